This is an optimization exercise on Yosys and OpenROAD, whose aim is a short achievable clock period and few clock cycles, not a production implementation.
Function was checked by simulation only, so behaviour that the tests miss may differ from the original.
Runs are listed by start time; runs that overlapped did not see each other's results, and the first one shown may already differ from the original design.
Not every run is shown, and edits may drop behaviour that the tests do not exercise.
Power is estimated from default activity; no workload was simulated.

==> flow/design.v <==
module program_counter(
    input clk,
    input rst,
    input [31:0] new_address,
    output reg [31:0] current_address
    );
    always @ (posedge clk) begin
        if (rst) begin
            current_address <= 32'd256;
        end else begin
            current_address <= new_address;
        end
    end
endmodule
`timescale 1ns / 1ps
module control_unit (
            input [5:0] opcode,
            output reg [1:0] RegDst,
            output reg MemRead,
            output reg [1:0] MemtoReg,
            output reg [1:0] ALUOp,
            output reg MemWrite,
            output reg ALUsrc,
            output reg RegWrite,
            output reg Branch,
            output reg Jump,
            output reg jal,
            output reg JumpReg
    );
   always @(*)
   begin
        case(opcode)
        default: begin  
                RegDst    = 2'b00;
                MemRead   = 0;
                MemtoReg  = 2'b00;
                ALUOp     = 2'b00;
                MemWrite  = 0;
                ALUsrc    = 0;
                RegWrite  = 0;
                Branch    = 0;
                Jump      = 0;
                jal       = 0;
                JumpReg   = 0;
                end
        6'b000011: begin  
                RegDst    = 2'b10;
                MemRead   = 0;
                MemtoReg  = 2'b10;
                ALUOp     = 2'b10;
                MemWrite  = 0;
                ALUsrc    = 0;
                RegWrite  = 1;  
                Branch    = 0;
                Jump      = 1;
                jal       = 1;
                JumpReg   = 0;
                end
       6'b000010: begin   
                RegDst    = 2'b00;
                MemRead   = 0;
                MemtoReg  = 2'b00;
                ALUOp     = 2'b10;
                MemWrite  = 0;
                ALUsrc    = 0;
                RegWrite  = 0;
                Branch    = 0;
                Jump      = 1;
                jal       = 0;
                JumpReg   = 0;
                end
        6'b000000: begin  
                RegDst    = 2'b01;
                MemRead   = 0;
                MemtoReg  = 2'b00;
                ALUOp     = 2'b10;
                MemWrite  = 0;
                ALUsrc    = 0;
                RegWrite  = 1;
                Branch    = 0;
                Jump      = 0;
                jal       = 0;
                JumpReg   = 0;
                end
          6'b100000: begin  
                RegDst    = 2'b00;
                MemRead   = 1;
                MemtoReg  = 2'b01;
                ALUOp     = 2'b00;
                MemWrite  = 0;
                ALUsrc    = 1;
                RegWrite  = 1;
                Branch    = 0;
                Jump      = 0;
                jal       = 0;
                JumpReg   = 0;
                end
        6'b100011: begin  
                RegDst    = 2'b00;
                MemRead   = 1;
                MemtoReg  = 2'b01;
                ALUOp     = 2'b00;
                MemWrite  = 0;
                ALUsrc    = 1;
                RegWrite  = 1;
                Branch    = 0;
                Jump      = 0;
                jal       = 0;
                JumpReg   = 0;
                end
        6'b101011: begin  
                RegDst    = 2'b00;
                MemRead   = 0;
                MemtoReg  = 2'b00;
                ALUOp     = 2'b00;
                MemWrite  = 1;
                ALUsrc    = 1;
                RegWrite  = 0;
                Branch    = 0;
                Jump      = 0;
                jal       = 0;
                JumpReg   = 0;
                end
        6'b001000: begin  
                RegDst    = 2'b00;
                MemRead   = 0;
                MemtoReg  = 2'b00;
                ALUOp     = 2'b00;
                MemWrite  = 0;
                ALUsrc    = 1;
                RegWrite  = 1;
                Branch    = 0;
                Jump      = 0;
                jal       = 0;
                JumpReg   = 0;
                end
        6'b000100: begin  
                RegDst    = 2'b00;
                MemRead   = 0;
                MemtoReg  = 2'b00;
                ALUOp     = 2'b01;
                MemWrite  = 0;
                ALUsrc    = 0;
                RegWrite  = 0;
                Branch    = 1;
                Jump      = 0;
                jal       = 0;
                JumpReg   = 0;
                end
        endcase
   end
endmodule
`timescale 1ns / 1ps
module Bit2MUX_5Bit(
    input [1:0] RegDst,
    input [4:0] rt,
    input [4:0] rd,
    output reg [4:0] Write_Register
    );
always @(*) begin
    case( RegDst)
        2'b00:begin
        Write_Register = rt;
        end
        2'b01:begin
        Write_Register = rd;
        end
        2'b10:begin  
        Write_Register = 5'd31;
        end
        default: begin 
        Write_Register = 5'd0;
        end
    endcase
end  
endmodule
`timescale 1ns / 1ps
module register(
    input clk,
    input rst,
    input reg_write,
    input [4:0]read_register_1,
    input [4:0]read_register_2,
    input [4:0]write_register,
    input [31:0]write_data,
    output [31:0]read_data_1,
    output [31:0]read_data_2
    );
    reg [31:0] Regfile [0:31];
    integer i;
    assign read_data_1 = (read_register_1 == 5'd0) ? 32'd0 : Regfile[read_register_1];
    assign read_data_2 = (read_register_2 == 5'd0) ? 32'd0 : Regfile[read_register_2];
    always @(posedge clk)  
    begin
        if (rst)
        begin
            for (i=0; i<32; i=i+1)
            begin
                Regfile[i] <= 32'd0;
            end
        end
        else if (reg_write == 1'b1 && write_register != 5'd0) begin
            Regfile[write_register] <= write_data;
        end
    end
endmodule
`timescale 1ns / 1ps
module alu_control(
           input [1:0] alu_op,   
           input [5:0] func, 
           output reg [3:0] alu_ctrl  
    );
    always @(*)
    begin
                case(alu_op)
                default: alu_ctrl = 4'b0010;
                2'b00:  
                begin
                    alu_ctrl = 4'b0010;
                end
                2'b01:  
                begin
                    alu_ctrl = 4'b0110;
                end
                2'b10:
                begin
                    case(func)
                    default: alu_ctrl = 4'b0101;
                    6'b100000:  
                    begin
                        alu_ctrl = 4'b0010;
                    end
                    6'b100010:  
                    begin
                        alu_ctrl = 4'b0110;
                    end
                    6'b100100:  
                    begin
                        alu_ctrl = 4'b0000;
                    end
                    6'b100101:  
                    begin
                        alu_ctrl = 4'b0001;
                    end
                    6'b101010:  
                    begin
                        alu_ctrl = 4'b0111;
                    end
                    6'b001000:  
                    begin
                        alu_ctrl = 4'b0101;
                    end
                    6'b000000:  
                    begin
                        alu_ctrl = 4'b1111;
                    end
                    endcase
                end
                endcase
            end
        endmodule
`timescale 1ns / 1ps
module sign_extended(
    input [15:0] in,
    output reg [31:0] out
    );
    always @(*)
    begin
        out[31:0] = { {16{in[15]}}, in[15:0] };
    end
endmodule
`timescale 1ns / 1ps
module ALU(
  input [4:0]   shamt,
	input [31:0]	a,
	input [31:0]	b,
	input [3:0] alu_con,
	output reg [31:0]		s,
	output 		zero
	);
	always @(*) begin
    		case(alu_con)
        			4'b0010:
        				    s = a + b;
        			4'b0110:
        				    s = a - b;
        			4'b0000:
        				    s = a & b;
        			4'b0001:
        				    s = a | b;
        			4'b0111:
        				    s = {31'd0, $signed(a) < $signed(b)};
        			4'b1111:
        			      s = b << (shamt);
              default:
                    s = 32'd0;
    	   endcase
	end
    assign zero = (s == 0) ? 1:0;
endmodule
`timescale 1ns / 1ps
module mux(
    input [1:0] MemtoReg,
    input [31:0] data_from_mem,
    input [31:0] alu_result,
    input [31:0] PC_4,
    output reg [31:0] write_data
    );
    always @(*) begin
        case( MemtoReg)
            2'b01:begin
                write_data = data_from_mem;
            end
            2'b00:begin
                write_data = alu_result;
            end
            2'b10:begin
                write_data = PC_4;
            end
            default: begin 
                write_data = 32'd0;
            end
        endcase
    end  
endmodule
module mips_core(
    input clk,
    input rst,                   
    output [31:0] imem_addr,
    input  [31:0] imem_data,
    output [31:0] dmem_addr,
    output [31:0] dmem_wdata,
    output        dmem_we,
    input  [31:0] dmem_rdata
    );
    wire [31:0] new_address, current_address;
    program_counter pc(
        .clk(clk),
        .rst(rst),
        .new_address(new_address),
        .current_address(current_address)
    );
    wire [31:0] instruction;
    assign imem_addr = current_address;
    assign instruction = imem_data;
    wire [1:0]RegDst;
    wire MemRead;
    wire [1:0]MemtoReg;
    wire [1:0] ALUOp;
    wire MemWrite;
    wire ALUsrc;
    wire RegWrite;
    wire Branch;
    wire Jump;
    wire jal;
    wire JumpReg_cu;
    control_unit cu(
        .opcode(instruction[31:26]),
        .RegDst(RegDst),
        .MemRead(MemRead),
        .MemtoReg(MemtoReg),
        .ALUOp(ALUOp),
        .MemWrite(MemWrite),
        .ALUsrc(ALUsrc),
        .RegWrite(RegWrite),
        .Branch(Branch),
        .Jump(Jump),
        .jal(jal),
        .JumpReg(JumpReg_cu)
        );
    wire JumpReg;
    assign JumpReg = JumpReg_cu | ((instruction[31:26] == 6'b000000) && (instruction[5:0] == 6'b001000));
    wire [31:0] write_data, read_data_1, read_data_2;
    wire [4:0] write_register;
    Bit2MUX_5Bit wr_mux(
            .RegDst(RegDst),
            .rt(instruction[20:16]),
            .rd(instruction[15:11]),
            .Write_Register(write_register)
       );
    register rf(
        .clk(clk),
        .rst(rst),
        .reg_write(RegWrite & ~JumpReg),
        .read_register_1(instruction[25:21]),
        .read_register_2(instruction[20:16]),
        .write_register(write_register),
        .write_data(write_data),
        .read_data_1(read_data_1),
        .read_data_2(read_data_2)
        );
    wire [3:0] alu_ctrl;
    alu_control alu_con(
        .alu_op(ALUOp),
        .func(instruction[5:0]),
        .alu_ctrl(alu_ctrl)
        );
    wire [31:0] imm_signed_extended;
    sign_extended se(
        .in(instruction[15:0]),
        .out(imm_signed_extended)
        );
    wire [31:0] alu_result;
    wire zero;
    ALU alu(
        .shamt(instruction[10:6]),
        .a(read_data_1),
        .b(ALUsrc ? imm_signed_extended : read_data_2),
        .alu_con(alu_ctrl),
        .s(alu_result),
        .zero(zero)
        );
    wire [31:0] tmp_new_address;
    assign tmp_new_address = current_address + 4;  
    assign new_address = JumpReg ? read_data_1 : Jump ? {tmp_new_address[31:28], instruction[25:0], 2'b00} :
        ((Branch && zero) ? tmp_new_address + (imm_signed_extended << 2) : tmp_new_address);
    wire [31:0] data_from_mem;
    assign data_from_mem = dmem_rdata;
    mux m(
      .MemtoReg(MemtoReg),
      .data_from_mem(data_from_mem),
      .alu_result(alu_result),
      .PC_4(tmp_new_address),
      .write_data(write_data)
      );
    assign dmem_addr  = alu_result;
    assign dmem_wdata = read_data_2;
    assign dmem_we    = MemWrite;
endmodule
==> flow/run.sh <==
#!/bin/bash
# synth_recipe.tcl (not shown) runs the flow's synth.tcl, then flattens the netlist and writes it again
# the make line also repeats each setting of config.mk as NAME=value (left out here)
make -C /OpenROAD-flow-scripts/flow DESIGN_CONFIG=/design/flow/config.mk WORK_HOME=/design/flow/orfs CLKGATE_MAP_FILE= SYNTH_SCRIPT=/design/flow/synth_recipe.tcl finish
==> flow/config.mk <==
export PLATFORM = sky130hd
export DESIGN_NAME = mips_core
export DESIGN_NICKNAME = mips_core
export VERILOG_FILES = /design/flow/design.v
export SDC_FILE = /design/flow/constraint.sdc
export NUM_CORES = 4
export LEC_CHECK = 0
export CAP_MARGIN = 20
export CORE_MARGIN = 2
export CORE_UTILIZATION = 40
export PLACE_DENSITY = 0.6
export SETUP_SLACK_MARGIN = 0.3
export SLEW_MARGIN = 20
==> flow/constraint.sdc <==
create_clock -name core_clock -period 11.0 [get_ports {clk}]
set_input_delay 2.2000 -clock core_clock [delete_from_list [all_inputs] [get_ports {clk}]]
set_output_delay 2.2000 -clock core_clock [all_outputs]
set_load 0.01 [all_outputs]
==> results of run 1 <==
## timing repair
action,CTS,global route
buffers inserted,1,10
cloned,0,1
pin swaps,2,9
setup endpoints to repair,3,6
gates resized for setup,12,48
## critical path, cell delays in order
cell and delay (ns):
sky130_fd_sc_hd__buf_12 0.23, sky130_fd_sc_hd__buf_12 0.25, sky130_fd_sc_hd__buf_12 0.23, sky130_fd_sc_hd__buf_4 0.21, sky130_fd_sc_hd__buf_4 0.31, sky130_fd_sc_hd__mux4_2 0.55, sky130_fd_sc_hd__a22o_1 0.19, sky130_fd_sc_hd__a211o_1 0.36
sky130_fd_sc_hd__and3_1 0.26, sky130_fd_sc_hd__a21oi_1 0.38, sky130_fd_sc_hd__ha_1 0.35, sky130_fd_sc_hd__buf_4 0.18, sky130_fd_sc_hd__a21o_1 0.17, sky130_fd_sc_hd__nand2_1 0.15, sky130_fd_sc_hd__a311oi_1 0.15, sky130_fd_sc_hd__or2_2 0.32
sky130_fd_sc_hd__or4b_2 0.63, sky130_fd_sc_hd__a31oi_2 0.20, sky130_fd_sc_hd__xor2_1 0.11, sky130_fd_sc_hd__o21ai_1 0.23, sky130_fd_sc_hd__buf_4 0.16, sky130_fd_sc_hd__clkdlybuf4s50_1 0.53
## layout make-up
class | count | area, um^2 | area share
Clock inverter | 64 | 644 | 0.00868
Timing Repair Buffer | 639 | 5650 | 0.0760
Tap cell | 2072 | 2590 | 0.0349
Inverter | 129 | 484 | 0.00652
Antenna cell | 4 | 10.0 | 0.000135
Sequential cell | 1056 | 31400 | 0.423
Clock buffer | 132 | 2880 | 0.0388
Multi-Input combinational cell | 3562 | 30600 | 0.412
## placed cells by master (no fill, tap or decap), types with 22 or more instances in the layout
cell type and count:
sky130_fd_sc_hd__o211ai_1 25, sky130_fd_sc_hd__and3_1 42, sky130_fd_sc_hd__nand4_1 34, sky130_fd_sc_hd__nor2_1 1204
sky130_fd_sc_hd__nand2_1 177, sky130_fd_sc_hd__mux2_2 46, sky130_fd_sc_hd__a211oi_1 37, sky130_fd_sc_hd__nor3_1 64
sky130_fd_sc_hd__or3_1 23, sky130_fd_sc_hd__ha_1 132, sky130_fd_sc_hd__a22oi_1 46, sky130_fd_sc_hd__a21oi_1 115
sky130_fd_sc_hd__buf_4 446, sky130_fd_sc_hd__buf_12 30, sky130_fd_sc_hd__conb_1 32, sky130_fd_sc_hd__inv_1 127
sky130_fd_sc_hd__xnor2_1 47, sky130_fd_sc_hd__mux2i_1 118, sky130_fd_sc_hd__nand3_1 42, sky130_fd_sc_hd__a211o_1 22
sky130_fd_sc_hd__o21ai_0 125, sky130_fd_sc_hd__edfxtp_1 1024, sky130_fd_sc_hd__o221ai_1 27, sky130_fd_sc_hd__clkinv_1 29
sky130_fd_sc_hd__a22o_1 51, sky130_fd_sc_hd__xor2_1 25, sky130_fd_sc_hd__nand2_2 33, sky130_fd_sc_hd__clkbuf_16 113
sky130_fd_sc_hd__a21o_1 24, sky130_fd_sc_hd__a31oi_1 31, sky130_fd_sc_hd__nand2b_2 31, sky130_fd_sc_hd__o22ai_1 36
sky130_fd_sc_hd__clkdlybuf4s50_1 151, sky130_fd_sc_hd__mux4_2 526, sky130_fd_sc_hd__o31ai_1 22, sky130_fd_sc_hd__dfxtp_1 32
## path summary, 6_finish.rpt
check | endpoint
max reg2reg | pc.current_address[11]$_SDFF_PP0_
max | dmem_addr[28]
min reg2reg | pc.current_address[0]$_SDFFE_PP0P_
min | pc.current_address[0]$_SDFFE_PP0P_
## stage by stage
| stage | std cells | util | setup WS, ns |
|---|---|---|---|
| after detailed placement | 7444 | 0.445 | -0.0256 |
| after CTS | 7641 | 0.467 | 0.304 |
| after global routing | 7654 | 0.470 | 0.241 |
| after global placement | 7444 | 0.445 | -0.0908 |
| after floorplan | 5226 | - | 0.830 |
| final | 7658 | 0.470 | 0.370 |
## power breakdown
part           total (mW)  switching (mW)  leakage (nW)  internal [mW]
Combinational        3.57            2.33          14.4           1.23
Sequential           4.62          0.0774          10.8           4.55
Clock                3.76            1.65          1.70           2.12
Total                12.0            4.06          26.9           7.90
## state kept, by name (all words and copies together) (netlist names)
register / flops
pc.current_address: 32
rf.Regfile: 1024
## per-layer routing
metal | GRT usage | part of all wire | up-vias
met5 | 0 | 0.00014 | -
met4 | 0.179 | 0.062 | 6
met3 | 0.0850 | 0.13 | 715
met2 | 0.495 | 0.44 | 3948
met1 | 0.427 | 0.36 | 26000
li1 | - | - | 20500
## cell families (layout without fill, tap and decap cells)
family / after synthesis / in the layout
adders and majority gates: 137 / 137
buffers and inverters: 608 / 964
AOI/OAI and AO/OA: 813 / 813
and+or+nand+nor: 1808 / 1808
xor gates and xnor gates: 72 / 72
DFF: 1056 / 1056
muxes: 700 / 700
other: 1 / 36
==> tab_implementation.tex, run 1 <==
\begin{tabular}{lr}
\hline
Metric & Value \\
\hline
\multicolumn{2}{l}{\textbf{Setup path}} \\
\quad R2R Setup Slk & about 3.3 ns \\
\quad Launch point of the critical path & imem\_data[16] \\
\quad Critical Path AT & between 8 and 9 ns \\
\quad Launch instance of the worst register-to-register path & rf.Regfile[14][10]\$\_SDFFCE\_PN0P\_ \\
\quad Category of the worst setup path launch point & input pin \\
\quad Critical path capture point type & output pin \\
\quad Worst endpoint required time & 8.80 ns \\
\quad Type of the worst setup path & in -> out \\
\quad Depth of the worst register-to-register path & 25 \\
\quad Worst Path Max Fanout & 26 \\
\multicolumn{2}{l}{\textbf{Floorplan}} \\
\quad Total I/O pin count & between 150 and 200 \\
\quad Full die area & 162000 um\^{}2 \\
\quad Core footprint & $\sim$160000 um\^{}2 \\
\quad Std cell rows & roughly 150 \\
\quad Effective utilization at floorplan & 0.402 \\
\quad Die width & 403 um \\
\quad Die height & 403 um \\
\multicolumn{2}{l}{\textbf{Synth}} \\
\quad Seq/Total Area, Yosys & 0.494 \\
\quad Synth area leader & sky130\_fd\_sc\_hd\_\_edfxtp\_1 \\
\quad Cell area after synthesis & around 64000 um\^{}2 \\
\quad Yosys warning count & 8 \\
\quad Most used standard cell by instance count after synthesis & sky130\_fd\_sc\_hd\_\_nor2\_1 \\
\quad Top cell type's share of synthesized area & 0.484 \\
\quad Post-synthesis compound-gate area fraction & 0.0919 \\
\quad Unique masters post-synth & 106 \\
\quad Multiplexer area fraction after synthesis & 0.215 \\
\quad Adder-cell area share of the yosys netlist & 0.0273 \\
\quad Cell types with the largest area share after synthesis & sky130\_fd\_sc\_hd\_\_edfxtp\_1, sky130\_fd\_sc\_hd\_\_mux4\_2, sky130\_fd\_sc\_hd\_\_nor2\_1 \\
\quad Count of flip-flops with a built-in enable after synthesis & between 1000 and 1500 \\
\quad Fraction of registers with async set or reset after synthesis & 0 \\
\quad Synthesized area per cell & about 12 um\^{}2 \\
\quad Gate count of the mapped netlist & around 5200 \\
\quad Dominant combinational cell family by area after synthesis & multiplexers \\
\quad \#FFs+latches synth & 1056 \\
\quad Cell types with the highest counts after synthesis & sky130\_fd\_sc\_hd\_\_nor2\_1, sky130\_fd\_sc\_hd\_\_edfxtp\_1, sky130\_fd\_sc\_hd\_\_mux4\_2 \\
\quad Most used flip-flop cell after synthesis & sky130\_fd\_sc\_hd\_\_edfxtp\_1 \\
\quad Simple-gate area share of the yosys netlist & 0.122 \\
\quad Share of the synthesized netlist area taken by xor and xnor gates & 0.00992 \\
\multicolumn{2}{l}{\textbf{CTS}} \\
\quad Worst skew pair latency & $\sim$0.77 ns \\
\quad Clock-pin slew on the worst setup and hold paths & $\sim$0.08 ns \\
\quad CTS max path bufs & 3 \\
\quad Clock sink count & $\sim$1100 \\
\quad Hold Buf Count CTS & 0 \\
\quad Clock root buffer & sky130\_fd\_sc\_hd\_\_clkbuf\_16 \\
\quad Clock tree from TritonCTS & done \\
\quad CTS H-tree lvls & 3 \\
\quad TritonCTS buffer count & between 100 and 150 \\
\multicolumn{2}{l}{\textbf{Place}} \\
\quad Instance area after placement & between 70000 and 80000 um\^{}2 \\
\quad PortBufs & about 160 \\
\quad GP Congestion & 1.04 \\
\quad Detailed placer's ending HPWL & approximately 180 mm \\
\multicolumn{2}{l}{\textbf{STA}} \\
\quad Max-slew violation total from the final report & 0 \\
\quad Hold\_ws & 0.598 ns \\
\quad Maximum clock rate & between 90 and 100 MHz \\
\quad Post-Route Setup TNS & 0 ns \\
\quad RSZ-0062 raised after global routing & yes \\
\quad Minimum period implied by the final worst setup slack & between 10 and 15 ns \\
\quad Actual slew at the worst max-slew pin & $\sim$1.2 ns \\
\quad Portion of the clock cycle consumed by the worst path in the final layout & 0.966 \\
\quad Hold violation count in the final report & 0 \\
\quad Slew Limit Headroom & 0.179 \\
\quad Setup-violating endpoint count in the final report & 0 \\
\quad Final setup skew & around 0.067 ns \\
\multicolumn{2}{l}{\textbf{Route}} \\
\quad Routed via count & approximately 50000 \\
\quad Antenna Violating Nets Remaining & 0 \\
\quad Routed length per placed instance & 35.1 um \\
\quad Via/cell ratio & $\sim$6.7 \\
\quad Wire length reported by the detailed router & $\sim$270 mm \\
\quad Number of detailed-route iterations in the first pass & 8 \\
\quad Starting DRC count in detailed routing & 8453 \\
\quad DRC viols & 0 \\
\multicolumn{2}{l}{\textbf{Global route}} \\
\quad Largest net degree at the start of global routing & 49 \\
\quad Wire length of the first global-routing pass & roughly 380 mm \\
\quad Via count of the first global-routing pass & between 40000 and 50000 \\
\quad Congestion Overflow GR & 0 \\
\quad Number of antenna violations at the first check in global routing & 11 \\
\quad Tot GR Track Use & 0.326 \\
\multicolumn{2}{l}{\textbf{Finish}} \\
\quad Fraction of layout instances using a drive strength above 1 & 0.252 \\
\quad Final Cell Area & about 74000 um\^{}2 \\
\quad Count of fill cells added during filler insertion & about 14000 \\
\quad Number of nets in the layout & between 5000 and 6000 \\
\quad Area growth from synthesis to layout & 16.9\% \\
\multicolumn{2}{l}{\textbf{Job}} \\
\quad Max-capacitance violation count & 0 \\
\multicolumn{2}{l}{\textbf{Power and ir drop}} \\
\quad Overall Power & about 12 mW \\
\quad Worst vdd ir & 0.137 mV \\
\quad Cell leakage power & between 20 and 30 nW \\
\quad Pwr/cell area & approximately 160 nW/um\^{}2 \\
\multicolumn{2}{l}{\textbf{Min path}} \\
\quad Hold WC Path Type & reg -> reg \\
\quad Worst hold path cell count & 2 \\
\quad Startpoint of the worst hold path & pc.current\_address[0]\$\_SDFFE\_PP0P\_ \\
\multicolumn{2}{l}{\textbf{Status}} \\
\quad Status & finished clean \\
\hline
\end{tabular}
Testbench counts, summed over its fixed seeds: cycles 24,473.
==> run 2, diff against run 1 <==
--- a/flow/design.v
+++ b/flow/design.v
@@ -334,96 +334,156 @@
     input  [31:0] dmem_rdata
     );
-    wire [31:0] new_address, current_address;
-    program_counter pc(
-        .clk(clk),
-        .rst(rst),
-        .new_address(new_address),
-        .current_address(current_address)
-    );
-    wire [31:0] instruction;
-    assign imem_addr = current_address;
-    assign instruction = imem_data;
-    wire [1:0]RegDst;
-    wire MemRead;
-    wire [1:0]MemtoReg;
-    wire [1:0] ALUOp;
-    wire MemWrite;
-    wire ALUsrc;
-    wire RegWrite;
-    wire Branch;
-    wire Jump;
-    wire jal;
-    wire JumpReg_cu;
-    control_unit cu(
-        .opcode(instruction[31:26]),
-        .RegDst(RegDst),
-        .MemRead(MemRead),
-        .MemtoReg(MemtoReg),
-        .ALUOp(ALUOp),
-        .MemWrite(MemWrite),
-        .ALUsrc(ALUsrc),
-        .RegWrite(RegWrite),
-        .Branch(Branch),
-        .Jump(Jump),
-        .jal(jal),
-        .JumpReg(JumpReg_cu)
-        );
-    wire JumpReg;
-    assign JumpReg = JumpReg_cu | ((instruction[31:26] == 6'b000000) && (instruction[5:0] == 6'b001000));
-    wire [31:0] write_data, read_data_1, read_data_2;
-    wire [4:0] write_register;
-    Bit2MUX_5Bit wr_mux(
-            .RegDst(RegDst),
-            .rt(instruction[20:16]),
-            .rd(instruction[15:11]),
-            .Write_Register(write_register)
-       );
-    register rf(
-        .clk(clk),
-        .rst(rst),
-        .reg_write(RegWrite & ~JumpReg),
-        .read_register_1(instruction[25:21]),
-        .read_register_2(instruction[20:16]),
-        .write_register(write_register),
-        .write_data(write_data),
-        .read_data_1(read_data_1),
-        .read_data_2(read_data_2)
-        );
-    wire [3:0] alu_ctrl;
-    alu_control alu_con(
-        .alu_op(ALUOp),
-        .func(instruction[5:0]),
-        .alu_ctrl(alu_ctrl)
-        );
-    wire [31:0] imm_signed_extended;
-    sign_extended se(
-        .in(instruction[15:0]),
-        .out(imm_signed_extended)
-        );
-    wire [31:0] alu_result;
-    wire zero;
-    ALU alu(
-        .shamt(instruction[10:6]),
-        .a(read_data_1),
-        .b(ALUsrc ? imm_signed_extended : read_data_2),
-        .alu_con(alu_ctrl),
-        .s(alu_result),
-        .zero(zero)
-        );
-    wire [31:0] tmp_new_address;
-    assign tmp_new_address = current_address + 4;  
-    assign new_address = JumpReg ? read_data_1 : Jump ? {tmp_new_address[31:28], instruction[25:0], 2'b00} :
-        ((Branch && zero) ? tmp_new_address + (imm_signed_extended << 2) : tmp_new_address);
-    wire [31:0] data_from_mem;
-    assign data_from_mem = dmem_rdata;
-    mux m(
-      .MemtoReg(MemtoReg),
-      .data_from_mem(data_from_mem),
-      .alu_result(alu_result),
-      .PC_4(tmp_new_address),
-      .write_data(write_data)
-      );
-    assign dmem_addr  = alu_result;
-    assign dmem_wdata = read_data_2;
-    assign dmem_we    = MemWrite;
+    reg  [31:0] pc;              
+    reg  [31:0] ras;             
+    reg         d_v;             
+    reg  [31:0] d_ir;
+    reg  [31:0] d_pc4;
+    reg  [31:0] d_pred;          
+    reg         e_v;             
+    reg  [31:0] e_a, e_b, e_sd;
+    reg         e_fa, e_fb, e_fsd;    
+    reg         e_add, e_sub, e_and, e_or, e_slt, e_sll;
+    reg  [4:0]  e_sh;
+    reg  [4:0]  e_dst;
+    reg         e_wr, e_ld, e_st, e_beq, e_jr;
+    reg  [31:0] e_brt;           
+    reg  [31:0] e_pred;          
+    reg  [31:0] m_res;           
+    reg  [31:0] m_wd;
+    reg         m_st, m_ld, m_wr;
+    reg  [4:0]  m_dst;
+    reg  [31:0] w_val;           
+    reg         w_wr;
+    reg  [4:0]  w_dst;
+    reg  [31:0] rf [1:31];
+    assign imem_addr = pc;
+    wire [31:0] pc4  = pc + 32'd4;
+    wire [31:0] fi   = imem_data;
+    wire f_j   = (fi[31:27] == 5'b00001);                         
+    wire f_jr  = (fi[31:26] == 6'd0) && (fi[5:0] == 6'b001000);   
+    wire [31:0] f_jt = {pc4[31:28], fi[25:0], 2'b00};
+    wire [5:0]  op = d_ir[31:26];
+    wire [5:0]  fn = d_ir[5:0];
+    wire [4:0]  rs = d_ir[25:21];
+    wire [4:0]  rt = d_ir[20:16];
+    wire [4:0]  rd = d_ir[15:11];
+    wire [31:0] imm = {{16{d_ir[15]}}, d_ir[15:0]};
+    wire is_r    = (op == 6'b000000);
+    wire is_jr   = is_r && (fn == 6'b001000);
+    wire is_sll  = is_r && (fn == 6'b000000);
+    wire r_add   = is_r && (fn == 6'b100000);
+    wire r_sub   = is_r && (fn == 6'b100010);
+    wire r_and   = is_r && (fn == 6'b100100);
+    wire r_or    = is_r && (fn == 6'b100101);
+    wire r_slt   = is_r && (fn == 6'b101010);
+    wire is_addi = (op == 6'b001000);
+    wire is_ld   = (op == 6'b100011) || (op == 6'b100000);
+    wire is_st   = (op == 6'b101011);
+    wire is_beq  = (op == 6'b000100);
+    wire is_jal  = (op == 6'b000011);
+    wire beq_same = is_beq && (rs == rt);
+    wire beq_diff = is_beq && (rs != rt);
+    wire [4:0] dst = is_jal ? 5'd31 : is_r ? (is_jr ? 5'd0 : rd) :
+                     (is_addi || is_ld) ? rt : 5'd0;
+    wire wr = (dst != 5'd0);
+    wire use_rs = (is_r && !is_sll) || is_addi || is_ld || is_st || beq_diff;
+    wire use_rt = (is_r && !is_jr) || beq_diff;         
+    wire stall = d_v && e_v && e_ld &&
+                 ((use_rs && rs == e_dst) || (use_rt && rt == e_dst));
+    wire [31:0] m_val = m_ld ? dmem_rdata : m_res;
+    wire [31:0] rf_a = (rs == 5'd0) ? 32'd0 : rf[rs];
+    wire [31:0] rf_b = (rt == 5'd0) ? 32'd0 : rf[rt];
+    wire [31:0] va = (m_wr && rs == m_dst) ? m_val :
+                     (w_wr && rs == w_dst) ? w_val : rf_a;
+    wire [31:0] vb = (m_wr && rt == m_dst) ? m_val :
+                     (w_wr && rt == w_dst) ? w_val : rf_b;
+    wire [31:0] brt = d_pc4 + {imm[29:0], 2'b00};
+    wire d_red = d_v && beq_same;
+    wire [31:0] xa = e_fa ? m_res : e_a;
+    wire [31:0] xb = e_fb ? m_res : e_b;
+    wire [31:0] sum  = xa + xb;
+    wire [31:0] diff = xa - xb;
+    wire slt = (xa[31] ^ xb[31]) ? xa[31] : diff[31];
+    wire [31:0] res = ({32{e_add}} & sum) | ({32{e_sub}} & diff) |
+                      ({32{e_and}} & (xa & xb)) | ({32{e_or}} & (xa | xb)) |
+                      {31'd0, e_slt & slt} | ({32{e_sll}} & (xb << e_sh));
+    wire e_mis_b = e_v && e_beq && (xa == xb);
+    wire e_mis_j = e_v && e_jr && (xa != e_pred);
+    wire e_mis = e_mis_b || e_mis_j;
+    wire [31:0] e_tgt = e_jr ? xa : e_brt;
+    assign dmem_addr  = m_res;
+    assign dmem_wdata = m_wd;
+    assign dmem_we    = m_st;
+    integer i;
+    always @(posedge clk) begin
+        if (rst) begin
+            pc   <= 32'd256;
+            ras  <= 32'd0;
+            d_v  <= 1'b0;
+            e_v  <= 1'b0;
+            e_wr <= 1'b0; e_ld <= 1'b0; e_st <= 1'b0; e_beq <= 1'b0; e_jr <= 1'b0;
+            m_st <= 1'b0; m_ld <= 1'b0; m_wr <= 1'b0;
+            w_wr <= 1'b0;
+        end else begin
+            if (e_mis) begin
+                pc  <= e_tgt;
+                d_v <= 1'b0;
+            end else if (stall) begin
+                pc  <= pc;
+            end else if (d_red) begin
+                pc  <= brt;
+                d_v <= 1'b0;
+            end else begin
+                pc    <= f_j ? f_jt : f_jr ? ras : pc4;
+                d_v   <= 1'b1;
+                d_ir  <= fi;
+                d_pc4 <= pc4;
+                d_pred <= ras;
+            end
+            if (d_v && is_jal) ras <= d_pc4;
+            if (e_mis || stall || !d_v) begin
+                e_v  <= 1'b0;
+                e_wr <= 1'b0; e_ld <= 1'b0; e_st <= 1'b0; e_beq <= 1'b0; e_jr <= 1'b0;
+            end else begin
+                e_v   <= 1'b1;
+                e_wr  <= wr;
+                e_ld  <= is_ld;
+                e_st  <= is_st;
+                e_beq <= beq_diff;
+                e_jr  <= is_jr;
+            end
+            e_a   <= is_jal ? d_pc4 : va;
+            e_b   <= (is_addi || is_ld || is_st) ? imm : is_jal ? 32'd0 : vb;
+            e_sd  <= vb;
+            e_fa  <= use_rs && e_wr && rs == e_dst;
+            e_fb  <= use_rt && e_wr && rt == e_dst;
+            e_fsd <= is_st && e_wr && rt == e_dst;
+            e_add <= r_add || is_addi || is_ld || is_st || is_jal;
+            e_sub <= r_sub;
+            e_and <= r_and;
+            e_or  <= r_or;
+            e_slt <= r_slt;
+            e_sll <= is_sll;
+            e_sh  <= d_ir[10:6];
+            e_dst <= dst;
+            e_brt <= brt;
+            e_pred <= d_pred;
+            m_res <= res;
+            m_wd  <= e_fsd ? m_val : e_sd;
+            m_st  <= e_v && e_st;
+            m_ld  <= e_v && e_ld;
+            m_wr  <= e_v && e_wr;
+            m_dst <= e_dst;
+            w_val <= m_val;
+            w_wr  <= m_wr;
+            w_dst <= m_dst;
+        end
+    end
+    always @(posedge clk) begin
+        if (rst) begin
+            for (i = 1; i < 32; i = i + 1) rf[i] <= 32'd0;
+        end else if (w_wr) begin
+            rf[w_dst] <= w_val;
+        end
+    end
 endmodule
==> run 2 against run 1 <==
Compared with the run above:
- final area up 27%
- hold slack worse by 0.19 ns
- die area up 31%
- non-clock buffer count down 275
- register-to-register slack better by 0.43 ns
- largest power group unchanged
==> tab_implementation.tex, run 2 <==
\begin{tabular}{lr}
\hline
Metric & Value \\
\hline
\multicolumn{2}{l}{\textbf{STA}} \\
\quad RSZ-0062 raised after global routing & no \\
\quad Slew Limit Headroom & 0.167 (-0.0117) \\
\quad Post-Route Setup TNS & 0 ns (unchanged) \\
\quad Hold violation count in the final report & 0 (unchanged) \\
\quad Portion of the clock cycle consumed by the worst path in the final layout & 0.658 (-0.308) \\
\quad Max-slew violation total from the final report & 0 (unchanged) \\
\quad Maximum clock rate & 138 MHz (+47\%) \\
\quad Actual slew at the worst max-slew pin & 1.25 ns (+0.0250 ns) \\
\quad Minimum period implied by the final worst setup slack & 7.24 ns (-3.39 ns) \\
\quad Final setup skew & 0.0749 ns (+0.00802 ns) \\
\quad Setup-violating endpoint count in the final report & 0 (unchanged) \\
\quad Hold\_ws & 0.412 ns (-0.186 ns) \\
\multicolumn{2}{l}{\textbf{Route}} \\
\quad Routed via count & 56600 (+11\%) \\
\quad Routed length per placed instance & 33.7 um (-4.2\%) \\
\quad DRC viols & 0 (unchanged) \\
\quad Antenna Violating Nets Remaining & 0 (unchanged) \\
\quad Via/cell ratio & 6.28 (-6.0\%) \\
\quad Number of detailed-route iterations in the first pass & 10 (+2) \\
\quad Starting DRC count in detailed routing & 8003 (-5.3\%) \\
\quad Wire length reported by the detailed router & 304 mm (+13\%) \\
\multicolumn{2}{l}{\textbf{Status}} \\
\quad Status & finished clean \\
\multicolumn{2}{l}{\textbf{Power and ir drop}} \\
\quad Share of power burned in registers & 0.446 (+0.059) \\
\quad Pwr/cell area & 166 nW/um\^{}2 (+2.9\%) \\
\quad Worst vdd ir & 0.131 mV (-4.6\%) \\
\quad Combinational power share & 0.202 (-0.097) \\
\quad Internal power of the cells & 10.9 mW (+37\%) \\
\quad Cell leakage power & 33.2 nW (+23\%) \\
\quad Switching part of the total & 0.304 (-0.0353) \\
\quad Switching power & 4.74 mW (+17\%) \\
\quad Part of the total power dissipated in the clock network & 0.352 (+0.037) \\
\quad Overall Power & 15.6 mW (+30\%) \\
\multicolumn{2}{l}{\textbf{Finish}} \\
\quad Highest-count cells in the layout ignoring fill and taps & sky130\_fd\_sc\_hd\_\_edfxtp\_1, sky130\_fd\_sc\_hd\_\_and2\_1, sky130\_fd\_sc\_hd\_\_mux4\_2 \\
\quad Number of flip-flops under the largest register name & 1024 (unchanged) \\
\quad Number of non-filler instances in the completed layout & 9025 (+18\%) \\
\quad Number of nets in the layout & 6307 (+11\%) \\
\quad Count of fill cells added during filler insertion & 18200 (+30\%) \\
\quad Most common cell after layout, fill and taps aside & sky130\_fd\_sc\_hd\_\_edfxtp\_1 \\
\quad Area growth from synthesis to layout & 12.9\% \\
\quad Fraction of layout instances using a drive strength above 1 & 0.207 (-0.0445) \\
\quad Biggest register & rf \\
\multicolumn{2}{l}{\textbf{Global route}} \\
\quad Number of antenna violations at the first check in global routing & 21 (+10) \\
\quad Global routing usage on met1 & 0.380 (-0.0465) \\
\quad Congestion Overflow GR & 0 (unchanged) \\
\quad Global routing usage on met3 & 0.0571 (-0.0279) \\
\quad Via count of the first global-routing pass & 55500 (+12\%) \\
\quad Tot GR Track Use & 0.284 (-0.0423) \\
\quad GR Layer Usage met2 & 0.447 (-0.0476) \\
\quad Wire length of the first global-routing pass & 425 mm (+13\%) \\
\quad GRT Max-Usage Layer & met2 \\
\quad Largest net degree at the start of global routing & 122 (+150\%) \\
\multicolumn{2}{l}{\textbf{Job}} \\
\quad Max-capacitance violation count & 0 (unchanged) \\
\multicolumn{2}{l}{\textbf{CTS}} \\
\quad Post-CTS Resized & 0 (-12) \\
\quad Buffers inserted during post-CTS setup optimization & 0 (-1) \\
\quad Clock root buffer & sky130\_fd\_sc\_hd\_\_clkbuf\_16 \\
\quad CTS H-tree lvls & 4 (+1) \\
\quad TritonCTS buffer count & 164 (+48\%) \\
\quad CTS max path bufs & 3 (unchanged) \\
\quad Worst skew pair latency & 0.86 ns (+0.09 ns) \\
\quad Clock tree from TritonCTS & done \\
\quad Clock sink count & 1490 (+41\%) \\
\quad Clock-pin slew on the worst setup and hold paths & 0.06 ns (-0.02 ns) \\
\quad Hold Buf Count CTS & 0 (unchanged) \\
\multicolumn{2}{l}{\textbf{Setup path}} \\
\quad Cell seen most often among critical-path stages & sky130\_fd\_sc\_hd\_\_buf\_4 \\
\quad Launch point of the critical path & e\_fa\$\_DFFE\_PN\_ \\
\quad Critical path capture point type & flip-flop \\
\quad Launch instance of the worst register-to-register path & e\_fa\$\_DFFE\_PN\_ \\
\quad Critical Path AT & 7.68 ns (-0.75 ns) \\
\quad Depth of the worst register-to-register path & 14 (-44\%) \\
\quad Worst endpoint required time & 11.44 ns (+2.64 ns) \\
\quad Critical Path Max Stage Delay & 0.80 ns (+0.17 ns) \\
\quad Type of the worst setup path & reg -> reg \\
\quad Category of the worst setup path launch point & flip-flop \\
\quad CP max-delay cell & sky130\_fd\_sc\_hd\_\_nand2\_4 \\
\quad Worst Path Max Fanout & 65 (+150\%) \\
\quad Cells along the critical path & buf\_4 > buf\_4 > mux2i\_2 > ha\_1 > or2\_2 > nor2\_1 > nand2\_1 > or4\_1 > nand4b\_1 > nand2\_4 > nor3\_2 > nand2\_1 > inv\_4 > buf\_4 \\
\quad R2R Setup Slk & 3.76 ns (+0.43 ns) \\
\quad Terminus of the critical flop-to-flop path & d\_ir[3]\$\_DFFE\_PP\_ \\
\multicolumn{2}{l}{\textbf{Place}} \\
\quad Cell count after placement & 8706 (+17\%) \\
\quad GP Congestion & 0.989 (-5.2\%) \\
\quad Detailed placer's ending HPWL & 198 mm (+8.1\%) \\
\quad PortBufs & 162 (unchanged) \\
\multicolumn{2}{l}{\textbf{Floorplan}} \\
\quad Total I/O pin count & 163 (unchanged) \\
\quad Std cell rows & 167 (+14\%) \\
\quad Full die area & 212000 um\^{}2 (+31\%) \\
\quad Core footprint & 207000 um\^{}2 (+31\%) \\
\quad Effective utilization at floorplan & 0.402 (about the same) \\
\quad Die height & 460 um (+14\%) \\
\quad Die width & 460 um (+14\%) \\
\multicolumn{2}{l}{\textbf{Synth}} \\
\quad Share of the synthesized netlist area taken by xor and xnor gates & 0.0143 (+0.00437) \\
\quad Yosys warning count & 1 (-7) \\
\quad Gate count of the mapped netlist & 6123 (+18\%) \\
\quad Dominant combinational cell family by area after synthesis & multiplexers \\
\quad Unique masters post-synth & 92 (-13\%) \\
\quad Synth area leader & sky130\_fd\_sc\_hd\_\_edfxtp\_1 \\
\quad Top cell type's share of synthesized area & 0.506 (+0.0223) \\
\quad Cell types with the largest area share after synthesis & sky130\_fd\_sc\_hd\_\_edfxtp\_1, sky130\_fd\_sc\_hd\_\_mux4\_2, sky130\_fd\_sc\_hd\_\_and2\_1 \\
\quad Cell area after synthesis & 83300 um\^{}2 (+31\%) \\
\quad Adder-cell area share of the yosys netlist & 0.0211 (-0.00625) \\
\quad Fraction of registers with async set or reset after synthesis & 0 (unchanged) \\
\quad Post-synthesis compound-gate area fraction & 0.0702 (-0.0217) \\
\quad \#FFs+latches synth & 1490 (+41\%) \\
\quad Most used standard cell by instance count after synthesis & sky130\_fd\_sc\_hd\_\_edfxtp\_1 \\
\quad Cell types with the highest counts after synthesis & sky130\_fd\_sc\_hd\_\_edfxtp\_1, sky130\_fd\_sc\_hd\_\_and2\_1, sky130\_fd\_sc\_hd\_\_mux4\_2 \\
\quad Simple-gate area share of the yosys netlist & 0.121 (-0.000756) \\
\quad Multiplexer area fraction after synthesis & 0.213 (-0.00167) \\
\quad Synthesized area per cell & 13.6 um\^{}2 (+11\%) \\
\quad Seq/Total Area, Yosys & 0.527 (+0.0327) \\
\quad Count of flip-flops with a built-in enable after synthesis & 1405 (+37\%) \\
\quad Most used flip-flop cell after synthesis & sky130\_fd\_sc\_hd\_\_edfxtp\_1 \\
\multicolumn{2}{l}{\textbf{Min path}} \\
\quad Hold WC Path Type & reg -> reg \\
\quad Hold Crit Endpoint & e\_pred[19]\$\_DFFE\_PN\_ \\
\quad Startpoint of the worst hold path & d\_pred[19]\$\_DFFE\_PP\_ \\
\quad Worst hold path cell count & 0 (-2) \\
\hline
\end{tabular}
run 2: cell types whose count changed in the layout (fill, tap and decap cells not counted), moves of 32 or more:
cell                        before   now
sky130_fd_sc_hd__a22oi_1        46    12
sky130_fd_sc_hd__a21oi_1       115   290
sky130_fd_sc_hd__and2_1         21   998
sky130_fd_sc_hd__buf_4         446   172
sky130_fd_sc_hd__clkbuf_16     113   165
sky130_fd_sc_hd__nor2_1       1204   188
sky130_fd_sc_hd__mux2i_1       118   155
sky130_fd_sc_hd__mux4_2        526   686
sky130_fd_sc_hd__o21ai_0       125   175
sky130_fd_sc_hd__edfxtp_1     1024  1405
sky130_fd_sc_hd__xnor2_1        47    92
sky130_fd_sc_hd__conb_1         32     0
sky130_fd_sc_hd__dfxtp_1        32    73
sky130_fd_sc_hd__nand2_1       177   349
run 2: power by group through the flow:
stage	logic, mW	clock network, mW	registers (mW)
3_3_place_gp	2.99	0	7.10
5_1_grt	3.31	5.75	6.97
4_1_cts	3.01	5.55	6.99
6_report	3.15	5.49	6.95
3_5_place_dp	3.00	0	7.11
2_1_floorplan	1.91	0	6.83
run 2: worst max-delay path by stage:
stage / to / slack [ns]
finish: d_ir[3]$_DFFE_PP_ / 3.76
detailed placement: d_ir[4]$_DFFE_PP_ / 3.88
global route: d_pc4[6]$_DFFE_PP_ / 3.60
global placement: d_pred[5]$_DFFE_PP_ / 4.01
floorplan: rf[11][0]$_SDFFCE_PN0P_ / 2.95
CTS: d_pred[13]$_DFFE_PP_ / 3.87
run 2: kinds of logic (layout without fill, tap and decap cells):
family          after synthesis  in the layout
simple gates               1848           1848
buf+inv                     712            821
compound gates              904            904
flops                      1490           1490
other cells                   0              5
mux                         895            895
xor+xnor                    136            136
fa+ha+maj                   138            138
run 2: worst max-delay path, delay by kind of cell (launching register included):
kind | cells | cell delay [ns]
simple gates | 8 | 3.43
buf+inv | 4 | 1.80
mux | 1 | 0.69
fa+ha+maj | 1 | 0.43
flops | 1 | 0.33
run 2: metal layers:
metal / routed length [um] / up-vias
met3: 30400 / 598
met2: 140000 / 3387
met5: 62 / -
li1: - / 23400
met4: 15000 / 8
met1: 118000 / 29300
run 2: area by class of cell:
class	count	area (um^2)	area share
timing repair buffer	364	3430	0.0365
sequential	1490	43900	0.467
clock inverter	89	977	0.0104
inverter	162	618	0.00657
clock buffer	206	4300	0.0457
tap	2788	3490	0.0371
antenna	5	12.5	0.000133
multi-input combinational	3921	37300	0.397
run 2: through the flow:
| step | utilization | setup WS [ns] | cell area, um^2 |
|---|---|---|---|
| 2_1_floorplan | - | 2.95 | 83300 |
| 3_3_place_gp | 0.426 | 4.01 | 88300 |
| 3_5_place_dp | 0.427 | 3.88 | 88500 |
| 4_1_cts | 0.453 | 3.87 | 93800 |
| 5_1_grt | 0.454 | 3.60 | 94100 |
| 6_report | 0.454 | 3.76 | 94100 |
Testbench counts for the RTL of run 2, summed over its fixed seeds: cycles 26,868.
==> run 3, diff against run 2 <==
--- a/flow/design.v
+++ b/flow/design.v
@@ -334,7 +334,36 @@
     input  [31:0] dmem_rdata
     );
+    function [31:0] ks_add(input [31:0] a, input [31:0] b, input cin);
+        reg [31:0] g, p, gn, pn;
+        integer i, d;
+        begin
+            g = a & b;
+            p = a ^ b;
+            g[0] = g[0] | (p[0] & cin);
+            for (d = 1; d < 32; d = d * 2) begin
+                for (i = 0; i < 32; i = i + 1) begin
+                    if (i >= d) begin
+                        gn[i] = g[i] | (p[i] & g[i-d]);
+                        pn[i] = p[i] & p[i-d];
+                    end else begin
+                        gn[i] = g[i];
+                        pn[i] = p[i];
+                    end
+                end
+                g = gn;
+                p = pn;
+            end
+            ks_add = a ^ b ^ {g[30:0], cin};
+        end
+    endfunction
     reg  [31:0] pc;              
     reg  [31:0] ras;             
+    reg         btb_v  [0:3];    
+    reg  [29:0] btb_tag[0:3];
+    reg  [31:0] btb_tgt[0:3];
+    reg  [1:0]  btb_ptr;
     reg         d_v;             
+    reg         d_bp;            
+    reg  [31:0] d_pc;
     reg  [31:0] d_ir;
     reg  [31:0] d_pc4;
@@ -343,5 +372,5 @@
     reg  [31:0] e_a, e_b, e_sd;
     reg         e_fa, e_fb, e_fsd;    
-    reg         e_add, e_sub, e_and, e_or, e_slt, e_sll;
+    reg         e_ar, e_subx, e_and, e_or, e_slt, e_sll;
     reg  [4:0]  e_sh;
     reg  [4:0]  e_dst;
@@ -363,4 +392,12 @@
     wire f_jr  = (fi[31:26] == 6'd0) && (fi[5:0] == 6'b001000);   
     wire [31:0] f_jt = {pc4[31:28], fi[25:0], 2'b00};
+    wire [3:0] b_hit;
+    genvar g;
+    generate for (g = 0; g < 4; g = g + 1) begin : btb_look
+        assign b_hit[g] = btb_v[g] && (btb_tag[g] == pc[31:2]);
+    end endgenerate
+    wire f_bp = |b_hit;
+    wire [31:0] f_bt = ({32{b_hit[0]}} & btb_tgt[0]) | ({32{b_hit[1]}} & btb_tgt[1]) |
+                       ({32{b_hit[2]}} & btb_tgt[2]) | ({32{b_hit[3]}} & btb_tgt[3]);
     wire [5:0]  op = d_ir[31:26];
     wire [5:0]  fn = d_ir[5:0];
@@ -399,15 +436,27 @@
                      (w_wr && rt == w_dst) ? w_val : rf_b;
     wire [31:0] brt = d_pc4 + {imm[29:0], 2'b00};
-    wire d_red = d_v && beq_same;
+    wire d_red = d_v && beq_same && !d_bp;     
+    wire d_fix = d_v && d_bp && !beq_same;     
     wire [31:0] xa = e_fa ? m_res : e_a;
     wire [31:0] xb = e_fb ? m_res : e_b;
-    wire [31:0] sum  = xa + xb;
-    wire [31:0] diff = xa - xb;
-    wire slt = (xa[31] ^ xb[31]) ? xa[31] : diff[31];
-    wire [31:0] res = ({32{e_add}} & sum) | ({32{e_sub}} & diff) |
+    wire [31:0] mx = m_res ^ {32{e_subx}};
+    wire [31:0] r00 = ks_add(e_a,   e_b, e_subx);
+    wire [31:0] r10 = ks_add(m_res, e_b, e_subx);
+    wire [31:0] r01 = ks_add(e_a,   mx,  e_subx);
+    wire [31:0] r11 = ks_add(m_res, mx,  e_subx);
+    wire [31:0] ar = e_fa ? (e_fb ? r11 : r10) : (e_fb ? r01 : r00);
+    wire b31 = e_fb ? m_res[31] : ~e_b[31];      
+    wire slt = (xa[31] ^ b31) ? xa[31] : ar[31];
+    wire [31:0] res = ({32{e_ar}} & ar) |
                       ({32{e_and}} & (xa & xb)) | ({32{e_or}} & (xa | xb)) |
                       {31'd0, e_slt & slt} | ({32{e_sll}} & (xb << e_sh));
-    wire e_mis_b = e_v && e_beq && (xa == xb);
-    wire e_mis_j = e_v && e_jr && (xa != e_pred);
+    wire eq_ab = (e_a == e_b);
+    wire eq_mb = (m_res == e_b);
+    wire eq_am = (e_a == m_res);
+    wire eq = e_fa ? (e_fb ? 1'b1 : eq_mb) : (e_fb ? eq_am : eq_ab);
+    wire ne_ap = (e_a != e_pred);
+    wire ne_mp = (m_res != e_pred);
+    wire e_mis_b = e_v && e_beq && eq;
+    wire e_mis_j = e_v && e_jr && (e_fa ? ne_mp : ne_ap);
     wire e_mis = e_mis_b || e_mis_j;
     wire [31:0] e_tgt = e_jr ? xa : e_brt;
@@ -419,4 +468,6 @@
         if (rst) begin
             pc   <= 32'd256;
+            btb_v[0] <= 1'b0; btb_v[1] <= 1'b0; btb_v[2] <= 1'b0; btb_v[3] <= 1'b0;
+            btb_ptr <= 2'd0;
             ras  <= 32'd0;
             d_v  <= 1'b0;
@@ -434,12 +485,16 @@
                 pc  <= brt;
                 d_v <= 1'b0;
+            end else if (d_fix) begin
+                pc  <= d_pc4;
+                d_v <= 1'b0;
             end else begin
-                pc    <= f_j ? f_jt : f_jr ? ras : pc4;
+                pc    <= f_j ? f_jt : f_jr ? ras : f_bp ? f_bt : pc4;
                 d_v   <= 1'b1;
-                d_ir  <= fi;
-                d_pc4 <= pc4;
-                d_pred <= ras;
             end
             if (d_v && is_jal) ras <= d_pc4;
+            if (d_red) begin
+                btb_v[btb_ptr] <= 1'b1;
+                btb_ptr <= btb_ptr + 2'd1;
+            end
             if (e_mis || stall || !d_v) begin
                 e_v  <= 1'b0;
@@ -453,31 +508,45 @@
                 e_jr  <= is_jr;
             end
-            e_a   <= is_jal ? d_pc4 : va;
-            e_b   <= (is_addi || is_ld || is_st) ? imm : is_jal ? 32'd0 : vb;
-            e_sd  <= vb;
-            e_fa  <= use_rs && e_wr && rs == e_dst;
-            e_fb  <= use_rt && e_wr && rt == e_dst;
-            e_fsd <= is_st && e_wr && rt == e_dst;
-            e_add <= r_add || is_addi || is_ld || is_st || is_jal;
-            e_sub <= r_sub;
-            e_and <= r_and;
-            e_or  <= r_or;
-            e_slt <= r_slt;
-            e_sll <= is_sll;
-            e_sh  <= d_ir[10:6];
-            e_dst <= dst;
-            e_brt <= brt;
-            e_pred <= d_pred;
-            m_res <= res;
-            m_wd  <= e_fsd ? m_val : e_sd;
             m_st  <= e_v && e_st;
             m_ld  <= e_v && e_ld;
             m_wr  <= e_v && e_wr;
-            m_dst <= e_dst;
-            w_val <= m_val;
             w_wr  <= m_wr;
-            w_dst <= m_dst;
         end
     end
+    wire subx = r_sub || r_slt;
+    always @(posedge clk) begin
+        if (!stall) begin
+            d_ir  <= fi;
+            d_pc  <= pc;
+            d_bp  <= f_bp;
+            d_pc4 <= pc4;
+            d_pred <= ras;
+        end
+        if (d_red) begin
+            btb_tag[btb_ptr] <= d_pc[31:2];
+            btb_tgt[btb_ptr] <= brt;
+        end
+        e_a   <= is_jal ? d_pc4 : va;
+        e_b   <= subx ? ~vb : (is_addi || is_ld || is_st) ? imm : is_jal ? 32'd0 : vb;
+        e_sd  <= vb;
+        e_fa  <= use_rs && e_wr && rs == e_dst;
+        e_fb  <= use_rt && e_wr && rt == e_dst;
+        e_fsd <= is_st && e_wr && rt == e_dst;
+        e_ar  <= r_add || r_sub || is_addi || is_ld || is_st || is_jal;
+        e_subx <= subx;
+        e_and <= r_and;
+        e_or  <= r_or;
+        e_slt <= r_slt;
+        e_sll <= is_sll;
+        e_sh  <= d_ir[10:6];
+        e_dst <= dst;
+        e_brt <= brt;
+        e_pred <= d_pred;
+        m_res <= res;
+        m_wd  <= e_fsd ? m_val : e_sd;
+        m_dst <= e_dst;
+        w_val <= m_val;
+        w_dst <= m_dst;
+    end
     always @(posedge clk) begin
         if (rst) begin
==> flow/flow/run.sh (new file) <==
#!/bin/bash
# Standard ORFS layout, with timing repair aiming well below the clock period
# (the SDC and its period are unchanged; only the repair effort differs).
set -euo pipefail
MARGIN=${MARGIN:-8.0}
bash standard.sh SETUP_SLACK_MARGIN=$MARGIN finish > standard_make.log 2>&1
==> flow/standard.sh (new file) <==
#!/bin/bash
# synth_recipe.tcl (not shown) runs the flow's synth.tcl, then flattens the netlist and writes it again
# the make line also repeats each setting of config.mk as NAME=value (left out here)
make -C /OpenROAD-flow-scripts/flow DESIGN_CONFIG=/design/flow/config.mk WORK_HOME=/design/flow/orfs CLKGATE_MAP_FILE= SYNTH_SCRIPT=/design/flow/synth_recipe.tcl "${@:-finish}"
--- a/flow/config.mk
+++ b/flow/config.mk
@@ -6,4 +6,5 @@
 export NUM_CORES = 4
 export LEC_CHECK = 0
+export ABC_CLOCK_PERIOD_IN_PS = 2500
 export CAP_MARGIN = 20
 export CORE_MARGIN = 2
@@ -12,2 +13,3 @@
 export SETUP_SLACK_MARGIN = 0.3
 export SLEW_MARGIN = 20
+export TNS_END_PERCENT = 100
removed: flow/run.sh
==> run 3 against run 2 <==
Compared with the run above:
- cell count up 27%
- global-route usage up 5.3 points
- critical endpoint is now m_res[18]$_DFF_P_
- die area up 13%
- first-iteration DRC count up 51%
- wire length up 44%
- sequential share of layout area down 7.2 points
- area after synthesis up 13%
- fmax up 93%
- register-to-register slack better by 3.5 ns
- synthesized cell count up 16%
- final area up 34%
- clock power up 19%
==> tab_implementation.tex, run 3 <==
\begin{tabular}{lr}
\hline
Metric & Value \\
\hline
\multicolumn{2}{l}{\textbf{Synth}} \\
\quad Fraction of registers with async set or reset after synthesis & 0 (unchanged) \\
\quad Cell types with the largest area share after synthesis & sky130\_fd\_sc\_hd\_\_edfxtp\_1, sky130\_fd\_sc\_hd\_\_mux4\_2, sky130\_fd\_sc\_hd\_\_dfxtp\_1 \\
\quad Most used flip-flop cell after synthesis & sky130\_fd\_sc\_hd\_\_edfxtp\_1 \\
\quad Count of flip-flops with a built-in enable after synthesis & 1403 (-0.14\%) \\
\quad Cell area after synthesis & 94300 um\^{}2 (+13\%) \\
\quad Synth area leader & sky130\_fd\_sc\_hd\_\_edfxtp\_1 \\
\quad Seq/Total Area, Yosys & 0.526 (-0.000969) \\
\quad Synthesized area per cell & 13.2 um\^{}2 (-2.7\%) \\
\quad \#FFs+latches synth & 1775 (+19\%) \\
\quad Unique masters post-synth & 93 (+1.1\%) \\
\quad Cell types with the highest counts after synthesis & sky130\_fd\_sc\_hd\_\_edfxtp\_1, sky130\_fd\_sc\_hd\_\_and2\_1, sky130\_fd\_sc\_hd\_\_mux4\_2 \\
\quad Top cell type's share of synthesized area & 0.447 (-0.0595) \\
\quad Yosys warning count & 1 (unchanged) \\
\quad Most used standard cell by instance count after synthesis & sky130\_fd\_sc\_hd\_\_edfxtp\_1 \\
\quad Gate count of the mapped netlist & 7124 (+16\%) \\
\multicolumn{2}{l}{\textbf{STA}} \\
\quad Actual slew at the worst max-slew pin & 1.35 ns (+0.0978 ns) \\
\quad Hold violation count in the final report & 0 (unchanged) \\
\quad Hold\_ws & 0.340 ns (-0.0719 ns) \\
\quad Minimum period implied by the final worst setup slack & 3.74 ns (-3.49 ns) \\
\quad Maximum clock rate & 267 MHz (+93\%) \\
\quad Final setup skew & 0.0623 ns (-0.0126 ns) \\
\quad Post-Route Setup TNS & 0 ns (unchanged) \\
\quad RSZ-0062 raised after global routing & yes \\
\quad Max-slew violation total from the final report & 0 (unchanged) \\
\quad Portion of the clock cycle consumed by the worst path in the final layout & 0.340 (-0.318) \\
\quad Setup-violating endpoint count in the final report & 0 (unchanged) \\
\quad Slew Limit Headroom & 0.100 (-0.0672) \\
\multicolumn{2}{l}{\textbf{Setup path}} \\
\quad CP max-delay cell & sky130\_fd\_sc\_hd\_\_mux4\_2 \\
\quad Category of the worst setup path launch point & flip-flop \\
\quad Worst Path Max Fanout & 3 (-95\%) \\
\quad Critical Path AT & 4.50 ns (-3.18 ns) \\
\quad Cell class contributing the biggest share of worst-path delay & compound AO/OA/AOI/OAI gates \\
\quad Critical Path Max Stage Delay & 0.55 ns (-0.25 ns) \\
\quad Worst endpoint required time & 11.76 ns (+0.32 ns) \\
\quad Type of the worst setup path & reg -> reg \\
\quad Cells along the critical path & buf\_6 > fa\_2 > fa\_2 > a211oi\_2 > o211ai\_1 > a31o\_2 > a221o\_1 > o21ai\_4 > xnor2\_1 > mux4\_2 > a221o\_1 \\
\quad Critical path capture point type & flip-flop \\
\quad WP buf/inv & 1 (-3) \\
\multicolumn{2}{l}{\textbf{Power and ir drop}} \\
\quad Pwr/cell area & 139 nW/um\^{}2 (-16\%) \\
\quad Worst vdd ir & 0.137 mV (+5.2\%) \\
\quad Overall Power & 17.6 mW (+13\%) \\
\quad Cell leakage power & 47.1 nW (+42\%) \\
\multicolumn{2}{l}{\textbf{Finish}} \\
\quad Fraction of layout instances using a drive strength above 1 & 0.396 (+0.189) \\
\quad Count of fill cells added during filler insertion & 18600 (+2.3\%) \\
\quad Area growth from synthesis to layout & 34.1\% \\
\quad Number of flip-flops under the largest register name & 1024 (unchanged) \\
\quad Final core utilization & 0.539 (+0.0844) \\
\quad Most common cell after layout, fill and taps aside & sky130\_fd\_sc\_hd\_\_edfxtp\_1 \\
\quad Highest-count cells in the layout ignoring fill and taps & sky130\_fd\_sc\_hd\_\_edfxtp\_1, sky130\_fd\_sc\_hd\_\_and2\_1, sky130\_fd\_sc\_hd\_\_mux4\_2 \\
\quad Area taken by multi-input logic gates & 48200 um\^{}2 (+29\%) \\
\quad Biggest regs & rf x1024, btb\_tgt x128, btb\_tag x120 \\
\quad Biggest register & rf \\
\quad Area taken by flip-flops and latches & 49900 um\^{}2 (+14\%) \\
\quad Number of nets in the layout & 8343 (+32\%) \\
\multicolumn{2}{l}{\textbf{Place}} \\
\quad PortBufs & 162 (unchanged) \\
\quad Detailed placer's ending HPWL & 221 mm (+12\%) \\
\quad GP Congestion & 0.978 (-1.1\%) \\
\multicolumn{2}{l}{\textbf{CTS}} \\
\quad Clock-pin slew on the worst setup and hold paths & 0.07 ns (about the same) \\
\quad TritonCTS buffer count & 192 (+17\%) \\
\quad Clock tree from TritonCTS & done \\
\quad CTS max path bufs & 3 (unchanged) \\
\quad Clock root buffer & sky130\_fd\_sc\_hd\_\_clkbuf\_16 \\
\quad Hold Buf Count CTS & 0 (unchanged) \\
\quad CTS H-tree lvls & 4 (unchanged) \\
\quad Worst skew pair latency & 0.88 ns (+0.02 ns) \\
\quad Clock sink count & 1775 (+19\%) \\
\multicolumn{2}{l}{\textbf{Job}} \\
\quad Max-capacitance violation count & 0 (unchanged) \\
\multicolumn{2}{l}{\textbf{Route}} \\
\quad DRC viols & 0 (unchanged) \\
\quad Routed via count & 74900 (+32\%) \\
\quad Number of detailed-route iterations in the first pass & 7 (-3) \\
\quad Routed length per placed instance & 38.0 um (+13\%) \\
\quad Wire length reported by the detailed router & 436 mm (+44\%) \\
\quad Starting DRC count in detailed routing & 12100 (+51\%) \\
\quad Via/cell ratio & 6.54 (+4.2\%) \\
\quad Antenna Violating Nets Remaining & 0 (unchanged) \\
\multicolumn{2}{l}{\textbf{Floorplan}} \\
\quad Effective utilization at floorplan & 0.402 (-0.000715) \\
\quad Full die area & 240000 um\^{}2 (+13\%) \\
\quad Total I/O pin count & 163 (unchanged) \\
\quad Core footprint & 235000 um\^{}2 (+13\%) \\
\quad Std cell rows & 178 (+6.6\%) \\
\quad Die width & 490 um (+6.3\%) \\
\quad Die height & 490 um (+6.3\%) \\
\multicolumn{2}{l}{\textbf{Status}} \\
\quad Status & finished clean \\
\multicolumn{2}{l}{\textbf{Global route}} \\
\quad Number of antenna violations at the first check in global routing & 43 (+100\%) \\
\quad Tot GR Track Use & 0.336 (+0.0528) \\
\quad Via count of the first global-routing pass & 70100 (+26\%) \\
\quad Wire length of the first global-routing pass & 560 mm (+32\%) \\
\quad Congestion Overflow GR & 0 (unchanged) \\
\quad Largest net degree at the start of global routing & 74 (-39\%) \\
\multicolumn{2}{l}{\textbf{Min path}} \\
\quad Hold WC Path Type & reg -> reg \\
\hline
\end{tabular}
-- run 3: cell families after synthesis --
kind of cell / share of synthesized area
flip-flops: 0.526
buffers and inverters: 0.0297
AO/OA/AOI/OAI: 0.0763
XOR/XNOR: 0.0396
adder cells (fa/ha/maj): 0.0229
AND/OR/NAND/NOR: 0.119
multiplexers: 0.187
-- run 3: path summary, 6_finish.rpt --
| kind | from | end | slack [ns] | depth (start not counted) |
|---|---|---|---|---|
| worst min-delay path | d_pred[31]$_DFFE_PN_ | e_pred[31]$_DFF_P_ | 0.34 | 0 |
| worst max register to register | m_res[0]$_DFF_P_ | m_res[18]$_DFF_P_ | 7.26 | 11 |
| worst min register to register | d_pred[31]$_DFFE_PN_ | e_pred[31]$_DFF_P_ | 0.34 | 0 |
| worst max-delay path | m_res[0]$_DFF_P_ | m_res[18]$_DFF_P_ | 7.26 | 11 |
-- run 3: metrics by stage --
step                      std cells  instance area (um^2)  worst slack (ns)
after floorplan                7124                 95600              7.28
after global placement         9978                 99400              5.44
after detailed placement       9980                 99400              5.35
after CTS                     11200                120000              7.28
after global routing          11400                126000              7.19
final                         11500                126000              7.26
-- run 3: per-layer routing --
layer  global-route usage  up-vias  part of all wire
met5                    0        -           0.00028
met4                0.248       18              0.10
met3               0.0917     1824              0.13
met2                0.509     6439              0.43
met1                0.414    37400              0.33
li1                     -    29300                 -
-- run 3: repair_timing --
action | 4_1_cts | 5_1_grt
gates cloned | 154 | 45
pin swaps | 342 | 300
gates resized for setup | 1640 | 586
endpoints found under the setup margin | 2813 | 2054
setup buffers | 666 | 218
-- run 3: layout make-up --
type / count / share of cell area
sequential: 1775 / 0.394
multi-input combinational: 4705 / 0.381
timing repair buffer: 1303 / 0.139
clock buffer: 259 / 0.0416
tap: 3150 / 0.0312
clock inverter: 96 / 0.00709
inverter: 124 / 0.00420
antenna: 40 / 0.000791
timing repair inverter: 7 / 0.000673
-- run 3: power breakdown --
group | leakage, nW | internal, mW | switching [mW]
clock network | 3.01 | 3.65 | 2.90
logic | 26.7 | 1.46 | 1.84
registers | 17.5 | 7.47 | 0.297
Testbench counts for the RTL of run 3, summed over its fixed seeds: cycles 26,277.
==> run 4, diff against run 3 <==
--- a/flow/design.v
+++ b/flow/design.v
@@ -358,25 +358,36 @@
     endfunction
     reg  [31:0] pc;              
+    reg  [31:0] pq4;             
     reg  [31:0] ras;             
-    reg         btb_v  [0:3];    
-    reg  [29:0] btb_tag[0:3];
-    reg  [31:0] btb_tgt[0:3];
+    reg  [31:0] ras4;            
+    reg         btb_v   [0:3];
+    reg  [7:0]  btb_lo  [0:3];   
+    reg  [21:0] btb_hi  [0:3];   
+    reg  [31:0] btb_tgt [0:3];
+    reg  [31:0] btb_tgt4[0:3];   
     reg  [1:0]  btb_ptr;
+    reg         e_alloc;         
+    reg  [1:0]  e_bw;            
+    reg  [29:0] e_key;           
     reg         d_v;             
     reg         d_bp;            
-    reg  [31:0] d_pc;
+    reg  [3:0]  d_hit;
     reg  [31:0] d_ir;
     reg  [31:0] d_pc4;
+    reg  [31:0] d_pc8;           
     reg  [31:0] d_pred;          
     reg         e_v;             
     reg  [31:0] e_a, e_b, e_sd;
     reg         e_fa, e_fb, e_fsd;    
-    reg         e_ar, e_subx, e_and, e_or, e_slt, e_sll;
+    reg  [6:0]  e_sel;           
+    reg         e_and, e_or, e_slt, e_sll;
     reg  [4:0]  e_sh;
     reg  [4:0]  e_dst;
     reg         e_wr, e_ld, e_st, e_beq, e_jr;
     reg  [31:0] e_brt;           
+    reg  [31:0] e_brt4;          
     reg  [31:0] e_pred;          
     reg  [31:0] m_res;           
+    reg  [31:0] m_addr;          
     reg  [31:0] m_wd;
     reg         m_st, m_ld, m_wr;
@@ -387,5 +398,6 @@
     reg  [31:0] rf [1:31];
     assign imem_addr = pc;
-    wire [31:0] pc4  = pc + 32'd4;
+    wire [31:0] pc4  = pq4;
+    wire [31:0] pc8  = pq4 + 32'd4;
     wire [31:0] fi   = imem_data;
     wire f_j   = (fi[31:27] == 5'b00001);                         
@@ -395,9 +407,13 @@
     genvar g;
     generate for (g = 0; g < 4; g = g + 1) begin : btb_look
-        assign b_hit[g] = btb_v[g] && (btb_tag[g] == pc[31:2]);
+        assign b_hit[g] = btb_v[g] && (btb_lo[g] == pc4[9:2]);
     end endgenerate
-    wire f_bp = |b_hit;
-    wire [31:0] f_bt = ({32{b_hit[0]}} & btb_tgt[0]) | ({32{b_hit[1]}} & btb_tgt[1]) |
-                       ({32{b_hit[2]}} & btb_tgt[2]) | ({32{b_hit[3]}} & btb_tgt[3]);
+    wire f_bp = |b_hit && !e_alloc;
+    wire [31:0] f_bt  = ({32{b_hit[0]}} & btb_tgt[0])  | ({32{b_hit[1]}} & btb_tgt[1]) |
+                        ({32{b_hit[2]}} & btb_tgt[2])  | ({32{b_hit[3]}} & btb_tgt[3]);
+    wire [31:0] f_bt4 = ({32{b_hit[0]}} & btb_tgt4[0]) | ({32{b_hit[1]}} & btb_tgt4[1]) |
+                        ({32{b_hit[2]}} & btb_tgt4[2]) | ({32{b_hit[3]}} & btb_tgt4[3]);
+    wire [29:0] f_jt4w = {pc4[31:28], fi[25:0]} + 30'd1;
+    wire [31:0] f_jt4 = {f_jt4w, 2'b00};
     wire [5:0]  op = d_ir[31:26];
     wire [5:0]  fn = d_ir[5:0];
@@ -435,20 +451,35 @@
     wire [31:0] vb = (m_wr && rt == m_dst) ? m_val :
                      (w_wr && rt == w_dst) ? w_val : rf_b;
-    wire [31:0] brt = d_pc4 + {imm[29:0], 2'b00};
-    wire d_red = d_v && beq_same && !d_bp;     
-    wire d_fix = d_v && d_bp && !beq_same;     
+    wire [31:0] brt  = d_pc4 + {imm[29:0], 2'b00};
+    wire [31:0] brt4 = d_pc8 + {imm[29:0], 2'b00};
+    wire [3:0] hi_ok;
+    wire [3:0] lo_same;          
+    generate for (g = 0; g < 4; g = g + 1) begin : btb_chk
+        assign hi_ok[g]   = d_hit[g] && (btb_hi[g] == d_pc4[31:10]);
+        assign lo_same[g] = btb_v[g] && (btb_lo[g] == d_pc4[9:2]);
+    end endgenerate
+    wire d_red = d_v && beq_same && !(d_bp && |hi_ok);    
+    wire d_fix = d_v && d_bp && !beq_same;                
+    wire [1:0] b_w = lo_same[0] ? 2'd0 : lo_same[1] ? 2'd1 :
+                     lo_same[2] ? 2'd2 : lo_same[3] ? 2'd3 : btb_ptr;
     wire [31:0] xa = e_fa ? m_res : e_a;
     wire [31:0] xb = e_fb ? m_res : e_b;
-    wire [31:0] mx = m_res ^ {32{e_subx}};
-    wire [31:0] r00 = ks_add(e_a,   e_b, e_subx);
-    wire [31:0] r10 = ks_add(m_res, e_b, e_subx);
-    wire [31:0] r01 = ks_add(e_a,   mx,  e_subx);
-    wire [31:0] r11 = ks_add(m_res, mx,  e_subx);
-    wire [31:0] ar = e_fa ? (e_fb ? r11 : r10) : (e_fb ? r01 : r00);
+    wire [31:0] a00 = ks_add(e_a,   e_b,    1'b0);
+    wire [31:0] s00 = ks_add(e_a,   e_b,    1'b1);
+    wire [31:0] a10 = ks_add(m_res, e_b,    1'b0);
+    wire [31:0] s10 = ks_add(m_res, e_b,    1'b1);
+    wire [31:0] a01 = ks_add(e_a,   m_res,  1'b0);
+    wire [31:0] s01 = ks_add(e_a,   ~m_res, 1'b1);
+    wire [31:0] a11 = {m_res[30:0], 1'b0};
+    wire [31:0] shl = e_fb ? (m_res << e_sh) : (e_b << e_sh);
+    wire d31 = e_fa ? (e_fb ? 1'b0 : s10[31]) : (e_fb ? s01[31] : s00[31]);
     wire b31 = e_fb ? m_res[31] : ~e_b[31];      
-    wire slt = (xa[31] ^ b31) ? xa[31] : ar[31];
-    wire [31:0] res = ({32{e_ar}} & ar) |
+    wire slt = (xa[31] ^ b31) ? xa[31] : d31;
+    wire [31:0] res = ({32{e_sel[0]}} & a00) | ({32{e_sel[1]}} & s00) |
+                      ({32{e_sel[2]}} & a10) | ({32{e_sel[3]}} & s10) |
+                      ({32{e_sel[4]}} & a01) | ({32{e_sel[5]}} & s01) |
+                      ({32{e_sel[6]}} & a11) |
                       ({32{e_and}} & (xa & xb)) | ({32{e_or}} & (xa | xb)) |
-                      {31'd0, e_slt & slt} | ({32{e_sll}} & (xb << e_sh));
+                      {31'd0, e_slt & slt} | ({32{e_sll}} & shl);
     wire eq_ab = (e_a == e_b);
     wire eq_mb = (m_res == e_b);
@@ -461,5 +492,6 @@
     wire e_mis = e_mis_b || e_mis_j;
     wire [31:0] e_tgt = e_jr ? xa : e_brt;
-    assign dmem_addr  = m_res;
+    wire [31:0] e_tgt4 = e_jr ? (e_fa ? m_res + 32'd4 : e_a + 32'd4) : e_brt4;
+    assign dmem_addr  = m_addr;
     assign dmem_wdata = m_wd;
     assign dmem_we    = m_st;
@@ -468,7 +500,11 @@
         if (rst) begin
             pc   <= 32'd256;
+            pq4  <= 32'd260;
+            ras  <= 32'd0;
+            ras4 <= 32'd4;
             btb_v[0] <= 1'b0; btb_v[1] <= 1'b0; btb_v[2] <= 1'b0; btb_v[3] <= 1'b0;
             btb_ptr <= 2'd0;
-            ras  <= 32'd0;
+            e_alloc <= 1'b0;
+            m_addr <= 32'd0;
             d_v  <= 1'b0;
             e_v  <= 1'b0;
@@ -479,4 +515,5 @@
             if (e_mis) begin
                 pc  <= e_tgt;
+                pq4 <= e_tgt4;
                 d_v <= 1'b0;
             end else if (stall) begin
@@ -484,17 +521,23 @@
             end else if (d_red) begin
                 pc  <= brt;
+                pq4 <= brt4;
                 d_v <= 1'b0;
             end else if (d_fix) begin
                 pc  <= d_pc4;
+                pq4 <= d_pc8;
                 d_v <= 1'b0;
             end else begin
-                pc    <= f_j ? f_jt : f_jr ? ras : f_bp ? f_bt : pc4;
+                pc    <= f_j ? f_jt  : f_jr ? ras  : f_bp ? f_bt  : pc4;
+                pq4   <= f_j ? f_jt4 : f_jr ? ras4 : f_bp ? f_bt4 : pc8;
                 d_v   <= 1'b1;
             end
-            if (d_v && is_jal) ras <= d_pc4;
-            if (d_red) begin
-                btb_v[btb_ptr] <= 1'b1;
-                btb_ptr <= btb_ptr + 2'd1;
+            if (d_red && !(|lo_same)) btb_ptr <= btb_ptr + 2'd1;
+            e_alloc <= d_red;
+            if (e_alloc) btb_v[e_bw] <= 1'b1;
+            if (d_v && is_jal) begin
+                ras  <= d_pc4;
+                ras4 <= d_pc8;
             end
+            m_addr <= res;
             if (e_mis || stall || !d_v) begin
                 e_v  <= 1'b0;
@@ -515,24 +558,26 @@
     end
     wire subx = r_sub || r_slt;
+    wire ar = r_add || r_sub || is_addi || is_ld || is_st || is_jal;
+    wire fa = use_rs && e_wr && rs == e_dst;
+    wire fb = use_rt && e_wr && rt == e_dst;
     always @(posedge clk) begin
         if (!stall) begin
             d_ir  <= fi;
-            d_pc  <= pc;
-            d_bp  <= f_bp;
             d_pc4 <= pc4;
+            d_pc8 <= pc8;
+            d_bp  <= f_bp && !f_j && !f_jr;
+            d_hit <= b_hit;
             d_pred <= ras;
         end
-        if (d_red) begin
-            btb_tag[btb_ptr] <= d_pc[31:2];
-            btb_tgt[btb_ptr] <= brt;
-        end
         e_a   <= is_jal ? d_pc4 : va;
         e_b   <= subx ? ~vb : (is_addi || is_ld || is_st) ? imm : is_jal ? 32'd0 : vb;
         e_sd  <= vb;
-        e_fa  <= use_rs && e_wr && rs == e_dst;
-        e_fb  <= use_rt && e_wr && rt == e_dst;
+        e_fa  <= fa;
+        e_fb  <= fb;
         e_fsd <= is_st && e_wr && rt == e_dst;
-        e_ar  <= r_add || r_sub || is_addi || is_ld || is_st || is_jal;
-        e_subx <= subx;
+        e_sel <= {ar && fa && fb && !r_sub,
+                  ar && !fa && fb && r_sub,  ar && !fa && fb && !r_sub,
+                  ar && fa && !fb && r_sub,  ar && fa && !fb && !r_sub,
+                  ar && !fa && !fb && r_sub, ar && !fa && !fb && !r_sub};
         e_and <= r_and;
         e_or  <= r_or;
@@ -542,4 +587,13 @@
         e_dst <= dst;
         e_brt <= brt;
+        e_bw  <= b_w;
+        e_key <= d_pc4[31:2];
+        if (e_alloc) begin
+            btb_lo[e_bw]   <= e_key[7:0];
+            btb_hi[e_bw]   <= e_key[29:8];
+            btb_tgt[e_bw]  <= e_brt;
+            btb_tgt4[e_bw] <= e_brt4;
+        end
+        e_brt4 <= brt4;
         e_pred <= d_pred;
         m_res <= res;
==> flow/flow/run.sh (replaced) <==
#!/bin/bash
# Standard ORFS layout, with timing repair aiming well below the clock period
# (the SDC and its period are unchanged; only the repair effort differs) and
# the port buffers made plain buffers (buf_4) rather than the library's
# default pick.
set -euo pipefail
MARGIN=${MARGIN:-8.0}
bash standard.sh SETUP_SLACK_MARGIN=$MARGIN \
  "BUFFER_PORTS_ARGS=-buffer_cell sky130_fd_sc_hd__buf_4" \
  finish > standard_make.log 2>&1
==> run 4 against run 3 <==
Compared with the run above:
- now fails the layout checks on capacitance limit, slew limit
- synthesized cell count up 29%
- clock skew up 0.044 ns
- first-iteration DRC count up 45%
- hold slack worse by 0.016 ns
- setup slack worse by 0.61 ns
- critical path type unchanged
- highest routed layer unchanged
==> tab_implementation.tex, run 4 <==
\begin{tabular}{lr}
\hline
Metric & Value \\
\hline
\multicolumn{2}{l}{\textbf{Place}} \\
\quad Instance area after placement & 117000 um\^{}2 (+18\%) \\
\quad Detailed placer's ending HPWL & 305 mm (+38\%) \\
\quad Cell count after placement & 12500 (+25\%) \\
\quad PortBufs & 162 (unchanged) \\
\quad GP Congestion & 1.02 (+4.7\%) \\
\multicolumn{2}{l}{\textbf{CTS}} \\
\quad Clock-pin slew on the worst setup and hold paths & 0.07 ns (about the same) \\
\quad Clock sink count & 2061 (+16\%) \\
\quad CTS H-tree lvls & 4 (unchanged) \\
\quad Clock root buffer & sky130\_fd\_sc\_hd\_\_clkbuf\_16 \\
\quad CTS max path bufs & 4 (+1) \\
\quad Worst skew pair latency & 0.97 ns (+0.09 ns) \\
\quad Clock tree from TritonCTS & done \\
\quad Hold Buf Count CTS & 0 (unchanged) \\
\quad TritonCTS buffer count & 228 (+19\%) \\
\multicolumn{2}{l}{\textbf{Route}} \\
\quad Routed length per placed instance & 41.0 um (+7.8\%) \\
\quad Antenna Violating Nets Remaining & 0 (unchanged) \\
\quad DRC viols & 0 (unchanged) \\
\quad Via/cell ratio & 6.88 (+5.3\%) \\
\quad Routed via count & 97400 (+30\%) \\
\quad Starting DRC count in detailed routing & 17500 (+45\%) \\
\quad Number of detailed-route iterations in the first pass & 11 (+4) \\
\quad Wire length reported by the detailed router & 580 mm (+33\%) \\
\multicolumn{2}{l}{\textbf{Setup path}} \\
\quad R2R Setup Slk & 6.65 ns (-0.61 ns) \\
\quad Worst Path Max Fanout & 5 (+2) \\
\quad Cell seen most often among critical-path stages & sky130\_fd\_sc\_hd\_\_buf\_12 \\
\quad Cell class contributing the biggest share of worst-path delay & compound AO/OA/AOI/OAI gates \\
\quad Critical Path Max Stage Delay & 1.41 ns (+0.86 ns) \\
\quad WP buf/inv & 5 (+4) \\
\quad Worst endpoint required time & 11.75 ns (about the same) \\
\quad Cells along the critical path & buf\_12 > buf\_16 > buf\_12 > mux2\_4 > xnor2\_2 > nand4\_1 > or4\_4 > nor2\_4 > a311oi\_4 > buf\_4 > clkbuf\_16 > a211oi\_1 > a211oi\_2 \\
\quad Critical path capture point type & flip-flop \\
\quad Critical Path AT & 5.10 ns (+0.60 ns) \\
\quad CP max-delay cell & sky130\_fd\_sc\_hd\_\_a211oi\_1 \\
\quad Type of the worst setup path & reg -> reg \\
\quad Category of the worst setup path launch point & flip-flop \\
\multicolumn{2}{l}{\textbf{Synth}} \\
\quad Multiplexer area fraction after synthesis & 0.161 (-0.0254) \\
\quad Most used standard cell by instance count after synthesis & sky130\_fd\_sc\_hd\_\_edfxtp\_1 \\
\quad Seq/Total Area, Yosys & 0.507 (-0.0183) \\
\quad Most used flip-flop cell after synthesis & sky130\_fd\_sc\_hd\_\_edfxtp\_1 \\
\quad Adder-cell area share of the yosys netlist & 0.0227 (-0.000240) \\
\quad Count of flip-flops with a built-in enable after synthesis & 1527 (+8.8\%) \\
\quad Gate count of the mapped netlist & 9196 (+29\%) \\
\quad Cell types with the largest area share after synthesis & sky130\_fd\_sc\_hd\_\_edfxtp\_1, sky130\_fd\_sc\_hd\_\_mux4\_2, sky130\_fd\_sc\_hd\_\_dfxtp\_1 \\
\quad Unique masters post-synth & 102 (+9.7\%) \\
\quad Yosys warning count & 1 (unchanged) \\
\quad Synth area leader & sky130\_fd\_sc\_hd\_\_edfxtp\_1 \\
\quad Simple-gate area share of the yosys netlist & 0.127 (+0.00786) \\
\quad Cell types with the highest counts after synthesis & sky130\_fd\_sc\_hd\_\_edfxtp\_1, sky130\_fd\_sc\_hd\_\_and2\_1, sky130\_fd\_sc\_hd\_\_mux4\_2 \\
\quad Fraction of registers with async set or reset after synthesis & 0 (unchanged) \\
\quad Top cell type's share of synthesized area & 0.412 (-0.0352) \\
\quad \#FFs+latches synth & 2061 (+16\%) \\
\quad Post-synthesis compound-gate area fraction & 0.113 (+0.0371) \\
\quad Share of the synthesized netlist area taken by xor and xnor gates & 0.0329 (-0.00671) \\
\quad Synthesized area per cell & 12.1 um\^{}2 (-8.5\%) \\
\quad Cell area after synthesis & 111000 um\^{}2 (+18\%) \\
\quad Dominant combinational cell family by area after synthesis & multiplexers \\
\multicolumn{2}{l}{\textbf{Finish}} \\
\quad Number of nets in the layout & 10500 (+25\%) \\
\quad Number of flip-flops under the largest register name & 1024 (unchanged) \\
\quad Biggest register & rf \\
\quad Number of non-filler instances in the completed layout & 14200 (+24\%) \\
\quad Highest-count cells in the layout ignoring fill and taps & sky130\_fd\_sc\_hd\_\_edfxtp\_1, sky130\_fd\_sc\_hd\_\_and2\_1, sky130\_fd\_sc\_hd\_\_mux4\_2 \\
\quad Most common cell after layout, fill and taps aside & sky130\_fd\_sc\_hd\_\_edfxtp\_1 \\
\quad Final Cell Area & 153000 um\^{}2 (+21\%) \\
\quad Area growth from synthesis to layout & 37.3\% \\
\quad Biggest regs & rf x1024, btb\_tgt x128, btb\_tgt4 x120 \\
\quad Fraction of layout instances using a drive strength above 1 & 0.401 (+0.00430) \\
\multicolumn{2}{l}{\textbf{STA}} \\
\quad Hold violation count in the final report & 0 (unchanged) \\
\quad Maximum clock rate & 230 MHz (-14\%) \\
\quad RSZ-0062 raised after global routing & yes \\
\quad Slew Limit Headroom & -0.377 (-0.477) \\
\quad Portion of the clock cycle consumed by the worst path in the final layout & 0.396 (+0.0554) \\
\quad Setup-violating endpoint count in the final report & 0 (unchanged) \\
\quad Minimum period implied by the final worst setup slack & 4.35 ns (+0.610 ns) \\
\quad Actual slew at the worst max-slew pin & 2.01 ns (+0.661 ns) \\
\quad Post-Route Setup TNS & 0 ns (unchanged) \\
\quad Max-slew violation total from the final report & 6 (+6) \\
\quad Final setup skew & 0.106 ns (+0.0439 ns) \\
\multicolumn{2}{l}{\textbf{Power and ir drop}} \\
\quad Worst vdd ir & 0.126 mV (-8.0\%) \\
\quad Pwr/cell area & 163 nW/um\^{}2 (+17\%) \\
\quad Cell leakage power & 55.4 nW (+18\%) \\
\multicolumn{2}{l}{\textbf{Global route}} \\
\quad Largest net degree at the start of global routing & 76 (+2.7\%) \\
\quad Via count of the first global-routing pass & 88200 (+26\%) \\
\quad Congestion Overflow GR & 0 (unchanged) \\
\quad Tot GR Track Use & 0.350 (+0.0138) \\
\quad Wire length of the first global-routing pass & 703 mm (+26\%) \\
\quad Number of antenna violations at the first check in global routing & 56 (+30\%) \\
\multicolumn{2}{l}{\textbf{Floorplan}} \\
\quad Die height & 532 um (+8.6\%) \\
\quad Effective utilization at floorplan & 0.403 (+0.000911) \\
\quad Full die area & 283000 um\^{}2 (+18\%) \\
\quad Die width & 532 um (+8.6\%) \\
\quad Core footprint & 277000 um\^{}2 (+18\%) \\
\quad Total I/O pin count & 163 (unchanged) \\
\quad Std cell rows & 193 (+8.4\%) \\
\multicolumn{2}{l}{\textbf{Job}} \\
\quad Max-capacitance violation count & 2 (+2) \\
\multicolumn{2}{l}{\textbf{Status}} \\
\quad Status & finished with violations \\
\quad Layout check faults & capacitance limit, slew limit \\
\multicolumn{2}{l}{\textbf{Min path}} \\
\quad Hold WC Path Type & reg -> reg \\
\hline
\end{tabular}
run 4: power by group:
part | internal, mW | total, mW | switching (mW)
clock | 4.52 | 8.03 | 3.51
combinational | 2.97 | 7.32 | 4.35
sequential | 8.80 | 9.65 | 0.855
total | 16.3 | 25.0 | 8.71
run 4: kinds of logic after synthesis:
kind of cell             after synthesis
AO/OA/AOI/OAI                       1936
AND/OR/NAND/NOR                     2692
flip-flops                          2061
XOR/XNOR                             418
multiplexers                         929
adder cells (fa/ha/maj)              197
buffers and inverters                963
run 4: what timing repair did:
action | CTS | global route
setup endpoints to repair | 2590 | 2309
gates cloned | 138 | 170
setup buffers | 540 | 300
resized for setup | 1802 | 1157
pin swaps | 328 | 419
run 4: area by class of cell:
type	instances	area [um^2]
diodes	67	168
flip-flops and latches	2061	57000
well taps	3705	4640
repair inverters	17	285
repair buffers	1522	22700
fillers	22000	124000
inverters	179	773
multi-input cells	6181	59700
clock inverters	122	1360
clock buffers	300	6240
run 4: per-stage QoR:
stage	worst slack (ns)	util	power [mW]	hold slack (ns)
2_1_floorplan	6.86	-	12.2	0.323
3_3_place_gp	5.36	0.423	14.4	0.329
3_5_place_dp	5.39	0.423	14.5	0.327
4_1_cts	7.28	0.510	23.9	0.285
5_1_grt	6.70	0.552	25.4	0.323
6_report	6.65	0.553	25.0	0.324
run 4: worst paths after layout:
kind	startpoint	to	depth (start not counted)
hold reg to reg	d_pred[12]$_DFFE_PN_	e_pred[12]$_DFF_P_	0
setup / recovery	e_fb$_DFF_P_	pq4[14]$_SDFFE_PP0P_	13
setup reg to reg	e_fb$_DFF_P_	pq4[14]$_SDFFE_PP0P_	13
hold / removal	d_pred[12]$_DFFE_PN_	e_pred[12]$_DFF_P_	0
run 4: layer usage:
metal | routed length (um) | global-route usage | vias up
met5 | 273 | 0 | -
met4 | 66100 | 0.251 | 26
met3 | 82800 | 0.101 | 2935
met2 | 246000 | 0.532 | 9047
met1 | 185000 | 0.426 | 48200
li1 | - | - | 37200
Testbench counts for the RTL of run 4, summed over its fixed seeds: cycles 26,286.

[afterwards: timing with drivers on the ports]
The flow's constraints put no driver on any port. The routed layouts listed below were extracted and timed again, unchanged, in two steps.
Step 1, drivers: a clkbuf_16 drives clk and a buf_2 each remaining input, both assumed.
Step 2 adds t to the input delays and takes it off the output delays; t is the mean of the earliest and latest rising clock arrival at the registers after step 1. Input paths then give back, and output paths get back, about the clock's delay inside the block.
Slacks: no drivers / after step 1 / after step 2; pairs: no drivers / after step 1.
run | shift t [ns] | setup WS [ns] | worst hold slack (ns) | worst slew at a driven data input, ns | pins driven straight from the clock port
run 1 | 0.821 | 0.370 / 0.216 / 0.216 | 0.598 / 0.598 / 0.598 | 0.31 | 1
run 2 | 0.890 | 3.762 / 3.762 / 3.762 | 0.412 / 0.412 / 0.412 | 0.08 | 1
run 3 | 0.938 | 7.256 / 7.172 / 6.555 | 0.340 / 0.340 / 0.340 | 0.28 | 1
run 4 | 1.023 | 6.646 / 6.646 / 6.375 | 0.324 / 0.324 / 0.324 | 0.25 | 1
For run 3, which loses most, drivers alone change the setup slack by -0.084 ns; drivers and shift together by -0.701 ns.
